From an optimization exercise on the open Yosys and OpenROAD flow, aimed at small area; shortcuts taken in it are not production practice. In this exercise RTL edits were held to simulation tests only and were not proved equivalent to the original. The runs stand in the order in which they began. Some may have run side by side, so a run need not build on the results above it, and the first need not be the original design. The series may have gaps, and a smaller design here may also do less where the tests do not look. Power and IR drop assume default switching activity.

### design/flow/run.sh
#!/bin/bash
# synth_recipe.tcl (not shown) runs the flow's synth.tcl, then flattens the netlist and writes it again
# the make line also repeats each setting of config.mk as NAME=value (left out here)
make -C /OpenROAD-flow-scripts/flow DESIGN_CONFIG=/design/flow/config.mk WORK_HOME=/design/flow/orfs CLKGATE_MAP_FILE= SYNTH_SCRIPT=/design/flow/synth_recipe.tcl finish
### design/flow/config.mk
export PLATFORM = sky130hd
export DESIGN_NAME = axi_many_to_one_interconnect
export DESIGN_NICKNAME = axi_many_to_one_interconnect
export VERILOG_FILES = /design/flow/design.v
export SDC_FILE = /design/flow/constraint.sdc
export NUM_CORES = 4
export LEC_CHECK = 0
export CAP_MARGIN = 20
export CORE_AREA = 10 10 410 410
export DIE_AREA = 0 0 420 420
export PLACE_DENSITY = 0.5
export SLEW_MARGIN = 20
### design/flow/constraint.sdc
create_clock -name core_clock -period 5.0 [get_ports {clk}]
set_input_delay 1.0000 -clock core_clock [delete_from_list [all_inputs] [get_ports {clk}]]
set_output_delay 1.0000 -clock core_clock [all_outputs]
set_load 0.01 [all_outputs]
### design/flow/design.v
module priority_encoder # (
    parameter INPUT_WIDTH = 4,
    parameter ENC_WIDTH = $clog2(INPUT_WIDTH),
    parameter LSB_HIGH_PRIORITY = 0
)
(
    input logic [INPUT_WIDTH-1:0] input_unencoded,
    output logic [INPUT_WIDTH-1:0] output_unencoded,
    output logic [ENC_WIDTH-1:0] output_encoded,
    output logic output_valid
);
integer i;
always_comb begin
    if (LSB_HIGH_PRIORITY) begin
        i = INPUT_WIDTH;
        for (int k = INPUT_WIDTH - 1; k >= 0; k = k - 1)
            if (input_unencoded[k]) i = k;
    end else begin
        i = -1;
        for (int k = 0; k < INPUT_WIDTH; k = k + 1)
            if (input_unencoded[k]) i = k;
    end
    output_encoded = i[ENC_WIDTH-1:0];
end
assign output_valid = |input_unencoded;
assign output_unencoded = 1 << output_encoded;
endmodule
module arbiter # (
	parameter PORTS = 4,
	parameter ARB_TYPE_ROUND_ROBIN = 0,
	parameter ARB_BLOCK = 0,
	parameter ARB_BLOCK_ACK = 1,
	parameter ARB_LSB_HIGH_PRIORITY = 0
)
(
	input logic clk,
	input logic resetn,
	input logic [PORTS-1:0] request,
	input logic [PORTS-1:0] acknowledge,
	output logic [PORTS-1:0]         grant,
	output logic                     grant_valid,
	output logic [$clog2(PORTS)-1:0] grant_encoded
);
logic [PORTS-1:0]         grant_reg, grant_next;
logic                     grant_valid_reg, grant_valid_next;
logic [$clog2(PORTS)-1:0] grant_encoded_reg, grant_encoded_next;
assign grant_valid = grant_valid_reg;
assign grant = grant_reg;
assign grant_encoded = grant_encoded_reg;
logic                     request_valid;
logic [$clog2(PORTS)-1:0] request_index;
logic [PORTS-1:0]         request_mask;
priority_encoder #(
    .INPUT_WIDTH(PORTS),
    .LSB_HIGH_PRIORITY(ARB_LSB_HIGH_PRIORITY)
)
priority_encoder_request (
    .input_unencoded(request),
    .output_valid(request_valid),
    .output_encoded(request_index),
    .output_unencoded(request_mask)
);
logic [PORTS-1:0] mask_reg, mask_next;
logic masked_request_valid;
logic [$clog2(PORTS)-1:0] masked_request_index;
logic [PORTS-1:0] masked_request_mask;
priority_encoder #(
    .INPUT_WIDTH(PORTS),
    .LSB_HIGH_PRIORITY(ARB_LSB_HIGH_PRIORITY)
)
priority_encoder_masked (
    .input_unencoded(request & mask_reg),
    .output_valid(masked_request_valid),
    .output_encoded(masked_request_index),
    .output_unencoded(masked_request_mask)
);
always_comb begin : proc_grant
	grant_next = 0;
	grant_valid_next = 0;
	grant_encoded_next = 0;
	mask_next = 0;
	if (ARB_BLOCK && !ARB_BLOCK_ACK && grant_reg & request) begin
		grant_valid_next = grant_valid_reg;
		grant_next = grant_reg;
		grant_encoded_next = grant_encoded_reg;
	end else if (ARB_BLOCK && ARB_BLOCK_ACK && grant_valid && !(grant_reg & acknowledge)) begin
		grant_valid_next = grant_valid_reg;
		grant_next = grant_reg;
		grant_encoded_next = grant_encoded_reg;
	end else if (request_valid) begin
		if (ARB_TYPE_ROUND_ROBIN) begin
			if (masked_request_valid) begin
				grant_valid_next = 1;
				grant_next = masked_request_mask;
				grant_encoded_next = masked_request_index;
				if (ARB_LSB_HIGH_PRIORITY) begin
					mask_next = {PORTS{1'b1}} << (masked_request_index + 1);
				end else begin
					mask_next = {PORTS{1'b1}} >> (PORTS - masked_request_index);
				end
			end else begin
				grant_valid_next = 1;
				grant_next = request_mask;
				grant_encoded_next = request_index;
				if (ARB_LSB_HIGH_PRIORITY) begin
					mask_next = {PORTS{1'b1}} << (request_index + 1);
				end else begin
					mask_next = {PORTS{1'b1}} >> (PORTS - request_index);
				end
			end
		end else begin
			grant_valid_next = 1;
			grant_next = request_mask;
			grant_encoded_next = request_index;
		end
	end	
end
always_ff @(posedge clk or negedge resetn) begin
	if (~resetn) begin
		grant_reg <= 0;
		grant_valid_reg <= 0;
		grant_encoded_reg <= 0;
		mask_reg <= 0;
	end else begin
		grant_reg <= grant_next;
		grant_valid_reg <= grant_valid_next;
		grant_encoded_reg <= grant_encoded_next;
		mask_reg <= mask_next;
	end
end
endmodule
module axi_many_to_one_interconnect # (
	parameter C_S_COUNT = 4,
	parameter C_ADDR_WIDTH = 32,
	parameter C_DATA_WIDTH = 32,
	parameter C_STRB_WIDTH = C_DATA_WIDTH / 8,
	parameter C_ID_WIDTH = 4,
	parameter C_USER_WIDTH = 1,
	parameter C_ID_MT_USE = 1
)
(
	input logic clk,
	input logic resetn,
	input  logic [C_S_COUNT*C_ID_WIDTH-1:0]     s_axi_awid,
    input  logic [C_S_COUNT*C_ADDR_WIDTH-1:0]   s_axi_awaddr,
    input  logic [C_S_COUNT*8-1:0]              s_axi_awlen,
    input  logic [C_S_COUNT*3-1:0]              s_axi_awsize,
    input  logic [C_S_COUNT*2-1:0]              s_axi_awburst,
    input  logic [C_S_COUNT-1:0]                s_axi_awlock,
    input  logic [C_S_COUNT*4-1:0]              s_axi_awcache,
    input  logic [C_S_COUNT*3-1:0]              s_axi_awprot,
    input  logic [C_S_COUNT*4-1:0]              s_axi_awqos,
    input  logic [C_S_COUNT*C_USER_WIDTH-1:0]   s_axi_awuser,
    input  logic [C_S_COUNT-1:0]                s_axi_awvalid,
    output logic [C_S_COUNT-1:0]                s_axi_awready,
    input  logic [C_S_COUNT*C_DATA_WIDTH-1:0]   s_axi_wdata,
    input  logic [C_S_COUNT*C_STRB_WIDTH-1:0]   s_axi_wstrb,
    input  logic [C_S_COUNT-1:0]                s_axi_wlast,
    input  logic [C_S_COUNT*C_USER_WIDTH-1:0]   s_axi_wuser,
    input  logic [C_S_COUNT-1:0]                s_axi_wvalid,
    output logic [C_S_COUNT-1:0]                s_axi_wready,
    output logic [C_S_COUNT*C_ID_WIDTH-1:0]     s_axi_bid,
    output logic [C_S_COUNT*2-1:0]              s_axi_bresp,
    output logic [C_S_COUNT*C_USER_WIDTH-1:0]   s_axi_buser,
    output logic [C_S_COUNT-1:0]                s_axi_bvalid,
    input  logic [C_S_COUNT-1:0]                s_axi_bready,
    input  logic [C_S_COUNT*C_ID_WIDTH-1:0]     s_axi_arid,
    input  logic [C_S_COUNT*C_ADDR_WIDTH-1:0]   s_axi_araddr,
    input  logic [C_S_COUNT*8-1:0]              s_axi_arlen,
    input  logic [C_S_COUNT*3-1:0]              s_axi_arsize,
    input  logic [C_S_COUNT*2-1:0]              s_axi_arburst,
    input  logic [C_S_COUNT-1:0]                s_axi_arlock,
    input  logic [C_S_COUNT*4-1:0]              s_axi_arcache,
    input  logic [C_S_COUNT*3-1:0]              s_axi_arprot,
    input  logic [C_S_COUNT*4-1:0]              s_axi_arqos,
    input  logic [C_S_COUNT*C_USER_WIDTH-1:0]   s_axi_aruser,
    input  logic [C_S_COUNT-1:0]                s_axi_arvalid,
    output logic [C_S_COUNT-1:0]                s_axi_arready,
    output logic [C_S_COUNT*C_ID_WIDTH-1:0]     s_axi_rid,
    output logic [C_S_COUNT*C_DATA_WIDTH-1:0]   s_axi_rdata,
    output logic [C_S_COUNT*2-1:0]              s_axi_rresp,
    output logic [C_S_COUNT-1:0]                s_axi_rlast,
    output logic [C_S_COUNT*C_USER_WIDTH-1:0]   s_axi_ruser,
    output logic [C_S_COUNT-1:0]                s_axi_rvalid,
    input  logic [C_S_COUNT-1:0]                s_axi_rready,
	output logic [C_ID_WIDTH-1:0]   m_axi_awid,
    output logic [C_ADDR_WIDTH-1:0] m_axi_awaddr,
    output logic [7:0]              m_axi_awlen,
    output logic [2:0]              m_axi_awsize,
    output logic [1:0]              m_axi_awburst,
    output logic                    m_axi_awlock,
    output logic [3:0]              m_axi_awcache,
    output logic [2:0]              m_axi_awprot,
    output logic [3:0]              m_axi_awqos,
    output logic [3:0]              m_axi_awregion,
    output logic [C_USER_WIDTH-1:0] m_axi_awuser,
    output logic                    m_axi_awvalid,
    input  logic                    m_axi_awready,
    output logic [C_DATA_WIDTH-1:0] m_axi_wdata,
    output logic [C_STRB_WIDTH-1:0] m_axi_wstrb,
    output logic                    m_axi_wlast,
    output logic [C_USER_WIDTH-1:0] m_axi_wuser,
    output logic                    m_axi_wvalid,
    input  logic                    m_axi_wready,
    input  logic [C_ID_WIDTH-1:0]   m_axi_bid,
    input  logic [1:0]              m_axi_bresp,
    input  logic [C_USER_WIDTH-1:0] m_axi_buser,
    input  logic                    m_axi_bvalid,
    output logic                    m_axi_bready,
    output logic [C_ID_WIDTH-1:0]   m_axi_arid,
    output logic [C_ADDR_WIDTH-1:0] m_axi_araddr,
    output logic [7:0]              m_axi_arlen,
    output logic [2:0]              m_axi_arsize,
    output logic [1:0]              m_axi_arburst,
    output logic                    m_axi_arlock,
    output logic [3:0]              m_axi_arcache,
    output logic [2:0]              m_axi_arprot,
    output logic [3:0]              m_axi_arqos,
    output logic [3:0]              m_axi_arregion,
    output logic [C_USER_WIDTH-1:0] m_axi_aruser,
    output logic                    m_axi_arvalid,
    input  logic                    m_axi_arready,
    input  logic [C_ID_WIDTH-1:0]   m_axi_rid,
    input  logic [C_DATA_WIDTH-1:0] m_axi_rdata,
    input  logic [1:0]              m_axi_rresp,
    input  logic                    m_axi_rlast,
    input  logic [C_USER_WIDTH-1:0] m_axi_ruser,
    input  logic                    m_axi_rvalid,
    output logic                    m_axi_rready
);
parameter C_S_COUNT_LOG = $clog2(C_S_COUNT);
logic [C_S_COUNT-1:0] request;
logic [C_S_COUNT-1:0] acknowledge;
logic [C_S_COUNT-1:0] grant;
logic grant_valid;
logic [$clog2(C_S_COUNT)-1:0] grant_encoded;
logic read_finish_flag, read_finish_flag_next;
logic write_finish_flag, write_finish_flag_next;
genvar n;
generate
	for (n = 0; n < C_S_COUNT; n = n + 1) begin
		assign request[n] = s_axi_awvalid[n] | s_axi_arvalid[n];
	end
endgenerate
generate
	for (n = 0; n < C_S_COUNT; n = n + 1) begin
		assign acknowledge[n] = grant[n] && read_finish_flag && write_finish_flag;
	end
endgenerate
logic [C_S_COUNT_LOG-1:0] slave_select;
assign slave_select = grant_encoded;
arbiter # (
	.PORTS(C_S_COUNT),
	.ARB_TYPE_ROUND_ROBIN(1),
	.ARB_BLOCK(1),
	.ARB_BLOCK_ACK(1),
	.ARB_LSB_HIGH_PRIORITY(1)
) arbiter_inst (
	.clk(clk),
	.resetn(resetn),
	.request(request),
	.acknowledge(acknowledge),
	.grant(grant),
	.grant_valid(grant_valid),
	.grant_encoded(grant_encoded)
);
enum logic [1:0] {ST_IDLE, ST_TRANSACTION, ST_FINISH} curr_state, next_state;
always_comb begin
	next_state = curr_state;
	case (curr_state)
		ST_IDLE: begin
			if (grant_valid) begin
				next_state = ST_TRANSACTION;
			end
		end
		ST_TRANSACTION: begin
			if (read_finish_flag && write_finish_flag) begin
				next_state = ST_FINISH;
			end
		end
		ST_FINISH: begin
			next_state = ST_IDLE;
		end
	endcase
end
always_ff @ (posedge clk or negedge resetn) begin
	if (~resetn) begin
		curr_state <= ST_IDLE;
	end else begin
		curr_state <= next_state;
	end
end
logic [C_ID_WIDTH-1:0]   axi_awid_reg, axi_awid_next, axi_awid_selected;
logic [C_ADDR_WIDTH-1:0] axi_awaddr_reg, axi_awaddr_next, axi_awaddr_selected;
logic [7:0]              axi_awlen_reg, axi_awlen_next, axi_awlen_selected;
logic [2:0]              axi_awsize_reg, axi_awsize_next, axi_awsize_selected;
logic [1:0]              axi_awburst_reg, axi_awburst_next, axi_awburst_selected;
logic                    axi_awlock_reg, axi_awlock_next, axi_awlock_selected;
logic [3:0]              axi_awcache_reg, axi_awcache_next, axi_awcache_selected;
logic [2:0]              axi_awprot_reg, axi_awprot_next, axi_awprot_selected;
logic [3:0]              axi_awqos_reg, axi_awqos_next, axi_awqos_selected;
logic [C_USER_WIDTH-1:0] axi_awuser_reg, axi_awuser_next, axi_awuser_selected;
logic                    axi_awvalid_reg, axi_awvalid_next, axi_awvalid_selected;
logic                    axi_awready_reg, axi_awready_next;
logic [C_DATA_WIDTH-1:0] axi_wdata_reg, axi_wdata_next, axi_wdata_selected;
logic [C_STRB_WIDTH-1:0] axi_wstrb_reg, axi_wstrb_next, axi_wstrb_selected;
logic                    axi_wlast_reg, axi_wlast_next, axi_wlast_selected;
logic [C_USER_WIDTH-1:0] axi_wuser_reg, axi_wuser_next, axi_wuser_selected;
logic                    axi_wvalid_reg, axi_wvalid_next, axi_wvalid_selected;
logic                    axi_wready_reg, axi_wready_next;
logic [C_ID_WIDTH-1:0]   axi_bid_reg, axi_bid_next;
logic [1:0]              axi_bresp_reg, axi_bresp_next;
logic [C_USER_WIDTH-1:0] axi_buser_reg, axi_buser_next;
logic                    axi_bvalid_reg, axi_bvalid_next;
logic                    axi_bready_reg, axi_bready_next, axi_bready_selected;
logic [C_ID_WIDTH-1:0]   axi_arid_reg, axi_arid_next, axi_arid_selected;
logic [C_ADDR_WIDTH-1:0] axi_araddr_reg, axi_araddr_next, axi_araddr_selected;
logic [7:0]              axi_arlen_reg, axi_arlen_next, axi_arlen_selected;
logic [2:0]              axi_arsize_reg, axi_arsize_next, axi_arsize_selected;
logic [1:0]              axi_arburst_reg, axi_arburst_next, axi_arburst_selected;
logic                    axi_arlock_reg, axi_arlock_next, axi_arlock_selected;
logic [3:0]              axi_arcache_reg, axi_arcache_next, axi_arcache_selected;
logic [2:0]              axi_arprot_reg, axi_arprot_next, axi_arprot_selected;
logic [3:0]              axi_arqos_reg, axi_arqos_next, axi_arqos_selected;
logic [C_USER_WIDTH-1:0] axi_aruser_reg, axi_aruser_next, axi_aruser_selected;
logic                    axi_arvalid_reg, axi_arvalid_next, axi_arvalid_selected;
logic                    axi_arready_reg, axi_arready_next;
logic [C_ID_WIDTH-1:0]   axi_rid_reg, axi_rid_next;
logic [C_DATA_WIDTH-1:0] axi_rdata_reg, axi_rdata_next;
logic [1:0]              axi_rresp_reg, axi_rresp_next;
logic                    axi_rlast_reg, axi_rlast_next;
logic [C_USER_WIDTH-1:0] axi_ruser_reg, axi_ruser_next;
logic                    axi_rvalid_reg, axi_rvalid_next;
logic                    axi_rready_reg, axi_rready_next, axi_rready_selected;
assign axi_awid_selected = s_axi_awid [slave_select*C_ID_WIDTH +: C_ID_WIDTH];
assign axi_awaddr_selected = s_axi_awaddr [slave_select*C_ADDR_WIDTH +: C_ADDR_WIDTH];
assign axi_awlen_selected = s_axi_awlen [slave_select*8 +: 8];
assign axi_awsize_selected = s_axi_awsize [slave_select*3 +: 3];
assign axi_awburst_selected = s_axi_awburst [slave_select*2 +: 2];
assign axi_awlock_selected = s_axi_awlock [slave_select];
assign axi_awcache_selected = s_axi_awcache [slave_select*4 +: 4];
assign axi_awprot_selected = s_axi_awprot [slave_select*3 +: 3];
assign axi_awuser_selected = s_axi_awuser [slave_select*C_USER_WIDTH +: C_USER_WIDTH];
assign axi_awqos_selected = s_axi_awqos [slave_select*4 +: 4];
assign axi_awvalid_selected = s_axi_awvalid [slave_select];
assign axi_wdata_selected = s_axi_wdata [slave_select*C_DATA_WIDTH +: C_DATA_WIDTH];
assign axi_wstrb_selected = s_axi_wstrb [slave_select*C_STRB_WIDTH +: C_STRB_WIDTH];
assign axi_wlast_selected = s_axi_wlast [slave_select];
assign axi_wuser_selected = s_axi_wuser [slave_select*C_USER_WIDTH +: C_USER_WIDTH];
assign axi_wvalid_selected = s_axi_wvalid [slave_select];
assign axi_bready_selected = s_axi_bready [slave_select];
assign axi_arid_selected = s_axi_arid [slave_select*C_ID_WIDTH +: C_ID_WIDTH];
assign axi_araddr_selected = s_axi_araddr [slave_select*C_ADDR_WIDTH +: C_ADDR_WIDTH];
assign axi_arlen_selected = s_axi_arlen [slave_select*8 +: 8];
assign axi_arsize_selected = s_axi_arsize [slave_select*3 +: 3];
assign axi_arburst_selected = s_axi_arburst [slave_select*2 +: 2];
assign axi_arlock_selected = s_axi_arlock [slave_select];
assign axi_arcache_selected = s_axi_arcache [slave_select*4 +: 4];
assign axi_arprot_selected = s_axi_arprot [slave_select*3 +: 3];
assign axi_arqos_selected = s_axi_arqos [slave_select*4 +: 4];
assign axi_arvalid_selected = s_axi_arvalid [slave_select];
assign axi_aruser_selected = s_axi_aruser [slave_select*C_USER_WIDTH +: C_USER_WIDTH];
assign axi_rready_selected = s_axi_rready [slave_select];
always_comb begin
	s_axi_awready = 0;
	s_axi_arready = 0;
	s_axi_wready = 0;
	s_axi_bid = 0;
	s_axi_bresp = 0;
	s_axi_buser = 0;
	s_axi_bvalid = 0;
	s_axi_rvalid = 0;
	s_axi_rid = 0;
	s_axi_rdata = 0;
	s_axi_rresp = 0;
	s_axi_rlast = 0;
	s_axi_ruser = 0;
	if (curr_state == ST_TRANSACTION) begin
		s_axi_awready[slave_select] = axi_awready_reg;
		s_axi_wready[slave_select] = axi_wready_reg;
		s_axi_bid[slave_select*C_ID_WIDTH +: C_ID_WIDTH] = axi_bid_reg;
		s_axi_bresp[slave_select*2 +: 2] = axi_bresp_reg;
		s_axi_buser[slave_select*C_USER_WIDTH +: C_USER_WIDTH] = axi_buser_reg;
		s_axi_bvalid[slave_select] = axi_bvalid_reg;
		s_axi_arready[slave_select] = axi_arready_reg;
		s_axi_rid[slave_select*C_ID_WIDTH +: C_ID_WIDTH] = axi_rid_reg;
		s_axi_rdata[slave_select*C_DATA_WIDTH +: C_DATA_WIDTH] = axi_rdata_reg;
		s_axi_rresp[slave_select*2 +: 2] = axi_rresp_reg;
		s_axi_rlast[slave_select] = axi_rlast_reg;
		s_axi_ruser[slave_select*C_USER_WIDTH +: C_USER_WIDTH] = axi_ruser_reg;
		s_axi_rvalid[slave_select] = axi_rvalid_reg;
	end
end
assign m_axi_awid = axi_awid_reg;
assign m_axi_awaddr = axi_awaddr_reg;
assign m_axi_awlen = axi_awlen_reg;
assign m_axi_awsize = axi_awsize_reg;
assign m_axi_awburst = axi_awburst_reg;
assign m_axi_awlock = axi_awlock_reg;
assign m_axi_awcache = axi_awcache_reg;
assign m_axi_awprot = axi_awprot_reg;
assign m_axi_awqos = axi_awqos_reg;
assign m_axi_awregion = 4'd0;
assign m_axi_awuser = axi_awuser_reg;
assign m_axi_awvalid = axi_awvalid_reg;
assign m_axi_wdata = axi_wdata_reg;
assign m_axi_wstrb = axi_wstrb_reg;
assign m_axi_wlast = axi_wlast_reg;
assign m_axi_wuser = axi_wuser_reg;
assign m_axi_wvalid = axi_wvalid_reg;
assign m_axi_bready = axi_bready_reg;
assign m_axi_arid = axi_arid_reg;
assign m_axi_araddr = axi_araddr_reg;
assign m_axi_arlen = axi_arlen_reg;
assign m_axi_arsize = axi_arsize_reg;
assign m_axi_arburst = axi_arburst_reg;
assign m_axi_arlock = axi_arlock_reg;
assign m_axi_arcache = axi_arcache_reg;
assign m_axi_arprot = axi_arprot_reg;
assign m_axi_arqos = axi_arqos_reg;
assign m_axi_arregion = 4'd0;
assign m_axi_aruser = axi_aruser_reg;
assign m_axi_arvalid = axi_arvalid_reg;
assign m_axi_rready = axi_rready_reg;
logic is_read, is_read_next;
logic s_awrite_beat_ready, s_write_beat_ready, s_write_resp_beat_ready, s_aread_beat_ready, s_read_beat_ready;
logic m_awrite_beat_ready, m_write_beat_ready, m_write_resp_beat_ready, m_aread_beat_ready, m_read_beat_ready;
assign s_awrite_beat_ready = axi_awvalid_selected && axi_awready_reg;
assign s_write_beat_ready = axi_wvalid_selected && axi_wready_reg;
assign s_write_resp_beat_ready = axi_bvalid_reg && axi_bready_selected;
assign s_aread_beat_ready = axi_arvalid_selected && axi_arready_reg;
assign s_read_beat_ready = axi_rvalid_reg && axi_rready_selected;
assign m_awrite_beat_ready = axi_awvalid_reg && m_axi_awready;
assign m_write_beat_ready = axi_wvalid_reg && m_axi_wready;
assign m_write_resp_beat_ready = m_axi_bvalid && axi_bready_reg;
assign m_aread_beat_ready = axi_arvalid_reg && m_axi_arready;
assign m_read_beat_ready = m_axi_rvalid && axi_rready_reg;
generate
	if (C_ID_MT_USE) begin
		logic [4:0] read_declared_transaction_counter, read_declared_transaction_counter_next;
		logic [4:0] write_declared_transaction_counter, write_declared_transaction_counter_next;
		logic [4:0] read_completed_transaction_counter, read_completed_transaction_counter_next;
		logic [4:0] write_completed_transaction_counter, write_completed_transaction_counter_next;
		logic [4:0] wlast_counter, wlast_counter_next;
		logic write_counters_equal, read_counters_equal;
		logic write_ids_equal, read_ids_equal;
		assign write_counters_equal = write_declared_transaction_counter == write_completed_transaction_counter;
		assign read_counters_equal = read_declared_transaction_counter == read_completed_transaction_counter;
		assign write_ids_equal = axi_awid_selected == axi_awid_reg;
		assign read_ids_equal = axi_arid_selected == axi_arid_reg;
		always_comb begin
			axi_awready_next = 1'b0;
			axi_wready_next = 1'b0;
			axi_arready_next = 1'b0;
			read_finish_flag_next = 1'b0;
			write_finish_flag_next = 1'b0;
			read_declared_transaction_counter_next = read_declared_transaction_counter;
			write_declared_transaction_counter_next = write_declared_transaction_counter;
			read_completed_transaction_counter_next = read_completed_transaction_counter;
			write_completed_transaction_counter_next = write_completed_transaction_counter;
			wlast_counter_next = wlast_counter;
			case (curr_state)
				ST_IDLE: begin
					if (grant_valid) begin
						axi_arready_next =  1'b1;
						axi_awready_next = 1'b1;
						read_declared_transaction_counter_next = 0;
						write_declared_transaction_counter_next = 0;
						read_completed_transaction_counter_next = 0;
						write_completed_transaction_counter_next = 0;
						wlast_counter_next = 0;
					end
				end
				ST_TRANSACTION: begin
					if (s_awrite_beat_ready) begin
						axi_awready_next = 1'b0;
						write_declared_transaction_counter_next = write_declared_transaction_counter + 1;
					end else begin
						if (is_read && !read_finish_flag) begin
							axi_awready_next = (axi_awvalid_selected && write_ids_equal) && (!axi_awvalid_reg || m_axi_awready);
						end else begin
							axi_awready_next = !write_counters_equal && (axi_awvalid_selected && write_ids_equal) && (!axi_awvalid_reg || m_axi_awready);
						end
					end
					if (wlast_counter < write_declared_transaction_counter) begin
						axi_wready_next = s_write_beat_ready ? m_write_beat_ready : (!axi_wvalid_reg || m_axi_wready);
					end else begin
						axi_wready_next = 1'b0;
					end
					if (s_write_resp_beat_ready) begin
						write_completed_transaction_counter_next = write_completed_transaction_counter + 1;
					end
					if (s_write_beat_ready && axi_wlast_selected) begin
						wlast_counter_next = wlast_counter + 1;
					end
					if (is_read && !read_finish_flag) begin
						write_finish_flag_next = 1'b0;
					end else begin
						write_finish_flag_next = write_finish_flag ? 1'b1 : write_counters_equal && !s_awrite_beat_ready;
					end
					if (s_aread_beat_ready) begin
						axi_arready_next = 1'b0;
						read_declared_transaction_counter_next = read_declared_transaction_counter + 1;
					end else begin
						if (!is_read && !write_finish_flag) begin
							axi_arready_next = (axi_arvalid_selected && read_ids_equal) && (!axi_arvalid_reg || m_axi_arready);
						end else begin
							axi_arready_next = !read_counters_equal && (axi_arvalid_selected && read_ids_equal) && (!axi_arvalid_reg || m_axi_arready);
						end
					end
					if (s_read_beat_ready && axi_rlast_reg) begin
						read_completed_transaction_counter_next = read_completed_transaction_counter + 1;
					end
					if (!is_read && !write_finish_flag) begin
						read_finish_flag_next = 1'b0;
					end else begin
						read_finish_flag_next = read_finish_flag ? 1'b1 : read_counters_equal && !s_aread_beat_ready;
					end
				end
				ST_FINISH: begin
					read_finish_flag_next = 1'b0;
					write_finish_flag_next = 1'b0;
					wlast_counter_next = 1'b0;
					read_declared_transaction_counter_next = 0;
					write_declared_transaction_counter_next = 0;
					read_completed_transaction_counter_next = 0;
					write_completed_transaction_counter_next = 0;
				end
			endcase
		end
		always_ff @ (posedge clk or negedge resetn) begin
			if (~resetn) begin
				read_declared_transaction_counter <= 0;
				write_declared_transaction_counter <= 0;
				read_completed_transaction_counter <= 0;
				write_completed_transaction_counter <= 0;
				wlast_counter <= 0;
			end else begin
				read_declared_transaction_counter <= read_declared_transaction_counter_next;
				write_declared_transaction_counter <= write_declared_transaction_counter_next;
				read_completed_transaction_counter <= read_completed_transaction_counter_next;
				write_completed_transaction_counter <= write_completed_transaction_counter_next;
				wlast_counter <= wlast_counter_next;
			end
		end
	end else begin
		logic write_last_flag, write_last_flag_next;
		logic [3:0] wlast_counter, wlast_counter_next;
		logic [3:0] declared_transaction_counter, declared_transaction_counter_next;
		logic [3:0] completed_transaction_counter, completed_transaction_counter_next;
		logic counters_equal;
		assign counters_equal = declared_transaction_counter == completed_transaction_counter;
		always_comb begin
			axi_awready_next = 1'b0;
			axi_wready_next = 1'b0;
			axi_arready_next = 1'b0;
			read_finish_flag_next = 1'b0;
			write_finish_flag_next = 1'b0;
			declared_transaction_counter_next = declared_transaction_counter;
			completed_transaction_counter_next = completed_transaction_counter;
			wlast_counter_next = wlast_counter;
			case (curr_state)
				ST_IDLE: begin
					if (grant_valid) begin
						axi_arready_next = 1'b1;
						axi_awready_next = 1'b1;
						write_last_flag_next = 0;
						declared_transaction_counter_next = 0;
						completed_transaction_counter_next = 0;
						wlast_counter_next = 0;
					end
				end
				ST_TRANSACTION: begin
					if (is_read && !read_finish_flag) begin
						axi_awready_next =  !s_awrite_beat_ready && (!axi_awvalid_reg || m_axi_awready);
						write_finish_flag_next = 1'b0;
					end else begin
						axi_awready_next = 1'b0;
						if (is_read) begin
							write_finish_flag_next = write_finish_flag ? 1'b1 : counters_equal && !s_awrite_beat_ready;
						end else begin
							write_finish_flag_next = write_finish_flag ? 1'b1 : s_write_resp_beat_ready;
						end
					end
					if (is_read) begin
						if (wlast_counter < declared_transaction_counter) begin
							axi_wready_next = s_write_beat_ready ? m_write_beat_ready : !axi_wvalid_reg || m_axi_wready;
						end else begin
							axi_wready_next = 1'b0;
						end
					end else begin
						if (wlast_counter == 0) begin
							axi_wready_next = s_write_beat_ready ? m_write_beat_ready : !axi_wvalid_reg || m_axi_wready;
						end else begin
							axi_wready_next = 1'b0;
						end
					end
					if (!is_read && !write_finish_flag) begin
						axi_arready_next = !s_aread_beat_ready && !axi_arvalid_reg || m_axi_arready;
						read_finish_flag_next = 1'b0;
					end else begin
						axi_arready_next = 1'b0;
						if (is_read) begin
							read_finish_flag_next = read_finish_flag ? 1'b1 : s_read_beat_ready && axi_rlast_reg;
						end else begin
							read_finish_flag_next = read_finish_flag ? 1'b1 : counters_equal && !s_aread_beat_ready;
						end
					end
					if ((is_read && s_awrite_beat_ready) || (!is_read && s_aread_beat_ready)) begin
						declared_transaction_counter_next = declared_transaction_counter + 1;
					end
					if ((is_read && s_write_resp_beat_ready) || (!is_read && s_read_beat_ready && axi_rlast_reg)) begin
						completed_transaction_counter_next = completed_transaction_counter + 1;
					end
					if (s_write_beat_ready && axi_wlast_selected) begin
						wlast_counter_next = wlast_counter + 1;
					end
				end
				ST_FINISH: begin
					write_last_flag_next = 1'b0;
					read_finish_flag_next = 1'b0;
					wlast_counter_next = 0;
					declared_transaction_counter_next = 1'b0;
					completed_transaction_counter_next = 1'b0;
				end
			endcase
		end
		always_ff @ (posedge clk or negedge resetn) begin
			if (~resetn) begin
				wlast_counter <= 0;
				declared_transaction_counter <= 0;
				completed_transaction_counter <= 0;
			end else begin
				wlast_counter <= wlast_counter_next;
				declared_transaction_counter <= declared_transaction_counter_next;
				completed_transaction_counter <= completed_transaction_counter_next;
			end
		end
	end
endgenerate
always_comb begin
	axi_awvalid_next = 1'b0;
	axi_wvalid_next = 1'b0;
	axi_bready_next = 1'b0;
	axi_bvalid_next = 1'b0;
	axi_arvalid_next = 1'b0;
	axi_rvalid_next = 1'b0;
	axi_rready_next = 1'b0;
	is_read_next = is_read;
	axi_awid_next = axi_awid_reg;
	axi_awaddr_next = axi_awaddr_reg;
	axi_awlen_next = axi_awlen_reg;
	axi_awsize_next = axi_awsize_reg;
	axi_awburst_next = axi_awburst_reg;
	axi_awlock_next = axi_awlock_reg;
	axi_awcache_next = axi_awcache_reg;
	axi_awprot_next = axi_awprot_reg;
	axi_awqos_next = axi_awqos_reg;
	axi_awuser_next = axi_awuser_reg;
	axi_wdata_next = axi_wdata_reg;
	axi_wstrb_next = axi_wstrb_reg;
	axi_wlast_next = axi_wlast_reg;
	axi_wuser_next = axi_wuser_reg;
	axi_bid_next = axi_bid_reg;
	axi_bresp_next = axi_bresp_reg;
	axi_buser_next = axi_buser_reg;
	axi_arid_next = axi_arid_reg;
	axi_araddr_next = axi_araddr_reg;
	axi_arlen_next = axi_arlen_reg;
	axi_arsize_next = axi_arsize_reg;
	axi_arburst_next = axi_arburst_reg;
	axi_arlock_next = axi_arlock_reg;
	axi_arcache_next = axi_arcache_reg;
	axi_arprot_next = axi_arprot_reg;
	axi_arqos_next = axi_arqos_reg;
	axi_aruser_next = axi_aruser_reg;
	axi_rid_next = axi_rid_reg;
	axi_rdata_next = axi_rdata_reg;
	axi_rresp_next = axi_rresp_reg;
	axi_rlast_next = axi_rlast_reg;
	axi_ruser_next = axi_ruser_reg;
	case (curr_state)
		ST_IDLE: begin
			is_read_next = axi_arvalid_selected;
		end
		ST_TRANSACTION: begin
			if (s_awrite_beat_ready) begin
				axi_awid_next = axi_awid_selected;
				axi_awaddr_next = axi_awaddr_selected;
				axi_awlen_next = axi_awlen_selected;
				axi_awsize_next = axi_awsize_selected;
				axi_awburst_next = axi_awburst_selected;
				axi_awlock_next = axi_awlock_selected;
				axi_awcache_next = axi_awcache_selected;
				axi_awprot_next = axi_awprot_selected;
				axi_awqos_next = axi_awqos_selected;
				axi_awuser_next = axi_awuser_selected;
				axi_awvalid_next = 1'b1;
			end else begin
				axi_awid_next = axi_awid_reg;
				axi_awaddr_next = axi_awaddr_reg;
				axi_awlen_next = axi_awlen_reg;
				axi_awsize_next = axi_awsize_reg;
				axi_awburst_next = axi_awburst_reg;
				axi_awlock_next = axi_awlock_reg;
				axi_awcache_next = axi_awcache_reg;
				axi_awprot_next = axi_awprot_reg;
				axi_awqos_next = axi_awqos_reg;
				axi_awuser_next = axi_awuser_reg;
				axi_awvalid_next = m_awrite_beat_ready? 1'b0 : axi_awvalid_reg;
			end
			if (s_write_beat_ready) begin
				axi_wdata_next = axi_wdata_selected;
				axi_wstrb_next = axi_wstrb_selected;
				axi_wlast_next = axi_wlast_selected;
				axi_wuser_next = axi_wuser_selected;
				axi_wvalid_next = 1'b1;
			end else begin
				axi_wdata_next = axi_wdata_reg;
				axi_wstrb_next = axi_wstrb_reg;
				axi_wlast_next = axi_wlast_reg;
				axi_wuser_next = axi_wuser_reg;
				axi_wvalid_next = m_write_beat_ready ? 1'b0 : axi_wvalid_reg;
			end
			axi_bready_next = !axi_bvalid_reg || axi_bready_selected;
			if (m_write_resp_beat_ready) begin
				axi_bid_next = m_axi_bid;
				axi_bresp_next = m_axi_bresp;
				axi_buser_next = m_axi_buser;
				axi_bvalid_next = 1'b1;
			end else begin
				axi_bid_next = axi_bid_reg;
				axi_bresp_next = axi_bresp_reg;
				axi_buser_next = axi_buser_reg;
				axi_bvalid_next = s_write_resp_beat_ready ? 1'b0 : axi_bvalid_reg;
			end
			if (s_aread_beat_ready) begin
				axi_arid_next = axi_arid_selected;
				axi_araddr_next = axi_araddr_selected;
				axi_arlen_next = axi_arlen_selected;
				axi_arsize_next = axi_arsize_selected;
				axi_arburst_next = axi_arburst_selected;
				axi_arlock_next = axi_arlock_selected;
				axi_arcache_next = axi_arcache_selected;
				axi_arprot_next = axi_arprot_selected;
				axi_arqos_next = axi_arqos_selected;
				axi_aruser_next = axi_aruser_selected;
				axi_arvalid_next = 1'b1;
			end else begin
				axi_arid_next = axi_arid_reg;
				axi_araddr_next = axi_araddr_reg;
				axi_arlen_next = axi_arlen_reg;
				axi_arsize_next = axi_arsize_reg;
				axi_arburst_next = axi_arburst_reg;
				axi_arlock_next = axi_arlock_reg;
				axi_arcache_next = axi_arcache_reg;
				axi_arprot_next = axi_arprot_reg;
				axi_arqos_next = axi_arqos_reg;
				axi_aruser_next = axi_aruser_reg;
				axi_arvalid_next = m_aread_beat_ready ? 1'b0 : axi_arvalid_reg;
			end
			if (read_finish_flag) begin
				axi_rready_next = 0;
			end else begin
				axi_rready_next = m_read_beat_ready ? s_read_beat_ready : (!axi_rvalid_reg || axi_rready_selected);
			end
			if (m_read_beat_ready) begin
				axi_rid_next = m_axi_rid;
				axi_rdata_next = m_axi_rdata;
				axi_rresp_next = m_axi_rresp;
				axi_rlast_next = m_axi_rlast;
				axi_ruser_next = m_axi_ruser;
				axi_rvalid_next = 1'b1;
			end else begin
				axi_rid_next = axi_rid_reg;
				axi_rdata_next = axi_rdata_reg;
				axi_rresp_next = axi_rresp_reg;
				axi_rlast_next = axi_rlast_reg;
				axi_ruser_next = axi_ruser_reg;
				axi_rvalid_next = s_read_beat_ready ? 1'b0 : axi_rvalid_reg;
			end
		end
	endcase
end
always_ff @ (posedge clk or negedge resetn) begin
	if (~resetn) begin
		axi_awvalid_reg <= 0;
		axi_awready_reg <= 0;
		axi_wvalid_reg <= 0;
		axi_wready_reg <= 0;
		axi_bvalid_reg <= 0;
		axi_bready_reg <= 0;
		axi_arvalid_reg <= 0;
		axi_arready_reg <= 0;
		axi_rready_reg <= 0;
		axi_rvalid_reg <= 0;
		read_finish_flag <= 0;
		write_finish_flag <= 0;
		is_read <= 0;
		axi_awid_reg <= 0;
		axi_arid_reg <= 0;
	end else begin
		axi_awid_reg <= axi_awid_next;
		axi_arid_reg <= axi_arid_next;
		axi_awvalid_reg <= axi_awvalid_next;
		axi_awready_reg <= axi_awready_next;
		axi_wvalid_reg <= axi_wvalid_next;
		axi_wready_reg <= axi_wready_next;
		axi_bvalid_reg <= axi_bvalid_next;
		axi_bready_reg <= axi_bready_next;
		axi_arvalid_reg <= axi_arvalid_next;
		axi_arready_reg <= axi_arready_next;
		axi_rvalid_reg <= axi_rvalid_next;
		axi_rready_reg <= axi_rready_next;
		read_finish_flag <= read_finish_flag_next;
		write_finish_flag <= write_finish_flag_next;
		is_read <= is_read_next;
	end
end
always_ff @ (posedge clk) begin
	if (resetn) begin
		axi_awaddr_reg <= axi_awaddr_next;
		axi_awlen_reg <= axi_awlen_next;
		axi_awsize_reg <= axi_awsize_next;
		axi_awburst_reg <= axi_awburst_next;
		axi_awlock_reg <= axi_awlock_next;
		axi_awcache_reg <= axi_awcache_next;
		axi_awprot_reg <= axi_awprot_next;
		axi_awqos_reg <= axi_awqos_next;
		axi_awuser_reg <= axi_awuser_next;
		axi_wdata_reg <= axi_wdata_next;
		axi_wstrb_reg <= axi_wstrb_next;
		axi_wlast_reg <= axi_wlast_next;
		axi_wuser_reg <= axi_wuser_next;
		axi_bid_reg <= axi_bid_next;
		axi_bresp_reg <= axi_bresp_next;
		axi_buser_reg <= axi_buser_next;
		axi_araddr_reg <= axi_araddr_next;
		axi_arlen_reg <= axi_arlen_next;
		axi_arsize_reg <= axi_arsize_next;
		axi_arburst_reg <= axi_arburst_next;
		axi_arlock_reg <= axi_arlock_next;
		axi_arcache_reg <= axi_arcache_next;
		axi_arprot_reg <= axi_arprot_next;
		axi_arqos_reg <= axi_arqos_next;
		axi_aruser_reg <= axi_aruser_next;
		axi_rid_reg <= axi_rid_next;
		axi_rdata_reg <= axi_rdata_next;
		axi_rresp_reg <= axi_rresp_next;
		axi_rlast_reg <= axi_rlast_next;
		axi_ruser_reg <= axi_ruser_next;
	end
end
endmodule
==> results of run 1 <==
-- cell usage after synthesis, types with 6 or more instances --
cell type,count,share of area
sky130_fd_sc_hd__nand2_1,23,0.0059
sky130_fd_sc_hd__buf_4,8,0.0041
sky130_fd_sc_hd__mux2_2,12,0.0093
sky130_fd_sc_hd__inv_1,11,0.0028
sky130_fd_sc_hd__nor2b_1,7,0.0030
sky130_fd_sc_hd__mux4_2,167,0.26
sky130_fd_sc_hd__and2_1,210,0.090
sky130_fd_sc_hd__nand3_1,17,0.0058
sky130_fd_sc_hd__o21ai_0,11,0.0038
sky130_fd_sc_hd__clkbuf_1,34,0.0088
sky130_fd_sc_hd__ha_1,13,0.011
sky130_fd_sc_hd__buf_2,25,0.0086
sky130_fd_sc_hd__edfxtp_1,201,0.41
sky130_fd_sc_hd__a21oi_1,9,0.0031
sky130_fd_sc_hd__nor2_1,27,0.0070
sky130_fd_sc_hd__dfrtp_1,59,0.10
sky130_fd_sc_hd__a22o_1,17,0.010
sky130_fd_sc_hd__xnor2_1,23,0.014
sky130_fd_sc_hd__xor2_1,6,0.0036
sky130_fd_sc_hd__a21o_1,6,0.0031
sky130_fd_sc_hd__nor3_1,13,0.0045
sky130_fd_sc_hd__nand4_1,10,0.0043
-- cell type report --
class,count,area [µm²],area share
Inverter,12,45.0,0.00153
Clock inverter,25,244,0.00830
Multi-Input combinational cell,616,6710,0.228
Tap cell,2072,2590,0.0882
Clock buffer,48,1050,0.0358
Sequential cell,260,7520,0.256
Antenna cell,9,22.5,0.000766
Timing Repair Buffer,1119,11200,0.381
-- per-layer routing --
metal / up-vias / wire [µm] / track usage
met3: 127 / 9540 / 0.0421
met4: 14 / 3670 / 0.0391
met5: - / 80 / 0
met2: 701 / 55100 / 0.205
met1: 6718 / 38600 / 0.123
li1: 5920 / - / -
-- logic make-up (layout without fill, tap and decap cells) --
family | after synthesis | in the layout | share of synthesized area
xor+xnor | 29 | 29 | 0.0174
other cells | 1 | 18 | 0.000257
mux | 181 | 181 | 0.269
buf+inv | 87 | 1204 | 0.0292
fa+ha+maj | 13 | 13 | 0.0112
compound gates | 55 | 55 | 0.0261
flops | 260 | 260 | 0.515
simple gates | 329 | 329 | 0.132
-- worst max-delay path, delay by kind of cell, from the launching register on --
family	cells	cell delay, ns
fa+ha+maj	1	0.20
flops	1	0.43
simple gates	3	1.26
buf+inv	2	0.64
-- worst paths after layout --
path	from	to	slack (ns)
worst max-delay path	arbiter_inst.grant_encoded_reg[0]	s_axi_rdata[81]	0.86
worst min-delay path	resetn	axi_arid_reg[0]	0.30
worst max register to register	arbiter_inst.grant_encoded_reg[0]	axi_awready_reg	1.78
worst min register to register	arbiter_inst.grant_reg[0]	arbiter_inst.grant_reg[0]	0.49
max in group asynchronous	resetn	arbiter_inst.grant_encoded_reg[1]	3.51
min in group core_clock	arbiter_inst.grant_reg[0]	arbiter_inst.grant_reg[0]	0.49
-- where the power goes --
part | switching, mW | total [mW] | internal [mW] | leakage [nW]
clock network | 1.19 | 2.91 | 1.71 | 0.634
registers | 0.279 | 3.16 | 2.88 | 2.59
logic | 2.65 | 5.53 | 2.88 | 6.56
-- cell usage in the layout, fill, tap and decap left out, types with 13 or more instances in the layout --
master / netlist / final
sky130_fd_sc_hd__nand2_1: 23 / 23
sky130_fd_sc_hd__edfxtp_1: 201 / 201
sky130_fd_sc_hd__nor2_1: 27 / 23
sky130_fd_sc_hd__buf_4: 8 / 18
sky130_fd_sc_hd__clkdlybuf4s50_1: 0 / 1095
sky130_fd_sc_hd__ha_1: 13 / 13
sky130_fd_sc_hd__and2_1: 210 / 210
sky130_fd_sc_hd__mux4_2: 167 / 167
sky130_fd_sc_hd__clkbuf_16: 0 / 41
sky130_fd_sc_hd__xnor2_1: 23 / 23
sky130_fd_sc_hd__nand3_1: 17 / 17
sky130_fd_sc_hd__a22o_1: 17 / 17
sky130_fd_sc_hd__dfrtp_1: 59 / 57
-- stage by stage --
step,power [mW],util,setup WS [ns],hold slack [ns]
CTS,12.0,0.185,0.711,0.267
global placement,8.89,0.177,1.45,0.480
global route,12.3,0.185,0.576,0.296
floorplan,6.00,-,0.696,0.450
detailed placement,8.91,0.177,1.39,0.481
finish,11.6,0.185,0.859,0.303
==> run summary, run 1 <==
Run status:
- The run finished with no timing, DRC or antenna violations.

Power:
- The leakage dissipation is just under 10 nW.
- The worst IR drop on VDD is approximately 320 µV.
- The power density over the cells is around 400 mW/mm².

Final layout:
- The final non-filler cell total is about 4.2k.
- The layout filler cell count is ~17k.
- With fillers left out, the area of the finished cells amounts to approximately 0.029 mm².
- The layout cell share with drive strength beyond 1 is 0.133.
- The number of nets in the finished design is between 2k and 3k.
- Compared with the post-synthesis result, the final layout area differs by 102%.

Synthesis:
- In this run, synthesis produced a sequential element count of between 200 and 300.
- The commonest register cell after synthesis is sky130_fd_sc_hd__edfxtp_1.
- The cell area after synthesis is approximately 0.015 mm².
- Yosys printed 3 warnings.
- The number of flops mapped to enable cells by yosys is around 200.
- Of all flip-flops after synthesis, the portion carrying an async set or reset was 0.227.
- Synthesis handed over a netlist of 955 instances.
- The synthesized area per cell is ~15 µm².
- The netlist uses 46 different library cells.
- The share of the Yosys chip area taken by registers is 0.515.

Clocking:
- The H-tree was split into 2 levels.
- For this design, the sink count on the clock tree is 260.
- The number of buffers inserted for hold repair after clock tree synthesis is 0.
- The clock latency of the later-clocked register in the worst-skew pair is 0.59 ns.
- The clock-pin transition on the worst setup and hold timing paths is approximately 0.06 ns.
- In this run the deepest clock path goes through 3 buffers.
- Buffers added to address setup during post-CTS repair amount to 0.
- Post-CTS repair changed the size of 0 cells.
- The clock tree from TritonCTS is yes.
- The number of clock buffers added by TritonCTS is 40.
- The clock root buffer is sky130_fd_sc_hd__clkbuf_16.

Route:
- The final antenna-violating net count is 0.
- The via count normalized by instance count is approximately 3.2.
- For this run, design rule violations remaining after detail routing come to 0.
- The average wire per cell in the routed design is approximately 26 µm.
- The pre-antenna-repair detailed-routing pass consisted of 5 iterations.
- The count of routing violations after the opening detailed-route iteration is approximately 740.
- The routed wire length is 107000 µm.
- The number of vias after detailed routing is approximately 13k.

STA:
- The transition time of the tightest slew-check pin is 0.933 ns.
- The share of the cycle needed by the critical path after routing is 0.828.
- Summed over all failing endpoints, the final setup total negative slack is 0 ns.
- The final hold violation count is 0.
- The setup-violating endpoint count in the final report is 0.
- Setup repair after global routing left no endpoint under its margin.
- Based on the critical path, the design can be clocked at up to ~240 MHz.
- After layout, the minimum clock period comes to about 4.1 ns.
- The final number of max-transition violations is 0.
- The worst pin sits at a relative slew slack of 0.378.
- Between clock sinks in the finished design, the worst skew comes to roughly 0.026 ns.

Setup path:
- The worst setup path is launched from a register.
- The peak per-stage delay on the critical path is 0.82 ns.
- The critical path endpoint category is an output pin.
- The worst reg2reg path depth is 6.
- The worst path arrival time is approximately 3.1 ns.
- The worst path required time is ~4.0 ns.
- The biggest fanout along the worst timing path is between 50 and 60.
- The slowest stage of the critical path belongs to the cell sky130_fd_sc_hd__and3_2.
- The critical path in this run is classified as register to output pin.
- The signal on the critical path passes through inv_2 > ha_1 > nor2b_1 > and3_2 > and2_1 > clkdlybuf4s50_1.

Place:
- The total of buffers placed on input and output ports is ~1.1k.
- In this run, placement finished with an instance count of around 4.1k.
- The congestion estimate from routability-driven global placement came to approximately 0.83.
- The post-DP HPWL is just over 90000 µm.
- The post-detailed-placement cell area is between 0.02 and 0.03 mm².

Die:
- The horizontal extent of the die is 420 µm.
- The core region is 0.159 mm².
- The die covers ~0.18 mm².
- The number of top-level pins is between 1k and 1.5k.
- The vertical die dimension is between 400 and 500 µm.
- The number of placement rows is roughly 150.
- The initial cell density of the core is 0.0918.

Global routing:
- The number of global-route vias before repair came to 14.6k.
- Entering global routing, the biggest net connects 59 pins.
- The first global-routing pass estimated 137000 µm of wire.
- Summed over all layers, the global routing overflow is 0.
- The initial antenna violation count came to 25.
- The total routing resource utilization after global routing is 0.114.

Hold path:
- The tightest min-delay check is of the input pin to asynchronous set/reset pin type.

Flow run:
- Max-cap violations in this run came to 0.
==> inputs of run 2 (changes only) <==
==> design/flow/design.v (replaced) <==
module priority_encoder # (
    parameter INPUT_WIDTH = 4
)
(
    input  logic [INPUT_WIDTH-1:0] input_unencoded,
    output logic [INPUT_WIDTH-1:0] output_unencoded,
    output logic                   output_valid
);
logic [INPUT_WIDTH-1:0] below;
always_comb begin
    below[0] = 1'b0;
    for (int k = 1; k < INPUT_WIDTH; k = k + 1)
        below[k] = below[k-1] | input_unencoded[k-1];
end
assign output_unencoded = input_unencoded & ~below;
assign output_valid = |input_unencoded;
endmodule
module arbiter # (
	parameter PORTS = 4
)
(
	input  logic             clk,
	input  logic             resetn,
	input  logic [PORTS-1:0] request,
	input  logic             release_grant,
	output logic [PORTS-1:0] grant,
	output logic             grant_valid
);
logic [PORTS-1:0] grant_reg;
logic             arbitrated;    
logic [PORTS-1:0] mask;
logic [PORTS-1:0] req_pick, masked_pick;
logic             masked_valid, req_valid;
logic             hold;
assign grant = grant_reg;
assign grant_valid = |grant_reg;
assign hold = grant_valid && !release_grant;
always_comb begin
	mask[0] = 1'b0;
	for (int k = 1; k < PORTS; k = k + 1)
		mask[k] = mask[k-1] | grant_reg[k-1];
end
priority_encoder #(.INPUT_WIDTH(PORTS)) pe_request (
	.input_unencoded(request),
	.output_unencoded(req_pick),
	.output_valid(req_valid)
);
priority_encoder #(.INPUT_WIDTH(PORTS)) pe_masked (
	.input_unencoded(request & mask & {PORTS{arbitrated}}),
	.output_unencoded(masked_pick),
	.output_valid(masked_valid)
);
always_ff @(posedge clk or negedge resetn) begin
	if (~resetn) begin
		grant_reg <= 0;
		arbitrated <= 1'b0;
	end else begin
		arbitrated <= !hold;
		if (!hold)
			grant_reg <= masked_valid ? masked_pick : req_pick;
	end
end
endmodule
module axi_many_to_one_interconnect # (
	parameter C_S_COUNT = 4,
	parameter C_ADDR_WIDTH = 32,
	parameter C_DATA_WIDTH = 32,
	parameter C_STRB_WIDTH = C_DATA_WIDTH / 8,
	parameter C_ID_WIDTH = 4,
	parameter C_USER_WIDTH = 1,
	parameter C_ID_MT_USE = 1
)
(
	input logic clk,
	input logic resetn,
	input  logic [C_S_COUNT*C_ID_WIDTH-1:0]     s_axi_awid,
    input  logic [C_S_COUNT*C_ADDR_WIDTH-1:0]   s_axi_awaddr,
    input  logic [C_S_COUNT*8-1:0]              s_axi_awlen,
    input  logic [C_S_COUNT*3-1:0]              s_axi_awsize,
    input  logic [C_S_COUNT*2-1:0]              s_axi_awburst,
    input  logic [C_S_COUNT-1:0]                s_axi_awlock,
    input  logic [C_S_COUNT*4-1:0]              s_axi_awcache,
    input  logic [C_S_COUNT*3-1:0]              s_axi_awprot,
    input  logic [C_S_COUNT*4-1:0]              s_axi_awqos,
    input  logic [C_S_COUNT*C_USER_WIDTH-1:0]   s_axi_awuser,
    input  logic [C_S_COUNT-1:0]                s_axi_awvalid,
    output logic [C_S_COUNT-1:0]                s_axi_awready,
    input  logic [C_S_COUNT*C_DATA_WIDTH-1:0]   s_axi_wdata,
    input  logic [C_S_COUNT*C_STRB_WIDTH-1:0]   s_axi_wstrb,
    input  logic [C_S_COUNT-1:0]                s_axi_wlast,
    input  logic [C_S_COUNT*C_USER_WIDTH-1:0]   s_axi_wuser,
    input  logic [C_S_COUNT-1:0]                s_axi_wvalid,
    output logic [C_S_COUNT-1:0]                s_axi_wready,
    output logic [C_S_COUNT*C_ID_WIDTH-1:0]     s_axi_bid,
    output logic [C_S_COUNT*2-1:0]              s_axi_bresp,
    output logic [C_S_COUNT*C_USER_WIDTH-1:0]   s_axi_buser,
    output logic [C_S_COUNT-1:0]                s_axi_bvalid,
    input  logic [C_S_COUNT-1:0]                s_axi_bready,
    input  logic [C_S_COUNT*C_ID_WIDTH-1:0]     s_axi_arid,
    input  logic [C_S_COUNT*C_ADDR_WIDTH-1:0]   s_axi_araddr,
    input  logic [C_S_COUNT*8-1:0]              s_axi_arlen,
    input  logic [C_S_COUNT*3-1:0]              s_axi_arsize,
    input  logic [C_S_COUNT*2-1:0]              s_axi_arburst,
    input  logic [C_S_COUNT-1:0]                s_axi_arlock,
    input  logic [C_S_COUNT*4-1:0]              s_axi_arcache,
    input  logic [C_S_COUNT*3-1:0]              s_axi_arprot,
    input  logic [C_S_COUNT*4-1:0]              s_axi_arqos,
    input  logic [C_S_COUNT*C_USER_WIDTH-1:0]   s_axi_aruser,
    input  logic [C_S_COUNT-1:0]                s_axi_arvalid,
    output logic [C_S_COUNT-1:0]                s_axi_arready,
    output logic [C_S_COUNT*C_ID_WIDTH-1:0]     s_axi_rid,
    output logic [C_S_COUNT*C_DATA_WIDTH-1:0]   s_axi_rdata,
    output logic [C_S_COUNT*2-1:0]              s_axi_rresp,
    output logic [C_S_COUNT-1:0]                s_axi_rlast,
    output logic [C_S_COUNT*C_USER_WIDTH-1:0]   s_axi_ruser,
    output logic [C_S_COUNT-1:0]                s_axi_rvalid,
    input  logic [C_S_COUNT-1:0]                s_axi_rready,
	output logic [C_ID_WIDTH-1:0]   m_axi_awid,
    output logic [C_ADDR_WIDTH-1:0] m_axi_awaddr,
    output logic [7:0]              m_axi_awlen,
    output logic [2:0]              m_axi_awsize,
    output logic [1:0]              m_axi_awburst,
    output logic                    m_axi_awlock,
    output logic [3:0]              m_axi_awcache,
    output logic [2:0]              m_axi_awprot,
    output logic [3:0]              m_axi_awqos,
    output logic [3:0]              m_axi_awregion,
    output logic [C_USER_WIDTH-1:0] m_axi_awuser,
    output logic                    m_axi_awvalid,
    input  logic                    m_axi_awready,
    output logic [C_DATA_WIDTH-1:0] m_axi_wdata,
    output logic [C_STRB_WIDTH-1:0] m_axi_wstrb,
    output logic                    m_axi_wlast,
    output logic [C_USER_WIDTH-1:0] m_axi_wuser,
    output logic                    m_axi_wvalid,
    input  logic                    m_axi_wready,
    input  logic [C_ID_WIDTH-1:0]   m_axi_bid,
    input  logic [1:0]              m_axi_bresp,
    input  logic [C_USER_WIDTH-1:0] m_axi_buser,
    input  logic                    m_axi_bvalid,
    output logic                    m_axi_bready,
    output logic [C_ID_WIDTH-1:0]   m_axi_arid,
    output logic [C_ADDR_WIDTH-1:0] m_axi_araddr,
    output logic [7:0]              m_axi_arlen,
    output logic [2:0]              m_axi_arsize,
    output logic [1:0]              m_axi_arburst,
    output logic                    m_axi_arlock,
    output logic [3:0]              m_axi_arcache,
    output logic [2:0]              m_axi_arprot,
    output logic [3:0]              m_axi_arqos,
    output logic [3:0]              m_axi_arregion,
    output logic [C_USER_WIDTH-1:0] m_axi_aruser,
    output logic                    m_axi_arvalid,
    input  logic                    m_axi_arready,
    input  logic [C_ID_WIDTH-1:0]   m_axi_rid,
    input  logic [C_DATA_WIDTH-1:0] m_axi_rdata,
    input  logic [1:0]              m_axi_rresp,
    input  logic                    m_axi_rlast,
    input  logic [C_USER_WIDTH-1:0] m_axi_ruser,
    input  logic                    m_axi_rvalid,
    output logic                    m_axi_rready
);
localparam N  = C_S_COUNT;
localparam IW = C_ID_WIDTH;
localparam AW = C_ADDR_WIDTH;
localparam DW = C_DATA_WIDTH;
localparam SW = C_STRB_WIDTH;
localparam UW = C_USER_WIDTH;
localparam APW = AW + 8 + 3 + 2 + 1 + 4 + 3 + 4 + UW;
localparam WPW = DW + SW + 1 + UW;
logic [N-1:0] request;
logic [N-1:0] grant;         
logic         grant_valid;
logic         read_finish_flag, write_finish_flag;
assign request = s_axi_awvalid | s_axi_arvalid;
arbiter #(.PORTS(N)) arbiter_inst (
	.clk(clk),
	.resetn(resetn),
	.request(request),
	.release_grant(read_finish_flag && write_finish_flag),
	.grant(grant),
	.grant_valid(grant_valid)
);
logic st_trans, st_finish;
logic st_idle;
assign st_idle = !st_trans && !st_finish;
always_ff @(posedge clk or negedge resetn) begin
	if (~resetn) begin
		st_trans <= 1'b0;
		st_finish <= 1'b0;
	end else begin
		st_trans <= st_idle ? grant_valid : (st_trans && !(read_finish_flag && write_finish_flag));
		st_finish <= st_trans && read_finish_flag && write_finish_flag;
	end
end
function automatic logic sel1(input logic [N-1:0] g, input logic [N-1:0] v);
	sel1 = |(g & v);
endfunction
logic awvalid_sel, wvalid_sel, arvalid_sel, bready_sel, rready_sel, wlast_sel;
logic [IW-1:0] awid_sel, arid_sel;
assign awvalid_sel = sel1(grant, s_axi_awvalid);
assign wvalid_sel  = sel1(grant, s_axi_wvalid);
assign arvalid_sel = sel1(grant, s_axi_arvalid);
assign bready_sel  = sel1(grant, s_axi_bready);
assign rready_sel  = sel1(grant, s_axi_rready);
assign wlast_sel   = sel1(grant, s_axi_wlast);
always_comb begin
	awid_sel = '0;
	arid_sel = '0;
	for (int i = 0; i < N; i = i + 1) begin
		awid_sel = awid_sel | ({IW{grant[i]}} & s_axi_awid[i*IW +: IW]);
		arid_sel = arid_sel | ({IW{grant[i]}} & s_axi_arid[i*IW +: IW]);
	end
end
logic [IW-1:0]  awid_reg, arid_reg;
logic [APW-1:0] aw_reg, ar_reg;
logic [WPW-1:0] w_reg;
logic [IW+2+UW-1:0] b_reg;                
logic [IW+DW+2+1+UW-1:0] r_reg;            
logic awvalid_reg, wvalid_reg, arvalid_reg, bvalid_reg, rvalid_reg;
logic awready_reg, wready_reg, arready_reg, bready_reg, rready_reg;
logic is_read;
logic [4:0] wdecl_cnt, wcomp_cnt, wlast_cnt;
logic [4:0] rout_cnt;                      
logic rlast_reg;
assign rlast_reg = r_reg[UW];
logic s_aw_hs, s_w_hs, s_b_hs, s_ar_hs, s_r_hs;
logic m_w_hs, m_b_hs, m_r_hs;
assign s_aw_hs = st_trans && awvalid_sel && awready_reg;
assign s_w_hs  = st_trans && wvalid_sel && wready_reg;
assign s_b_hs  = bvalid_reg && bready_sel;
assign s_ar_hs = st_trans && arvalid_sel && arready_reg;
assign s_r_hs  = rvalid_reg && rready_sel;
assign m_w_hs  = wvalid_reg && m_axi_wready;
assign m_b_hs  = st_trans && m_axi_bvalid && bready_reg;
assign m_r_hs  = st_trans && m_axi_rvalid && rready_reg;
logic wcnt_eq, rcnt_eq, write_ids_equal, read_ids_equal;
assign wcnt_eq = wdecl_cnt == wcomp_cnt;
assign rcnt_eq = rout_cnt == 5'd0;
assign write_ids_equal = awid_sel == awid_reg;
assign read_ids_equal = arid_sel == arid_reg;
logic rd_open, wr_open;    
assign rd_open = is_read && !read_finish_flag;
assign wr_open = !is_read && !write_finish_flag;
always_ff @(posedge clk or negedge resetn) begin
	if (~resetn) begin
		awvalid_reg <= 1'b0;
		awready_reg <= 1'b0;
		wvalid_reg <= 1'b0;
		wready_reg <= 1'b0;
		bvalid_reg <= 1'b0;
		bready_reg <= 1'b0;
		arvalid_reg <= 1'b0;
		arready_reg <= 1'b0;
		rvalid_reg <= 1'b0;
		rready_reg <= 1'b0;
		read_finish_flag <= 1'b0;
		write_finish_flag <= 1'b0;
		is_read <= 1'b0;
		wdecl_cnt <= '0;
		wcomp_cnt <= '0;
		wlast_cnt <= '0;
		rout_cnt <= '0;
	end else begin
		if (st_idle)
			is_read <= arvalid_sel;
		if (st_trans) begin
			awready_reg <= !s_aw_hs && awvalid_sel && write_ids_equal && (!awvalid_reg || m_axi_awready)
				&& (rd_open || !wcnt_eq);
			arready_reg <= !s_ar_hs && arvalid_sel && read_ids_equal && (!arvalid_reg || m_axi_arready)
				&& (wr_open || !rcnt_eq);
			wready_reg <= (wlast_cnt < wdecl_cnt) && (s_w_hs ? m_w_hs : (!wvalid_reg || m_axi_wready));
			write_finish_flag <= !rd_open && (write_finish_flag || (wcnt_eq && !s_aw_hs));
			read_finish_flag <= !wr_open && (read_finish_flag || (rcnt_eq && !s_ar_hs));
			wdecl_cnt <= wdecl_cnt + {4'd0, s_aw_hs};
			wcomp_cnt <= wcomp_cnt + {4'd0, s_b_hs};
			wlast_cnt <= wlast_cnt + {4'd0, s_w_hs && wlast_sel};
			rout_cnt <= rout_cnt + {{4{s_r_hs && rlast_reg && !s_ar_hs}}, (s_r_hs && rlast_reg) != s_ar_hs};
			awvalid_reg <= s_aw_hs || (awvalid_reg && !m_axi_awready);
			wvalid_reg <= s_w_hs || (wvalid_reg && !m_axi_wready);
			bready_reg <= !bvalid_reg || bready_sel;
			bvalid_reg <= m_b_hs || (bvalid_reg && !s_b_hs);
			arvalid_reg <= s_ar_hs || (arvalid_reg && !m_axi_arready);
			rready_reg <= !read_finish_flag && (m_r_hs ? s_r_hs : (!rvalid_reg || rready_sel));
			rvalid_reg <= m_r_hs || (rvalid_reg && !s_r_hs);
		end else begin
			awready_reg <= st_idle && grant_valid;
			arready_reg <= st_idle && grant_valid;
			wready_reg <= 1'b0;
			write_finish_flag <= 1'b0;
			read_finish_flag <= 1'b0;
			wdecl_cnt <= '0;
			wcomp_cnt <= '0;
			wlast_cnt <= '0;
			rout_cnt <= '0;
			awvalid_reg <= 1'b0;
			wvalid_reg <= 1'b0;
			bready_reg <= 1'b0;
			bvalid_reg <= 1'b0;
			arvalid_reg <= 1'b0;
			rready_reg <= 1'b0;
			rvalid_reg <= 1'b0;
		end
	end
end
always_ff @(posedge clk or negedge resetn) begin
	if (~resetn) begin
		awid_reg <= '0;
		arid_reg <= '0;
	end else begin
		if (s_aw_hs) awid_reg <= awid_sel;
		if (s_ar_hs) arid_reg <= arid_sel;
	end
end
logic [N*APW-1:0] aw_in, ar_in;
logic [N*WPW-1:0] w_in;
genvar n;
generate
	for (n = 0; n < N; n = n + 1) begin : g_in
		assign aw_in[n*APW +: APW] = {s_axi_awaddr[n*AW +: AW], s_axi_awlen[n*8 +: 8], s_axi_awsize[n*3 +: 3],
			s_axi_awburst[n*2 +: 2], s_axi_awlock[n], s_axi_awcache[n*4 +: 4], s_axi_awprot[n*3 +: 3],
			s_axi_awqos[n*4 +: 4], s_axi_awuser[n*UW +: UW]};
		assign ar_in[n*APW +: APW] = {s_axi_araddr[n*AW +: AW], s_axi_arlen[n*8 +: 8], s_axi_arsize[n*3 +: 3],
			s_axi_arburst[n*2 +: 2], s_axi_arlock[n], s_axi_arcache[n*4 +: 4], s_axi_arprot[n*3 +: 3],
			s_axi_arqos[n*4 +: 4], s_axi_aruser[n*UW +: UW]};
		assign w_in[n*WPW +: WPW] = {s_axi_wdata[n*DW +: DW], s_axi_wstrb[n*SW +: SW], s_axi_wlast[n],
			s_axi_wuser[n*UW +: UW]};
	end
endgenerate
logic [N-1:0] aw_ld, w_ld, ar_ld;
assign aw_ld = grant & {N{s_aw_hs}};
assign w_ld  = grant & {N{s_w_hs}};
assign ar_ld = grant & {N{s_ar_hs}};
logic [APW-1:0] aw_next, ar_next;
logic [WPW-1:0] w_next;
always_comb begin
	aw_next = {APW{!s_aw_hs}} & aw_reg;
	ar_next = {APW{!s_ar_hs}} & ar_reg;
	w_next  = {WPW{!s_w_hs}} & w_reg;
	for (int i = 0; i < N; i = i + 1) begin
		aw_next = aw_next | ({APW{aw_ld[i]}} & aw_in[i*APW +: APW]);
		ar_next = ar_next | ({APW{ar_ld[i]}} & ar_in[i*APW +: APW]);
		w_next  = w_next  | ({WPW{w_ld[i]}} & w_in[i*WPW +: WPW]);
	end
end
always_ff @(posedge clk) begin
	aw_reg <= aw_next;
	ar_reg <= ar_next;
	w_reg <= w_next;
	if (m_b_hs) b_reg <= {m_axi_bid, m_axi_bresp, m_axi_buser};
	if (m_r_hs) r_reg <= {m_axi_rid, m_axi_rdata, m_axi_rresp, m_axi_rlast, m_axi_ruser};
end
logic [N-1:0] gt;    
assign gt = grant & {N{st_trans}};
assign s_axi_awready = gt & {N{awready_reg}};
assign s_axi_wready  = gt & {N{wready_reg}};
assign s_axi_arready = gt & {N{arready_reg}};
assign s_axi_bvalid  = gt & {N{bvalid_reg}};
assign s_axi_rvalid  = gt & {N{rvalid_reg}};
assign s_axi_bid   = {N{b_reg[2+UW +: IW]}};
assign s_axi_bresp = {N{b_reg[UW +: 2]}};
assign s_axi_buser = {N{b_reg[0 +: UW]}};
assign s_axi_rid   = {N{r_reg[DW+2+1+UW +: IW]}};
assign s_axi_rdata = {N{r_reg[2+1+UW +: DW]}};
assign s_axi_rresp = {N{r_reg[1+UW +: 2]}};
assign s_axi_rlast = {N{r_reg[UW]}};
assign s_axi_ruser = {N{r_reg[0 +: UW]}};
assign m_axi_awid = awid_reg;
assign {m_axi_awaddr, m_axi_awlen, m_axi_awsize, m_axi_awburst, m_axi_awlock, m_axi_awcache, m_axi_awprot,
	m_axi_awqos, m_axi_awuser} = aw_reg;
assign m_axi_awregion = 4'd0;
assign m_axi_awvalid = awvalid_reg;
assign {m_axi_wdata, m_axi_wstrb, m_axi_wlast, m_axi_wuser} = w_reg;
assign m_axi_wvalid = wvalid_reg;
assign m_axi_bready = bready_reg;
assign m_axi_arid = arid_reg;
assign {m_axi_araddr, m_axi_arlen, m_axi_arsize, m_axi_arburst, m_axi_arlock, m_axi_arcache, m_axi_arprot,
	m_axi_arqos, m_axi_aruser} = ar_reg;
assign m_axi_arregion = 4'd0;
assign m_axi_arvalid = arvalid_reg;
assign m_axi_rready = rready_reg;
endmodule
==> run 2 against run 1 <==
  * Still clean on timing, DRC and antenna
  * Die area is the same
  * Clock power shrank 8.2%
  * Register-to-register slack lost 0.21 ns
  * Count of clock-buffer cells in the layout grew 4
  * Worst setup slack gained 0.23 ns
  * Sequential power grew 25%
  * First-iteration DRC count grew 120%
  * Sequential cell count shrank 11
  * Synthesized cell count grew 32%
  * Core utilization shrank 2.0 points
==> run summary, run 2 <==
Final layout:
- In the layout the commonest cells are sky130_fd_sc_hd__clkdlybuf4s50_1, sky130_fd_sc_hd__dfxtp_1, sky130_fd_sc_hd__nor2_1.
- The layout filler cell count is roughly 18k.
- For this run, the post-layout net count is approximately 2.9k.
- The most common cell after layout, fill and taps aside is sky130_fd_sc_hd__clkdlybuf4s50_1.
- In the final layout, the share of cells above drive strength 1 is 0.0513.
- The multi-input combinational cells in the finished layout cover a total of approximately 0.0053 mm².
- The area growth from synthesis to layout is 108%.
- In the final layout, flip-flops and latches occupy between 0.005 and 0.006 mm².

Route:
- After detailed routing, the average wire length per cell comes to ~25 µm.
- The number of remaining DRC errors is 0.
- The final antenna-violating net count is 0.
- In this run, the number of DRC markers left after iteration 0 of detailed routing was 1591.
- The number of vias after detailed routing is ~15k.
- The via count normalized by instance count is 3.52.
- After detailed routing, the total wire length is between 100000 and 150000 µm.
- The pre-antenna-repair detailed-routing pass consisted of 9 iterations.

Synthesis:
- The commonest register cell after synthesis is sky130_fd_sc_hd__dfxtp_1.
- Of all cell types, the one taking the most synthesized area is sky130_fd_sc_hd__dfxtp_1.
- Yosys attributes the largest share of cell area to sky130_fd_sc_hd__dfxtp_1, sky130_fd_sc_hd__edfxtp_1, sky130_fd_sc_hd__dfrtp_1.
- The proportion of register bits with asynchronous set or reset after synthesis is 0.193.
- The synthesized area per cell is 9.94 µm².
- The netlist uses 49 different library cells.
- Of the synthesized area, sequential elements account for 0.453.
- The top cell type's share of synthesized area is 0.245.
- After synthesis, the most frequently instantiated cells are sky130_fd_sc_hd__dfxtp_1, sky130_fd_sc_hd__buf_4, sky130_fd_sc_hd__nor2_1, sky130_fd_sc_hd__a221o_1, sky130_fd_sc_hd__a222oi_1.
- The synthesized netlist occupies a cell area of around 0.013 mm².
- sky130_fd_sc_hd__dfxtp_1 is the most common cell in the netlist.
- Synthesis produced a netlist whose cell count is around 1.3k.
- The number of warning messages in the yosys log is 3.
- The number of flops mapped to enable cells by yosys is 47.
- After synthesis the netlist holds a flip-flop and latch count of about 250.

Clocking:
- The tree built by TritonCTS fans out to between 200 and 250 sinks.
- Hold repair after CTS inserted 0 buffers.
- Post-CTS repair changed the size of 0 cells.
- The clock latency of the later-clocked register in the worst-skew pair is 0.61 ns.
- The number of setup buffers added after CTS is 0.
- TritonCTS built the clock tree.
- The clock-pin transition on the worst setup and hold timing paths is about 0.050 ns.
- Counting along the longest clock path gives a buffer depth of 3.
- The number of buffers added by the clock tree synthesis step is 38.
- The root buffer cell chosen for the clock tree is sky130_fd_sc_hd__clkbuf_16.
- CTS built an H-tree with a depth of 2.

Global routing:
- The first global-routing pass estimated about 140000 µm of wire.
- The pin count of the biggest net entering global routing is 62.
- The initial antenna violation count was 64.
- In the global route stage, overall resource usage came out at 0.110.
- The total global routing overflow is 0.
- The number of global-route vias before repair is around 15k.

Power:
- In this run the power density over the cells is around 530 mW/mm².
- The share of total power dissipated in combinational logic is 0.519.
- The register share of total power is 0.287.
- For this design the total switching power over the nets is 5.57 mW.
- The analysis attributes to cell leakage a power of about 9.3 nW.
- The switching share of power is 0.405.
- The internal power summed over all cells is slightly above 8 mW.
- Of the total power, the clock network draws 0.194.
- The worst IR drop on VDD is ~180 µV.

STA:
- The highest clock frequency the design can meet is around 260 MHz.
- The worst setup skew after layout is between 0.02 and 0.03 ns.
- The routed design could run at a clock period as short as 3.91 ns.
- The setup-violating endpoint count in the final report is 0.
- The final number of max-transition violations is 0.
- The setup slack of the critical path after layout is around 1.1 ns.
- The tightest slew margin relative to the limit is 0.364.
- Setup total negative slack on the finished layout was measured at 0 ns.
- The transition time of the tightest slew-check pin is roughly 0.95 ns.
- The final hold violation count is 0.
- In the finished design, the share of the clock period the worst path needs comes to 0.781.
- Setup repair after global routing left no endpoint under its margin.

Die:
- For this configuration, the core starts out at a cell density of 0.0792.
- The full die area is 0.176 mm².
- The horizontal extent of the die is 420 µm.
- The number of top-level pins is 1105.
- The vertical die dimension is around 420 µm.
- The placeable core region is 0.159 mm².
- In this run the core area contains 146 standard-cell rows.

Setup path:
- The worst path arrival time is slightly below 3 ns.
- The worst path required time is about 4.0 ns.
- The worst setup path is captured at an output pin.
- By startpoint and endpoint, the worst setup path is classified as register to output pin.
- The slack of the worst reg-to-reg path is 1.57 ns.
- STA classifies the critical path startpoint as a register.
- In this run the worst path has a maximum fanout of 50.

Hold path:
- The worst min-delay path category is register to register.

Place:
- The total of buffers placed on input and output ports is around 1.1k.
- The pre-CTS setup slack is between 0.9 and 1 ns.
- The post-DP HPWL is 89900 µm.
- At the end of routability-driven placement, the weighted congestion stood at 0.901.

Run status:
- The run finished with no timing, DRC or antenna violations.

Flow run:
- The max-cap violation count is 0.
run 2: changes by cell type after synthesis, sizes merged, moves of 116 or more:
cell / before / now
mux4: 167 / 0
buf: 41 / 180
and2: 210 / 13
dfxtp: 0 / 154
a221o: 0 / 117
a222oi: 0 / 116
edfxtp: 201 / 47
run 2: final timing paths:
kind	from	end	depth (start not counted)
worst max-delay path	arbiter_inst.grant_reg[1]	s_axi_rvalid[1]	3
worst min-delay path	ar_reg[23]	ar_reg[23]	1
worst max register to register	arbiter_inst.grant_reg[1]	wdecl_cnt[4]	10
worst min register to register	ar_reg[23]	ar_reg[23]	1
max in group asynchronous	resetn	arbiter_inst.grant_reg[2]	2
min in group asynchronous	resetn	wlast_cnt[1]	1
run 2: logic make-up after synthesis:
| group | share of synthesized area |
|---|---|
| AOI/OAI and AO/OA | 0.273 |
| and+or+nand+nor | 0.110 |
| buffers and inverters | 0.131 |
| DFF | 0.453 |
| xor gates and xnor gates | 0.0174 |
| adders and majority gates | 0.0149 |
| other | 0.000298 |
run 2: power by group through the flow:
stage          clock network [mW]  registers (mW)  logic [mW]
5_1_grt                      2.88            4.06        7.64
6_report                     2.67            3.94        7.12
2_1_floorplan                   0            3.87        3.13
3_3_place_gp                    0            3.97        7.30
3_5_place_dp                    0            3.97        7.34
4_1_cts                      2.83            3.95        7.36
run 2: stage by stage:
| stage | utilization | hold slack, ns | std cells | total power [mW] | cell area, µm² |
|---|---|---|---|---|---|
| after floorplan | - | 0.435 | 1271 | 7.01 | 12600 |
| final | 0.165 | 0.479 | 4286 | 13.7 | 26100 |
| after CTS | 0.164 | 0.486 | 4272 | 14.1 | 26100 |
| after detailed placement | 0.157 | 0.470 | 4204 | 11.3 | 24900 |
| after global placement | 0.157 | 0.468 | 4203 | 11.3 | 24900 |
| after global routing | 0.165 | 0.494 | 4275 | 14.6 | 26100 |
run 2: cell type report:
| class | instances | area share |
|---|---|---|
| repair buffers | 1128 | 0.430 |
| flip-flops and latches | 249 | 0.218 |
| multi-input cells | 745 | 0.203 |
| well taps | 2072 | 0.0992 |
| clock buffers | 52 | 0.0412 |
| clock inverters | 16 | 0.00522 |
| inverters | 11 | 0.00158 |
| diodes | 13 | 0.00124 |
run 2: layer usage:
layer	GRT usage	wire, µm
met4	0.0207	2010
met5	0	182
met2	0.203	55300
met1	0.121	38800
met3	0.0415	10500
run 2: worst max-delay path: stages, from the launching register on:
cell	delay, ns
sky130_fd_sc_hd__dfrtp_4	0.75
sky130_fd_sc_hd__buf_4	0.72
sky130_fd_sc_hd__and3_1	0.27
sky130_fd_sc_hd__clkdlybuf4s50_1	0.54
==> inputs of run 3 (changes only) <==
==> design/flow/flow/run.sh (new file) <==
#!/bin/bash
# The standard layout, except that the port buffers are the smallest buffer cell
# (buffer_ports -buffer_cell) instead of the one buffer_ports picks by default.
set -euo pipefail
cd "$(dirname "$0")/.."
bash standard.sh \
  "BUFFER_PORTS_ARGS=-buffer_cell sky130_fd_sc_hd__buf_1" \
  finish > flow_make.log 2>&1
==> design/flow/standard.sh (new file) <==
#!/bin/bash
# synth_recipe.tcl (not shown) runs the flow's synth.tcl, then flattens the netlist and writes it again
# the make line also repeats each setting of config.mk as NAME=value (left out here)
make -C /OpenROAD-flow-scripts/flow DESIGN_CONFIG=/design/flow/config.mk WORK_HOME=/design/flow/orfs CLKGATE_MAP_FILE= SYNTH_SCRIPT=/design/flow/synth_recipe.tcl "${@:-finish}"
removed: design/flow/run.sh
==> run 3 against run 2 <==
  * Routed wire length is 4.2% lower
  * Largest cell class is now flip-flops and latches
  * Worst hold slack about the same
  * Power is 11% lower
  * Die area is the same
  * Synthesized area is the same
  * Count of clock-buffer cells in the layout grew 1
  * Critical endpoint is now rout_cnt[4]
  * Worst setup slack better by 0.51 ns
  * Largest power group unchanged
  * Sequential cell count did not move
  * Highest routed layer unchanged
==> run summary, run 3 <==
Run status:
- The flow ran to the end and the layout has no timing, DRC or antenna violations.

Power:
- The power density over the cells is 634 mW/mm².
- The switching share of power is 0.452.
- The internal power summed over all cells is between 6 and 7 mW.
- The overall power after layout is between 10 and 15 mW.
- IR analysis of the VDD net gives a maximum drop of about 250 µV.
- For this design the total switching power over the nets is roughly 5.6 mW.
- The register share of total power is 0.318.
- In this run the static leakage power is ~6.3 nW.
- The share of total power dissipated in the clock network is 0.234.
- The portion of total power attributed to combinational logic is 0.449.

Route:
- The final layout contains routed wiring with a total length of 102000 µm.
- Using the TritonRoute via totals, the vias-per-cell ratio works out to 3.55.
- The number of remaining DRC errors is 0.
- The average wire per cell in the routed design is roughly 24 µm.
- The final antenna-violating net count is 0.
- The pre-antenna-repair detailed-routing pass consisted of 13 iterations.
- In this run, the number of DRC markers left after iteration 0 of detailed routing was approximately 1.8k.
- The number of vias after detailed routing is approximately 15k.

Synthesis:
- The biggest area consumer among synthesized cells is sky130_fd_sc_hd__dfxtp_1.
- In this run the cell area of the synthesized design comes to between 0.01 and 0.015 mm².
- The post-synthesis compound-gate area fraction came to 0.273.
- Synthesis handed over a netlist of 1264 instances.
- Of the total synthesized cell area, the portion taken by AND, OR, NAND and NOR gates is 0.110.
- Ranked by total cell area, the synthesized netlist is headed by sky130_fd_sc_hd__dfxtp_1, sky130_fd_sc_hd__edfxtp_1, sky130_fd_sc_hd__dfrtp_1.
- The sequential cell area fraction in the yosys report is 0.453.
- By instance count, the leading cell after synthesis is sky130_fd_sc_hd__dfxtp_1.
- The commonest register cell after synthesis is sky130_fd_sc_hd__dfxtp_1.
- The top cell type's share of synthesized area is 0.245.
- The mux contribution to synthesized area is 0.
- After synthesis, the mean cell area works out to 9.94 µm².
- After synthesis, the share of flip-flops with an asynchronous set or reset is 0.193.
- The post-synthesis share of cell area spent on full adders, half adders and majority gates is 0.0149.
- The number of warning messages in the yosys log is 3.
- By area, the combinational part of the netlist is dominated by compound AO/OA/AOI/OAI gates.
- Of the total synthesized cell area, the portion taken by XOR and XNOR cells is 0.0174.
- The post-synthesis sequential element count is approximately 250.
- In the synthesized netlist, the cells that appear most often are sky130_fd_sc_hd__dfxtp_1, sky130_fd_sc_hd__buf_4, sky130_fd_sc_hd__nor2_1, sky130_fd_sc_hd__a221o_1, sky130_fd_sc_hd__a222oi_1.
- The number of flops mapped to enable cells by yosys is 47.
- After synthesis, the netlist uses 49 different library cells.

Final layout:
- In the layout the commonest cells are sky130_fd_sc_hd__buf_1, sky130_fd_sc_hd__dfxtp_1, sky130_fd_sc_hd__nor2_1.
- The most common cell after layout, fill and taps aside is sky130_fd_sc_hd__buf_1.
- The finished layout holds 4289 standard cells, fillers aside.
- The layout cell share with drive strength beyond 1 is 0.0510.
- The number of nets in the finished design is between 2k and 3k.
- The signed area change from the synthesized netlist to the final layout is 54.2%.
- The final design instance area without fill is approximately 0.019 mm².

Die:
- The placeable core region is roughly 0.16 mm².
- The full die area is around 0.18 mm².
- The vertical die dimension is approximately 420 µm.
- The initial cell density of the core is 0.0792.
- The floorplan step set the die width to approximately 420 µm.
- The number of top-level pins is ~1.1k.
- The floorplan has roughly 150 rows.

STA:
- Setup slack closes at roughly 1.6 ns.
- Setup repair after global routing left no endpoint under its margin.
- For the final database, setup skew stands at roughly 0.037 ns.
- Dividing the final minimum period by the clock period gives 0.679.
- At the pin with the least slew margin, the transition time is about 0.94 ns.
- The worst pin sits at a relative slew slack of 0.366.
- The final hold violation count is 0.
- The highest clock frequency the design can meet is ~290 MHz.
- The final number of max-transition violations is 0.
- Setup violations remaining at the end of the flow were counted as 0.
- The minimum clock period after layout is 3.40 ns.
- Adding up every negative setup slack in the final design gives 0 ns.

Hold path:
- For hold timing, the worst endpoint is ar_reg[4].
- The hold-critical path depth is 1.
- The startpoint identified for the worst hold timing path is ar_reg[4].
- The worst min-delay path category is register to register.

Clocking:
- After clock tree synthesis, the setup repair step added 0 buffers.
- TritonCTS built the clock tree.
- The clock root buffer is sky130_fd_sc_hd__clkbuf_16.
- For this design, the sink count on the clock tree is 249.
- The later pin in the worst-skew pair is clocked with a latency of approximately 0.61 ns.
- The number of H-tree levels is 2.
- The clock-pin transition on the worst setup and hold timing paths is 0.06 ns.
- Buffers inserted during clock tree synthesis total 39.
- Hold repair after CTS inserted 0 buffers.
- The number of buffers between clock root and the deepest sink is 3.
- Once the clock tree was built, the resizer swapped 0 gates to a different size.

Setup path:
- STA puts the critical path data arrival time at around 3.9 ns.
- The element type at the critical path start is a register.
- The number of cells on the worst reg-to-reg path is 11.
- The critical path endpoint category is a register.
- The slack of the worst reg-to-reg path is ~1.6 ns.
- The category of the most critical setup path is register to register.
- The worst register-to-register path begins at arbiter_inst.grant_reg[2].
- The biggest fanout along the worst timing path is 39.
- At the worst endpoint, the required time is about 5.5 ns.
- The critical register-to-register path endpoint is rout_cnt[4].

Place:
- The pre-CTS setup slack is ~1.3 ns.
- The post-detailed-placement cell area is roughly 0.018 mm².
- The final estimated routing congestion in global placement is 0.946.
- The post-DP HPWL is 86600 µm.
- The total of buffers placed on input and output ports is approximately 1.1k.
- The count of placed standard cells including taps is ~4.2k.

Global routing:
- The pin count of the biggest net entering global routing is roughly 100.
- In the global route stage, overall resource usage came out at 0.106.
- The number of global-route vias before repair is between 10k and 15k.
- Global routing finished with a remaining overflow of 0.
- The initial antenna violation count is slightly below 70.
- The first global-routing pass estimated 129000 µm of wire.

Flow run:
- The max-cap violation count is 0.
run 3: cell counts after synthesis:
No cell type changed its count.
run 3: power groups by stage:
stage | Sequential, mW | Combinational, mW | Clock, mW
after floorplan | 3.87 | 3.13 | 0
after global placement | 3.94 | 5.62 | 0
after detailed placement | 3.96 | 5.66 | 0
after CTS | 3.93 | 5.68 | 3.03
after global routing | 4.04 | 6.00 | 3.08
final | 3.90 | 5.51 | 2.87
run 3: stage by stage:
step | hold WS, ns | utilization
after floorplan | 0.435 | -
after global placement | 0.467 | 0.113
after detailed placement | 0.467 | 0.113
after CTS | 0.464 | 0.122
after global routing | 0.493 | 0.122
final | 0.479 | 0.122
run 3: kinds of logic after synthesis:
kind of cell             Yosys count
AO/OA/AOI/OAI                    383
other                              1
buffers and inverters            277
flip-flops                       249
XOR/XNOR                          25
adder cells (fa/ha/maj)           15
AND/OR/NAND/NOR                  314
run 3: final cells by class:
cell class	instances	area [µm²]
Clock inverter	18	180
Clock buffer	53	1120
Timing Repair Buffer	1122	4370
Antenna cell	19	47.5
Inverter	11	41.3
Sequential cell	249	5710
Tap cell	2072	2590
Fill cell	18300	139000
Multi-Input combinational cell	745	5320
run 3: worst max-delay path: stages (launching register included):
cell	delay, ns
sky130_fd_sc_hd__dfrtp_4	0.86
sky130_fd_sc_hd__a22oi_1	0.28
sky130_fd_sc_hd__nand2_1	0.20
sky130_fd_sc_hd__nand3_4	0.22
sky130_fd_sc_hd__ha_1	0.46
sky130_fd_sc_hd__xor2_1	0.21
sky130_fd_sc_hd__ha_1	0.22
sky130_fd_sc_hd__o21a_1	0.17
sky130_fd_sc_hd__o21ai_0	0.15
sky130_fd_sc_hd__nor2_1	0.07
sky130_fd_sc_hd__or3_1	0.34
sky130_fd_sc_hd__a21oi_1	0.12
run 3: how the worst max path moves through the flow:
stage | from | end | slack, ns | cells after the start
6_report | arbiter_inst.grant_reg[2] | rout_cnt[4] | 1.60 | 11
5_1_grt | arbiter_inst.grant_reg[2] | rout_cnt[4] | 1.23 | 11
4_1_cts | arbiter_inst.grant_reg[2] | rout_cnt[4] | 1.39 | 11
3_5_place_dp | s_axi_arvalid[3] | rout_cnt[4] | 1.32 | 12
3_3_place_gp | s_axi_arvalid[3] | rout_cnt[4] | 1.27 | 12
2_1_floorplan | s_axi_arvalid[0] | rout_cnt[4] | 1.51 | 15
run 3: layer usage:
metal	vias up	GRT usage	routed length, µm
met5	-	0	345
met1	7358	0.114	36100
met3	193	0.0434	10900
li1	6650	-	-
met4	44	0.0301	3010
met2	987	0.188	51900
==> inputs of run 4 (changes only) <==
--- a/design/flow/design.v
+++ b/design/flow/design.v
@@ -246,60 +246,51 @@
 	if (~resetn) begin
 		awvalid_reg <= 1'b0;
-		awready_reg <= 1'b0;
 		wvalid_reg <= 1'b0;
-		wready_reg <= 1'b0;
-		bvalid_reg <= 1'b0;
 		bready_reg <= 1'b0;
 		arvalid_reg <= 1'b0;
-		arready_reg <= 1'b0;
-		rvalid_reg <= 1'b0;
 		rready_reg <= 1'b0;
-		read_finish_flag <= 1'b0;
+	end else if (st_trans) begin
+		awvalid_reg <= s_aw_hs || (awvalid_reg && !m_axi_awready);
+		wvalid_reg <= s_w_hs || (wvalid_reg && !m_axi_wready);
+		bready_reg <= !bvalid_reg || bready_sel;
+		arvalid_reg <= s_ar_hs || (arvalid_reg && !m_axi_arready);
+		rready_reg <= !read_finish_flag && (m_r_hs ? s_r_hs : (!rvalid_reg || rready_sel));
+	end else begin
+		awvalid_reg <= 1'b0;
+		wvalid_reg <= 1'b0;
+		bready_reg <= 1'b0;
+		arvalid_reg <= 1'b0;
+		rready_reg <= 1'b0;
+	end
+end
+always_ff @(posedge clk) begin
+	if (st_idle)
+		is_read <= arvalid_sel;
+	if (st_trans) begin
+		awready_reg <= !s_aw_hs && awvalid_sel && write_ids_equal && (!awvalid_reg || m_axi_awready)
+			&& (rd_open || !wcnt_eq);
+		arready_reg <= !s_ar_hs && arvalid_sel && read_ids_equal && (!arvalid_reg || m_axi_arready)
+			&& (wr_open || !rcnt_eq);
+		wready_reg <= (wlast_cnt < wdecl_cnt) && (s_w_hs ? m_w_hs : (!wvalid_reg || m_axi_wready));
+		write_finish_flag <= !rd_open && (write_finish_flag || (wcnt_eq && !s_aw_hs));
+		read_finish_flag <= !wr_open && (read_finish_flag || (rcnt_eq && !s_ar_hs));
+		wdecl_cnt <= wdecl_cnt + {4'd0, s_aw_hs};
+		wcomp_cnt <= wcomp_cnt + {4'd0, s_b_hs};
+		wlast_cnt <= wlast_cnt + {4'd0, s_w_hs && wlast_sel};
+		rout_cnt <= rout_cnt + {{4{s_r_hs && rlast_reg && !s_ar_hs}}, (s_r_hs && rlast_reg) != s_ar_hs};
+		bvalid_reg <= m_b_hs || (bvalid_reg && !s_b_hs);
+		rvalid_reg <= m_r_hs || (rvalid_reg && !s_r_hs);
+	end else begin
+		awready_reg <= st_idle && grant_valid;
+		arready_reg <= st_idle && grant_valid;
+		wready_reg <= 1'b0;
 		write_finish_flag <= 1'b0;
-		is_read <= 1'b0;
+		read_finish_flag <= 1'b0;
 		wdecl_cnt <= '0;
 		wcomp_cnt <= '0;
 		wlast_cnt <= '0;
 		rout_cnt <= '0;
-	end else begin
-		if (st_idle)
-			is_read <= arvalid_sel;
-		if (st_trans) begin
-			awready_reg <= !s_aw_hs && awvalid_sel && write_ids_equal && (!awvalid_reg || m_axi_awready)
-				&& (rd_open || !wcnt_eq);
-			arready_reg <= !s_ar_hs && arvalid_sel && read_ids_equal && (!arvalid_reg || m_axi_arready)
-				&& (wr_open || !rcnt_eq);
-			wready_reg <= (wlast_cnt < wdecl_cnt) && (s_w_hs ? m_w_hs : (!wvalid_reg || m_axi_wready));
-			write_finish_flag <= !rd_open && (write_finish_flag || (wcnt_eq && !s_aw_hs));
-			read_finish_flag <= !wr_open && (read_finish_flag || (rcnt_eq && !s_ar_hs));
-			wdecl_cnt <= wdecl_cnt + {4'd0, s_aw_hs};
-			wcomp_cnt <= wcomp_cnt + {4'd0, s_b_hs};
-			wlast_cnt <= wlast_cnt + {4'd0, s_w_hs && wlast_sel};
-			rout_cnt <= rout_cnt + {{4{s_r_hs && rlast_reg && !s_ar_hs}}, (s_r_hs && rlast_reg) != s_ar_hs};
-			awvalid_reg <= s_aw_hs || (awvalid_reg && !m_axi_awready);
-			wvalid_reg <= s_w_hs || (wvalid_reg && !m_axi_wready);
-			bready_reg <= !bvalid_reg || bready_sel;
-			bvalid_reg <= m_b_hs || (bvalid_reg && !s_b_hs);
-			arvalid_reg <= s_ar_hs || (arvalid_reg && !m_axi_arready);
-			rready_reg <= !read_finish_flag && (m_r_hs ? s_r_hs : (!rvalid_reg || rready_sel));
-			rvalid_reg <= m_r_hs || (rvalid_reg && !s_r_hs);
-		end else begin
-			awready_reg <= st_idle && grant_valid;
-			arready_reg <= st_idle && grant_valid;
-			wready_reg <= 1'b0;
-			write_finish_flag <= 1'b0;
-			read_finish_flag <= 1'b0;
-			wdecl_cnt <= '0;
-			wcomp_cnt <= '0;
-			wlast_cnt <= '0;
-			rout_cnt <= '0;
-			awvalid_reg <= 1'b0;
-			wvalid_reg <= 1'b0;
-			bready_reg <= 1'b0;
-			bvalid_reg <= 1'b0;
-			arvalid_reg <= 1'b0;
-			rready_reg <= 1'b0;
-			rvalid_reg <= 1'b0;
-		end
+		bvalid_reg <= 1'b0;
+		rvalid_reg <= 1'b0;
 	end
 end
@@ -334,20 +325,19 @@
 logic [APW-1:0] aw_next, ar_next;
 logic [WPW-1:0] w_next;
-always_comb begin
-	aw_next = {APW{!s_aw_hs}} & aw_reg;
-	ar_next = {APW{!s_ar_hs}} & ar_reg;
-	w_next  = {WPW{!s_w_hs}} & w_reg;
-	for (int i = 0; i < N; i = i + 1) begin
-		aw_next = aw_next | ({APW{aw_ld[i]}} & aw_in[i*APW +: APW]);
-		ar_next = ar_next | ({APW{ar_ld[i]}} & ar_in[i*APW +: APW]);
-		w_next  = w_next  | ({WPW{w_ld[i]}} & w_in[i*WPW +: WPW]);
-	end
-end
+axi_ic_select #(.N(N), .W(APW)) aw_select (.sel(aw_ld), .hold(!s_aw_hs), .in(aw_in), .q(aw_reg), .y(aw_next));
+axi_ic_select #(.N(N), .W(APW)) ar_select (.sel(ar_ld), .hold(!s_ar_hs), .in(ar_in), .q(ar_reg), .y(ar_next));
+axi_ic_select #(.N(N), .W(WPW)) w_select  (.sel(w_ld),  .hold(!s_w_hs),  .in(w_in),  .q(w_reg),  .y(w_next));
+logic [IW+2+UW-1:0] b_next;
+logic [IW+DW+2+1+UW-1:0] r_next;
+axi_ic_select #(.N(1), .W(IW+2+UW)) b_select (.sel(m_b_hs), .hold(!m_b_hs),
+	.in({m_axi_bid, m_axi_bresp, m_axi_buser}), .q(b_reg), .y(b_next));
+axi_ic_select #(.N(1), .W(IW+DW+2+1+UW)) r_select (.sel(m_r_hs), .hold(!m_r_hs),
+	.in({m_axi_rid, m_axi_rdata, m_axi_rresp, m_axi_rlast, m_axi_ruser}), .q(r_reg), .y(r_next));
 always_ff @(posedge clk) begin
 	aw_reg <= aw_next;
 	ar_reg <= ar_next;
 	w_reg <= w_next;
-	if (m_b_hs) b_reg <= {m_axi_bid, m_axi_bresp, m_axi_buser};
-	if (m_r_hs) r_reg <= {m_axi_rid, m_axi_rdata, m_axi_rresp, m_axi_rlast, m_axi_ruser};
+	b_reg <= b_next;
+	r_reg <= r_next;
 end
 logic [N-1:0] gt;    
@@ -381,2 +371,18 @@
 assign m_axi_rready = rready_reg;
 endmodule
+module axi_ic_select #(
+	parameter N = 4,
+	parameter W = 1
+) (
+	input  logic [N-1:0]   sel,
+	input  logic           hold,
+	input  logic [N*W-1:0] in,
+	input  logic [W-1:0]   q,
+	output logic [W-1:0]   y
+);
+always_comb begin
+	y = {W{hold}} & q;
+	for (int i = 0; i < N; i = i + 1)
+		y = y | ({W{sel[i]}} & in[i*W +: W]);
+end
+endmodule
==> design/flow/flow/run.sh (replaced) <==
#!/bin/bash
# The standard layout, with two changes:
# - the port buffers are the smallest buffer cell (buffer_ports -buffer_cell)
#   instead of the one buffer_ports picks by default;
# - clock tree synthesis clusters up to 30 sinks within 100 um per leaf buffer
#   and inserts no dummy loads.
set -euo pipefail
cd "$(dirname "$0")/.."
bash standard.sh \
  "BUFFER_PORTS_ARGS=-buffer_cell sky130_fd_sc_hd__buf_1" \
  "CTS_ARGS=-sink_clustering_enable -repair_clock_nets -sink_clustering_size 30 -sink_clustering_max_diameter 100 -dont_use_dummy_load" \
  finish > flow_make.log 2>&1
--- a/design/flow/config.mk
+++ b/design/flow/config.mk
@@ -11,2 +11,3 @@
 export PLACE_DENSITY = 0.5
 export SLEW_MARGIN = 20
+export SYNTH_HIERARCHICAL = 1
==> run 4 against run 3 <==
  * Combinational power decreased by 7.3%
  * Fmax fell by 1.6%
  * Largest power group unchanged
  * Global-route usage is 0.43 points higher
  * Highest routed layer unchanged
  * Synthesized area fell by 2.3%
  * Cell area shrank 6.1%
  * Worst hold slack worse by 0.076 ns
  * Sequential share of layout area down 1.4 points
  * Critical endpoint is now rout_cnt[4]
==> run summary, run 4 <==
Setup path:
- The biggest fanout along the worst timing path is 17.
- STA puts the critical path data required time at 5.49 ns.
- Together, buffers and inverters on the worst path number 1.
- In this design, the stage delay of the slowest critical-path cell is 0.71 ns.
- Data on the critical path arrives at its endpoint at 3.94 ns.
- The kind of cell with the highest combined delay on the critical path is simple AND/OR/NAND/NOR gates.
- STA classifies the critical path endpoint as a register.
- The worst setup path is launched from a register.
- Traced cell by cell, the critical path runs through a22oi_1 > nand2_1 > and3_1 > inv_2 > ha_1 > xor2_1 > ha_1 > o21a_1 > o21ai_0 > o21bai_1 > xnor2_1 > nor2_1.
- The slowest cell on the critical path is sky130_fd_sc_hd__dfrtp_2.
- The critical path is of the register to register type.
- The cell repeated most along the worst path is sky130_fd_sc_hd__ha_1.

Power:
- In this run the static leakage power is ~6.1 nW.
- The overall power after layout is roughly 11 mW.
- The worst-case IR drop observed on VDD is about 270 µV.
- The power density over the cells is 606 mW/mm².

Place:
- The post-DP HPWL is 91700 µm.
- Port buffering added 1096 buffers.
- The final estimated routing congestion in global placement is about 0.94.

STA:
- The share of the cycle needed by the critical path after routing is 0.690.
- The worst setup skew after layout is between 0.06 and 0.07 ns.
- The final hold violation count is 0.
- Setup violations remaining at the end of the flow were counted as 0.
- The tightest slew margin relative to the limit is 0.270.
- The final number of max-transition violations came to 0.
- Setup repair after global routing left no endpoint under its margin.
- The minimum clock period after layout is 3.45 ns.
- For the pin with the worst max-slew slack, the measured transition is 1.09 ns.
- For the final routed database, the setup TNS stands at 0 ns.
- Static timing analysis puts the maximum clock frequency at between 200 and 300 MHz.

Die:
- The number of top-level pins is 1105.
- The full die area is 0.176 mm².
- The number of placement rows is roughly 150.
- The core region is roughly 0.16 mm².
- For this configuration, the core starts out at a cell density of 0.0774.
- In this run the vertical extent of the chip is 420 µm.
- The horizontal extent of the die is approximately 420 µm.

Global routing:
- The pin count of the biggest net entering global routing is about 60.
- The total routing resource utilization after global routing is 0.110.
- The wire length of the first global-routing pass is between 100000 and 150000 µm.
- Summed over all layers, the global routing overflow is 0.
- The number of global-route vias before repair is roughly 14k.
- The initial antenna violation count was 54.

Final layout:
- For this run, the post-layout net count is slightly below 3k.
- From synthesis to final layout, the design area changed by 48.2%.
- The library cell used most frequently in the layout, excluding fill and tap cells, is sky130_fd_sc_hd__buf_1.
- The top cell types in the final layout, fill and taps aside, are sky130_fd_sc_hd__buf_1, sky130_fd_sc_hd__dfxtp_1, sky130_fd_sc_hd__a22oi_1, sky130_fd_sc_hd__nand2_1, sky130_fd_sc_hd__a222oi_1.
- The layout cell share with drive strength beyond 1 is 0.0382.

Route:
- After detailed routing, the number of vias per cell comes to between 3 and 4.
- The pre-antenna-repair detailed-routing pass consisted of 9 iterations.
- In the final routed layout, each cell accounts on average for around 25 µm.
- The count of routing violations after the opening detailed-route iteration is between 1.5k and 2k.
- The final route contains about 15k vias.
- The number of remaining DRC errors is 0.
- Once detail routing completed, the nets flagged for antenna violations numbered 0.
- Summed over all layers, the routed wires come to around 110000 µm.

Clocking:
- The number of buffers between clock root and the deepest sink is 3.
- The clock latency of the later-clocked register in the worst-skew pair is 0.64 ns.
- After clock tree synthesis, the clock-pin slew on the worst setup and hold paths is 0.08 ns.
- In this run the number of H-tree levels came out at 1.
- TritonCTS built the clock tree.
- Buffers added to address setup during post-CTS repair amount to 0.
- The tree built by TritonCTS fans out to 249 sinks.
- The number of buffers inserted for hold repair after clock tree synthesis is 0.
- The number of buffers added by the clock tree synthesis step is 26.
- The post-cts resize count is 0.
- The clock root buffer is sky130_fd_sc_hd__clkbuf_16.

Synthesis:
- The average instance in the mapped netlist occupies 9.64 µm².
- The Yosys step of the flow raised 13 warnings.
- The cell area that synthesis handed to floorplanning was between 0.01 and 0.015 mm².
- Counting every instance in the synthesized netlist gives around 1.3k.

Run status:
- The run finished with no timing, DRC or antenna violations.

Hold path:
- The worst min-delay path category is input pin to asynchronous set/reset pin.

Flow run:
- The max-cap violation count is 0.
==> run 4: cell types whose count changed in the layout (fill, tap and decap cells not counted), moves of 37 or more <==
cell,delta
sky130_fd_sc_hd__a22oi_1,+81
sky130_fd_sc_hd__nand2_1,+100
sky130_fd_sc_hd__a221o_1,-117
sky130_fd_sc_hd__dfxtp_1,+74
sky130_fd_sc_hd__nor2_1,-114
sky130_fd_sc_hd__edfxtp_1,-46
sky130_fd_sc_hd__a222oi_1,+38
sky130_fd_sc_hd__a22o_1,+44
sky130_fd_sc_hd__nand3_1,-37
==> run 4: cell type report <==
cell class	count	area, µm²
fill	18400	141000
multi-input combinational	763	5450
sequential	249	5100
timing repair buffer	1120	4310
tap	2072	2590
clock buffer	26	651
inverter	14	52.6
antenna	16	40.0
==> run 4: routing by layer <==
layer | wire [µm] | up-vias | GRT usage
li1 | - | 6612 | -
met3 | 10600 | 152 | 0.0387
met1 | 39100 | 7371 | 0.124
met2 | 54400 | 931 | 0.197
met4 | 2780 | 32 | 0.0250
met5 | 220 | - | 0
==> run 4: worst paths after layout <==
| path | slack [ns] | endpoint | cells after the start | from |
|---|---|---|---|---|
| worst max-delay path | 1.55 | rout_cnt[4] | 12 | arbiter_inst.grant_reg[0] |
| worst min-delay path | 0.40 | arid_reg[1] | 1 | resetn |
| worst max register to register | 1.55 | rout_cnt[4] | 12 | arbiter_inst.grant_reg[0] |
| worst min register to register | 0.49 | w_reg[35] | 2 | w_reg[35] |
| max in group asynchronous | 4.03 | arbiter_inst.grant_reg[1] | 1 | resetn |
| min in group core_clock | 0.49 | w_reg[35] | 2 | w_reg[35] |
==> run 4: per-stage QoR <==
stage | area, µm² | hold slack (ns) | utilization | setup WS [ns] | std cells
4_1_cts | 18200 | 0.363 | 0.114 | 1.44 | 4244
3_5_place_dp | 17500 | 0.476 | 0.110 | 1.17 | 4218
5_1_grt | 18200 | 0.392 | 0.114 | 1.27 | 4248
2_1_floorplan | 12300 | 0.435 | - | 1.65 | 1285
6_report | 18200 | 0.403 | 0.115 | 1.55 | 4260
3_3_place_gp | 17500 | 0.475 | 0.110 | 1.25 | 4218
==> run 4: power by group <==
part           internal, mW  total [mW]  switching, mW  leakage (nW)
logic                  1.84        5.11           3.27          3.64
clock network         0.902        1.81          0.909         0.320
registers              2.91        4.10           1.19          2.15
total                  5.65        11.0           5.37          6.11
==> inputs of run 5 (changes only) <==
--- a/design/flow/design.v
+++ b/design/flow/design.v
@@ -20,24 +20,22 @@
 )
 (
-	input  logic             clk,
-	input  logic             resetn,
 	input  logic [PORTS-1:0] request,
 	input  logic             release_grant,
-	output logic [PORTS-1:0] grant,
-	output logic             grant_valid
+	input  logic [PORTS-1:0] grant,         
+	input  logic             arbitrated,    
+	output logic [PORTS-1:0] grant_next,
+	output logic             arbitrated_next
 );
-logic [PORTS-1:0] grant_reg;
-logic             arbitrated;    
+logic             grant_valid;
 logic [PORTS-1:0] mask;
 logic [PORTS-1:0] req_pick, masked_pick;
 logic             masked_valid, req_valid;
 logic             hold;
-assign grant = grant_reg;
-assign grant_valid = |grant_reg;
+assign grant_valid = |grant;
 assign hold = grant_valid && !release_grant;
 always_comb begin
 	mask[0] = 1'b0;
 	for (int k = 1; k < PORTS; k = k + 1)
-		mask[k] = mask[k-1] | grant_reg[k-1];
+		mask[k] = mask[k-1] | grant[k-1];
 end
 priority_encoder #(.INPUT_WIDTH(PORTS)) pe_request (
@@ -51,14 +49,6 @@
 	.output_valid(masked_valid)
 );
-always_ff @(posedge clk or negedge resetn) begin
-	if (~resetn) begin
-		grant_reg <= 0;
-		arbitrated <= 1'b0;
-	end else begin
-		arbitrated <= !hold;
-		if (!hold)
-			grant_reg <= masked_valid ? masked_pick : req_pick;
-	end
-end
+assign arbitrated_next = !hold;
+assign grant_next = hold ? grant : (masked_valid ? masked_pick : req_pick);
 endmodule
 module axi_many_to_one_interconnect # (
@@ -174,12 +164,24 @@
 logic         read_finish_flag, write_finish_flag;
 assign request = s_axi_awvalid | s_axi_arvalid;
+logic [N-1:0] grant_next;
+logic         arbitrated, arbitrated_next;
 arbiter #(.PORTS(N)) arbiter_inst (
-	.clk(clk),
-	.resetn(resetn),
 	.request(request),
 	.release_grant(read_finish_flag && write_finish_flag),
 	.grant(grant),
-	.grant_valid(grant_valid)
+	.arbitrated(arbitrated),
+	.grant_next(grant_next),
+	.arbitrated_next(arbitrated_next)
 );
+assign grant_valid = |grant;
+always_ff @(posedge clk or negedge resetn) begin
+	if (~resetn) begin
+		grant <= '0;
+		arbitrated <= 1'b0;
+	end else begin
+		grant <= grant_next;
+		arbitrated <= arbitrated_next;
+	end
+end
 logic st_trans, st_finish;
 logic st_idle;
--- a/design/flow/config.mk
+++ b/design/flow/config.mk
@@ -9,5 +9,5 @@
 export CORE_AREA = 10 10 410 410
 export DIE_AREA = 0 0 420 420
-export PLACE_DENSITY = 0.5
+export PLACE_DENSITY = 0.75
 export SLEW_MARGIN = 20
 export SYNTH_HIERARCHICAL = 1
==> run 5 against run 4 <==
  * Fmax grew 1.7%
  * Largest cell class unchanged
  * Clock power decreased by 5%
  * Global-route usage is 1.5 points higher
==> run summary, run 5 <==
Run status:
- The run finished with no timing, DRC or antenna violations.

Route:
- The count of routing violations after the opening detailed-route iteration is about 2.3k.
- Using the TritonRoute via totals, the vias-per-cell ratio works out to 3.66.
- The average wire per cell in the routed design is between 20 and 30 µm.
- The final antenna-violating net count is 0.
- The first-pass detailed-route iteration total is 10.
- Across all layers, the routed design uses 15.7k vias.
- Summed over all layers, the routed wires come to between 100000 and 150000 µm.
- The number of remaining DRC errors is 0.

Final layout:
- The most common cell after layout, fill and taps aside is sky130_fd_sc_hd__buf_1.
- In the final layout, the share of cells above drive strength 1 is 0.0369.
- After filler insertion, the fill cell instance count of the layout stands at 18.4k.
- After routing the design area is around 0.018 mm².
- The signed area change from the synthesized netlist to the final layout is 48.1%.
- The number of nets in the finished design is between 2k and 3k.
- The final non-filler cell total is about 4.3k.
- In the layout the commonest cells are sky130_fd_sc_hd__buf_1, sky130_fd_sc_hd__dfxtp_1, sky130_fd_sc_hd__nand2_1.

STA:
- The minimum clock period after layout is approximately 3.4 ns.
- The final hold violation count is 0.
- Setup repair after global routing left no endpoint under its margin.
- Headroom to the max-slew limit came out at 0.265.
- The worst setup skew after layout is roughly 0.054 ns.
- The final number of max-transition violations is 0.
- The hold slack is around 0.40 ns.
- The transition time of the tightest slew-check pin is between 1 and 1.5 ns.
- The setup-violating endpoint count in the final report is 0.
- The setup TNS is 0 ns.
- Of the available clock period, the critical path in the final layout requires 0.678.
- Based on the critical path, the design can be clocked at up to between 200 and 300 MHz.

Die:
- During I/O placement, the number of pins put on the boundary was ~1.1k.
- The full die area is 0.176 mm².
- From bottom edge to top edge, the die measures between 400 and 500 µm.
- The floorplan has between 100 and 150 rows.
- For this configuration, the core starts out at a cell density of 0.0772.
- The horizontal extent of the die is about 420 µm.
- The total area inside the core boundary comes to about 0.16 mm².

Setup path:
- The startpoint of the lowest-slack register-to-register path is grant[0].
- The logic depth of the worst path, buffers included is 3.
- The start point of the critical path is grant[3].
- Among all stages on the critical path, the largest delay is contributed by sky130_fd_sc_hd__dfrtp_1.
- The buffers plus inverters on the worst setup path is 2.
- The kind of cell with the highest combined delay on the critical path is buffers and inverters.
- The element type at the critical path start is a register.
- The critical path endpoint category is an output pin.
- The worst register-to-register path has a depth of 13.
- STA puts the critical path data required time at 4.00 ns.
- The critical path ends at s_axi_rvalid[3].
- The endpoint identified for the worst register-to-register timing path is rout_cnt[4].
- In this run the worst path has a maximum fanout of 12.
- The peak per-stage delay on the critical path is around 0.72 ns.
- The signal on the critical path passes through buf_4 > and3_1 > buf_1.
- The slack of the worst reg-to-reg path is 1.89 ns.
- Data arrives at the worst endpoint at roughly 2.4 ns.
- The category of the most critical setup path is register to output pin.

Global routing:
- The initial antenna violation count is between 80 and 90.
- The total global routing overflow is 0.
- The total routing resource utilization after global routing is 0.125.
- For met3 alone, demand over resource in global routing was 0.0738.
- Entering global routing, the biggest net connects ~70 pins.
- The met1 track demand over resource in global routing is 0.153.
- The number of global-route vias before repair is ~15k.
- The global-route track usage on met2 is 0.189.
- After global routing, the most crowded layer is met2.
- The wire length of the first global-routing pass is around 150000 µm.

Synthesis:
- The number of warning messages in the yosys log is 13.
- The cell count after synthesis came out at around 1.3k.
- The synthesized area per cell is slightly below 10 µm².
- After synthesis the cells add up to 0.0123 mm².

Flow run:
- The max-cap violation count is 0.

Clocking:
- No sink is reached through more buffers than the 3 on the longest clock path.
- The post-cts resize count is 0.
- After clock tree synthesis, the clock-pin slew on the worst setup and hold paths is about 0.09 ns.
- The number of buffers added by the clock tree synthesis step is 24.
- The TritonCTS sink count is 249.
- The clock root buffer is sky130_fd_sc_hd__clkbuf_16.
- The number of H-tree levels is 1.
- The clock latency of the later-clocked register in the worst-skew pair is between 0.6 and 0.7 ns.
- The number of buffers inserted for hold repair after clock tree synthesis is 0.
- The number of setup buffers added after CTS is 0.
- The clock tree from TritonCTS is yes.

Place:
- After detailed placement, the design holds a cell count of approximately 4.2k.
- During placement, the flow inserted port buffers numbering around 1.1k.
- At the end of routability-driven placement, the weighted congestion stood at between 1 and 1.5.
- Once detailed placement completed, the half-perimeter wirelength came to 105000 µm.
- After detailed placement, the total cell area comes to around 0.017 mm².

Power:
- The power density over the cells is 688 mW/mm².
- The leakage dissipation is between 5 and 6 nW.
- The worst IR drop on VDD is approximately 280 µV.

Hold path:
- The worst min-delay path category is input pin to asynchronous set/reset pin.
run 5: where the power goes:
part | leakage (nW) | internal, mW | switching [mW]
logic | 3.34 | 2.27 | 4.41
clock network | 0.296 | 0.835 | 0.886
registers | 2.15 | 2.99 | 1.11
run 5: worst min path at each step:
stage	start	endpoint	slack (ns)	cells after the start
floorplan	read_finish_flag	rready_reg	0.43	1
global placement	w_reg[26]	w_reg[26]	0.47	2
detailed placement	ar_reg[57]	ar_reg[57]	0.48	2
CTS	resetn	awid_reg[1]	0.38	1
global route	resetn	awvalid_reg	0.41	1
finish	resetn	awvalid_reg	0.40	1
run 5: area by class of cell:
cell class | instances | area, µm² | share of cell area
repair buffers | 1117 | 4290 | 0.236
inverters | 17 | 63.8 | 0.00351
multi-input cells | 763 | 5440 | 0.299
flip-flops and latches | 249 | 5100 | 0.281
diodes | 31 | 77.6 | 0.00427
clock buffers | 24 | 601 | 0.0331
well taps | 2072 | 2590 | 0.143
run 5: through the flow:
stage / power [mW] / utilization / setup WS (ns)
global placement: 10.8 / 0.110 / 1.59
CTS: 12.7 / 0.114 / 1.47
floorplan: 8.03 / - / 1.85
detailed placement: 10.9 / 0.110 / 1.48
finish: 12.5 / 0.114 / 1.61
global route: 13.3 / 0.114 / 1.45
run 5: per-layer routing:
metal,up-vias,part of all wire
met2,1199,0.43
met1,7561,0.39
met3,199,0.15
met5,-,0.0032
met4,60,0.025
li1,6634,-
==> inputs of run 6 (changes only) <==
==> design/flow/run.sh (new file) <==
#!/bin/bash
# synth_recipe.tcl (not shown) runs the flow's synth.tcl, then flattens the netlist and writes it again
# the make line also repeats each setting of config.mk as NAME=value (left out here)
make -C /OpenROAD-flow-scripts/flow DESIGN_CONFIG=/design/flow/config.mk WORK_HOME=/design/flow/orfs CLKGATE_MAP_FILE= SYNTH_SCRIPT=/design/flow/synth_recipe.tcl finish
--- a/design/flow/config.mk
+++ b/design/flow/config.mk
@@ -8,4 +8,6 @@
 export CAP_MARGIN = 20
 export CORE_AREA = 10 10 410 410
+export CTS_CLUSTER_DIAMETER = 100
+export CTS_CLUSTER_SIZE = 30
 export DIE_AREA = 0 0 420 420
 export PLACE_DENSITY = 0.75
removed: design/flow/flow/run.sh
removed: design/flow/standard.sh
==> run 6 against run 5 <==
  * Combinational power grew about 30%
  * Core utilization grew 4.5 points
  * Routed wire length grew 3.9%
  * Synthesized area is the same
  * Sequential cell count is the same
  * Still clean
  * Register-to-register slack lost 0.19 ns
  * Final cell count grew 0.28%
  * Die area is the same
  * Worst setup slack lost 0.43 ns
==> run summary, run 6 <==
Final layout:
- The layout filler cell count is about 18k.
- The most common cell after layout, fill and taps aside is sky130_fd_sc_hd__clkdlybuf4s50_1.
- From synthesis to final layout, the design area changed by 106%.
- The top cell types in the final layout, fill and taps aside, are sky130_fd_sc_hd__clkdlybuf4s50_1, sky130_fd_sc_hd__dfxtp_1, sky130_fd_sc_hd__nand2_1.
- The layout cell share with drive strength beyond 1 is 0.0474.
- The final design instance area without fill is 0.0253 mm².
- The number of nets in the finished design is slightly below 3k.

Synthesis:
- The cell area after synthesis is about 0.012 mm².
- The number of warning messages in the yosys log is 13.
- The number of cells produced by synthesis is 1276.
- The synthesized area per cell is around 9.6 µm².

Clocking:
- The number of buffers inserted for hold repair after clock tree synthesis is 0.
- The clock latency of the later-clocked register in the worst-skew pair is about 0.65 ns.
- Buffers inserted during clock tree synthesis total 24.
- The number of setup buffers added after CTS is 0.
- The post-cts resize count is 0.
- The number of H-tree levels is 1.
- TritonCTS built the clock tree.
- The tree built by TritonCTS fans out to 249 sinks.
- The clock root buffer is sky130_fd_sc_hd__clkbuf_16.
- No sink is reached through more buffers than the 3 on the longest clock path.
- After clock tree synthesis, the clock-pin slew on the worst setup and hold paths is about 0.08 ns.

Die:
- The number of top-level pins is 1105.
- In this run the horizontal extent of the chip is 420 µm.
- For this configuration, the core starts out at a cell density of 0.0772.
- The region available for standard cell placement spans 0.159 mm².
- The full die area is about 0.18 mm².
- The vertical die dimension is 420 µm.
- The number of placement rows is ~150.

Setup path:
- By startpoint and endpoint, the worst setup path is classified as register to output pin.
- The worst setup path is launched from a register.
- For the worst setup path, the data arrival time is between 2 and 3 ns.
- The critical path endpoint category is an output pin.
- The worst path required time is 4.00 ns.
- In this run the worst path has a maximum fanout of 14.

Global routing:
- Global routing finished with a remaining overflow of 0.
- The pin count of the biggest net entering global routing is about 70.
- The initial antenna violation count was 78.
- The wire length of the first global-routing pass is approximately 160000 µm.
- The number of global-route vias before repair is 15.2k.
- The total routing resource utilization after global routing is 0.131.

Route:
- The routed wire length is between 100000 and 150000 µm.
- After the first detailed-routing iteration, the DRC count stood at around 2.2k.
- Dividing the detail-routed via count by the number of cells gives 3.63.
- The average wire per cell in the routed design is slightly below 30 µm.
- The number of vias after detailed routing is about 16k.
- The number of remaining DRC errors is 0.
- The first-pass detailed-route iteration total is 9.
- The detail route stage leaves a number of antenna-violating nets equal to 0.

STA:
- The final hold violation count is 0.
- Setup repair after global routing left no endpoint under its margin.
- Setup violations remaining at the end of the flow were counted as 0.
- The final number of max-transition violations is 0.
- The share of the cycle needed by the critical path after routing is 0.764.
- The tightest slew margin relative to the limit is 0.286.
- Across all hold checks on the routed design, the worst slack comes to around 0.5 ns.
- The worst setup skew after layout is about 0.051 ns.
- The setup slack of the critical path after layout is 1.18 ns.
- At the pin with the least slew margin, the transition time is 1.07 ns.
- For the final routed database, the setup TNS stands at 0 ns.
- The minimum clock period after layout is approximately 3.8 ns.
- The highest clock frequency the design can meet is 262 MHz.

Place:
- The pre-CTS setup slack is about 1.2 ns.
- The total of buffers placed on input and output ports is around 1.1k.
- The final estimated routing congestion in global placement is about 0.95.
- Detailed placement finished with a half-perimeter wire length of around 110000 µm.
- The post-detailed-placement cell area is about 0.024 mm².

Power:
- The power share of the clock group is 0.147.
- For this design the total switching power over the nets is between 6 and 7 mW.
- Total power for the finished layout comes to 15.1 mW.
- Cell internal power was estimated by the tool at 8.35 mW.
- IR analysis of the VDD net gives a maximum drop of 356 µV.
- Of the total power, registers draw 0.279.
- The switching share of power is 0.448.
- The leakage dissipation is 8.94 nW.
- Dividing total power by cell area gives a power density of 598 mW/mm².
- The portion of total power attributed to combinational logic is 0.574.

Run status:
- The flow ran to the end and the layout has no timing, DRC or antenna violations.

Flow run:
- The max-cap violation count is 0.

Hold path:
- In this run the worst hold path is classified as register to register.
-- run 6: cell types whose count changed in the layout (fill, tap and decap cells not counted), moves of 2 or more --
cell	change
sky130_fd_sc_hd__diode_2	-14
sky130_fd_sc_hd__clkdlybuf4s50_1	+1096
sky130_fd_sc_hd__inv_12	+4
sky130_fd_sc_hd__buf_1	-1095
sky130_fd_sc_hd__inv_16	+3
sky130_fd_sc_hd__buf_4	+7
sky130_fd_sc_hd__inv_8	+2
sky130_fd_sc_hd__clkinv_8	+4
sky130_fd_sc_hd__inv_6	+5
-- run 6: through the flow --
stage	utilization	instances
final	0.159	4285
after global routing	0.159	4270
after CTS	0.159	4268
after detailed placement	0.153	4224
after global placement	0.153	4224
after floorplan	-	1287
-- run 6: power by group through the flow --
stage	clock network [mW]	registers, mW	logic [mW]
after floorplan	0	4.02	4.01
after global placement	0	4.23	8.71
after detailed placement	0	4.27	8.80
after global routing	2.37	4.34	9.23
final	2.23	4.22	8.69
after CTS	2.33	4.23	8.83
-- run 6: path summary, 6_finish.rpt --
kind	start	end	slack, ns	cells after the start
setup / recovery	grant[3]	s_axi_wready[3]	1.18	3
min in group asynchronous	resetn	arvalid_reg	0.72	2
setup reg to reg	grant[3]	wlast_cnt[4]	1.70	12
max in group asynchronous	resetn	grant[1]	3.98	2
hold / removal	w_reg[35]	w_reg[35]	0.50	2
hold reg to reg	w_reg[35]	w_reg[35]	0.50	2
-- run 6: per-layer routing --
layer,up-vias,global-route usage,part of all wire
li1,6633,-,-
met1,7631,0.167,0.41
met2,1061,0.206,0.45
met3,169,0.0526,0.11
met4,50,0.0282,0.025
met5,-,0,0.0027
-- run 6: area by class of cell --
class	instances	area, µm²	area share
Timing Repair Buffer	1123	11200	0.442
Sequential cell	249	5100	0.202
Tap cell	2072	2590	0.102
Antenna cell	17	42.5	0.00168
Clock buffer	24	601	0.0237
Clock inverter	20	293	0.0116
Inverter	17	63.8	0.00252
Multi-Input combinational cell	763	5440	0.215
-- run 6: critical path, stage by stage (launching register included) --
cell	delay, ns
sky130_fd_sc_hd__dfrtp_1	0.90
sky130_fd_sc_hd__buf_4	0.45
sky130_fd_sc_hd__and3_1	0.22
sky130_fd_sc_hd__clkdlybuf4s50_1	0.59
==> inputs of run 7 (changes only) <==
--- a/design/flow/design.v
+++ b/design/flow/design.v
@@ -284,6 +284,6 @@
 		rvalid_reg <= m_r_hs || (rvalid_reg && !s_r_hs);
 	end else begin
-		awready_reg <= st_idle && grant_valid;
-		arready_reg <= st_idle && grant_valid;
+		awready_reg <= 1'b1;
+		arready_reg <= 1'b1;
 		wready_reg <= 1'b0;
 		write_finish_flag <= 1'b0;
==> design/flow/flow/run.sh (new file) <==
#!/bin/bash
# The standard layout, with two changes:
# - the port buffers are the smallest buffer cell (buffer_ports -buffer_cell)
#   instead of the one buffer_ports picks by default;
# - clock tree synthesis clusters up to 30 sinks within 110 um per leaf buffer
#   and inserts no dummy loads.
set -euo pipefail
cd "$(dirname "$0")/.."
bash standard.sh \
  "BUFFER_PORTS_ARGS=-buffer_cell sky130_fd_sc_hd__buf_1" \
  "CTS_ARGS=-sink_clustering_enable -repair_clock_nets -sink_clustering_size 30 -sink_clustering_max_diameter 110 -dont_use_dummy_load" \
  finish > flow_make.log 2>&1
==> design/flow/standard.sh (new file) <==
#!/bin/bash
# synth_recipe.tcl (not shown) runs the flow's synth.tcl, then flattens the netlist and writes it again
# the make line also repeats each setting of config.mk as NAME=value (left out here)
make -C /OpenROAD-flow-scripts/flow DESIGN_CONFIG=/design/flow/config.mk WORK_HOME=/design/flow/orfs CLKGATE_MAP_FILE= SYNTH_SCRIPT=/design/flow/synth_recipe.tcl "${@:-finish}"
--- a/design/flow/config.mk
+++ b/design/flow/config.mk
@@ -8,6 +8,4 @@
 export CAP_MARGIN = 20
 export CORE_AREA = 10 10 410 410
-export CTS_CLUSTER_DIAMETER = 100
-export CTS_CLUSTER_SIZE = 30
 export DIE_AREA = 0 0 420 420
 export PLACE_DENSITY = 0.75
removed: design/flow/run.sh
==> run 7 against run 6 <==
  * First-iteration DRC count decreased by 17%
  * Clock power decreased by 27%
  * Non-clock buffer count stayed put
==> run summary, run 7 <==
Run status:
- The flow ran to the end and the layout has no timing, DRC or antenna violations.

STA:
- The worst path needs roughly 3.5 ns of the cycle, external delays included.
- The share of the cycle needed by the critical path after routing is 0.697.
- The highest clock frequency the design can meet is between 200 and 300 MHz.
- Between clock sinks in the finished design, the worst skew comes to between 0.08 and 0.09 ns.
- The final hold violation count is 0.
- The setup TNS is 0 ns.
- The transition time of the tightest slew-check pin is about 1.1 ns.
- The final number of max-transition violations was 0.
- Setup repair after global routing left no endpoint under its margin.
- Setup violations remaining at the end of the flow were counted as 0.
- In this run the tightest slew margin relative to its limit is 0.249.

Die:
- The full die area is approximately 0.18 mm².
- For this configuration, the core starts out at a cell density of 0.0772.
- From bottom edge to top edge, the die measures approximately 420 µm.
- The placeable core region is around 0.16 mm².
- From left edge to right edge, the die measures 420 µm.
- In this run the count of I/O pins placed on the die edge is around 1.1k.
- The floorplan has about 150 rows.

Final layout:
- The most common cell after layout, fill and taps aside is sky130_fd_sc_hd__buf_1.
- The number of nets in the finished design is approximately 2.9k.
- The layout cell share with drive strength beyond 1 is 0.0382.
- The final non-filler cell total is around 4.3k.
- In the layout the commonest cells are sky130_fd_sc_hd__buf_1, sky130_fd_sc_hd__dfxtp_1, sky130_fd_sc_hd__nand2_1.
- The area growth from synthesis to layout is 47.6%.

Clocking:
- Buffers inserted to repair hold after CTS numbered 0.
- The clock tree from TritonCTS is yes.
- The clock root buffer is sky130_fd_sc_hd__clkbuf_16.
- The number of post-CTS setup repair buffers is 0.
- CTS built an H-tree with a depth of 1.
- After clock tree synthesis, the clock-pin slew on the worst setup and hold paths is approximately 0.090 ns.
- The clock passes through at most 3 buffers.
- The later pin in the worst-skew pair is clocked with a latency of ~0.61 ns.
- Buffers inserted during clock tree synthesis total 22.
- Clock tree synthesis found a total of 249 sinks.
- Gates resized during post-CTS repair numbered 0.

Route:
- The first-pass detailed-route iteration total is 10.
- The routed wire length is roughly 110000 µm.
- Once detail routing completed, the nets flagged for antenna violations numbered 0.
- The average wire per cell in the routed design is approximately 26 µm.
- In the routed layout, each cell is associated on average with a via count of between 3 and 4.
- The number of vias after detailed routing is roughly 15k.
- For this block, the initial DRC count from the detailed router was between 1.5k and 2k.
- The number of remaining DRC errors is 0.

Synthesis:
- The cell area after synthesis is between 0.01 and 0.015 mm².
- Synthesis produced ~1.3k cells.
- Averaged over all synthesized cells, the footprint is about 9.6 µm².
- The number of warning messages in the yosys log is 13.

Power:
- The worst IR drop on VDD is between 200 and 300 µV.
- The leakage dissipation is around 6.0 nW.
- The power density over the cells is between 600 and 700 mW/mm².

Setup path:
- The critical path goes through buf_4 > and3_1 > buf_1.
- Along the worst path, the maximum fanout reaches 21.
- Together, buffers and inverters on the worst path number 2.
- Grouping stages by cell kind, the critical path spends the most delay in flip-flops.
- The slowest cell on the critical path is sky130_fd_sc_hd__dfrtp_2.
- The category of the most critical setup path is register to output pin.
- Data arrives at the worst endpoint at approximately 2.5 ns.
- The worst setup path is launched from a register.
- The peak per-stage delay on the critical path is 0.89 ns.
- At the worst endpoint, the required time is around 4.0 ns.
- The critical path endpoint category is an output pin.

Place:
- The final estimated routing congestion in global placement is slightly above 1.
- Detailed placement ended at an HPWL of between 90000 and 100000 µm.
- The count of placed standard cells including taps is about 4.2k.
- The total of buffers placed on input and output ports is 1096.

Global routing:
- The pin count of the biggest net entering global routing is 59.
- The wire length of the first global-routing pass is around 140000 µm.
- The number of global-route vias before repair is between 10k and 15k.
- Summed over all layers, the global routing overflow is 0.
- The initial antenna violation count was 55.
- The total routing resource utilization after global routing is 0.115.

Hold path:
- The worst min-delay path category is input pin to asynchronous set/reset pin.

Flow run:
- Across the run, the number of max-cap violations was 0.
-- run 7: area by class of cell --
type / instances / area [µm²]
Antenna cell: 19 / 47.5
Clock buffer: 22 / 551
Fill cell: 18400 / 141000
Inverter: 15 / 56.3
Multi-Input combinational cell: 762 / 5430
Sequential cell: 249 / 5100
Tap cell: 2072 / 2590
Timing Repair Buffer: 1123 / 4320
-- run 7: per-stage QoR --
| stage | area [µm²] | power, mW | util | hold slack (ns) | setup WS [ns] |
|---|---|---|---|---|---|
| after floorplan | 12300 | 7.15 | - | 0.435 | 1.67 |
| after global placement | 17500 | 9.86 | 0.110 | 0.475 | 1.46 |
| after detailed placement | 17500 | 9.95 | 0.110 | 0.474 | 1.37 |
| after CTS | 18000 | 11.7 | 0.114 | 0.375 | 1.37 |
| after global routing | 18100 | 12.1 | 0.114 | 0.401 | 1.34 |
| final | 18100 | 11.3 | 0.114 | 0.407 | 1.52 |
-- run 7: where the power goes --
part / switching, mW / internal, mW / total (mW)
clock: 0.855 / 0.771 / 1.63
combinational: 3.69 / 1.95 / 5.65
sequential: 1.13 / 2.94 / 4.07
total: 5.68 / 5.66 / 11.3
-- run 7: layer usage --
| metal | share of wire | track usage | vias to the layer above |
|---|---|---|---|
| met4 | 0.035 | 0.0378 | 12 |
| met5 | 0.00070 | 0 | - |
| met2 | 0.47 | 0.189 | 982 |
| li1 | - | - | 6605 |
| met1 | 0.41 | 0.147 | 7407 |
| met3 | 0.084 | 0.0289 | 148 |
-- run 7: path summary, 6_finish.rpt --
path	start	end	slack [ns]	cells past startpoint
min in group core_clock	w_reg[13]	w_reg[13]	0.50	2
worst max-delay path	st_trans	s_axi_arready[2]	1.52	3
worst max register to register	grant[2]	rout_cnt[4]	1.70	13
max in group asynchronous	resetn	grant[2]	4.08	1
worst min register to register	w_reg[13]	w_reg[13]	0.50	2
worst min-delay path	resetn	wvalid_reg	0.41	1
==> inputs of run 8 (changes only) <==
--- a/design/flow/design.v
+++ b/design/flow/design.v
@@ -44,9 +44,15 @@
 	.output_valid(req_valid)
 );
-priority_encoder #(.INPUT_WIDTH(PORTS)) pe_masked (
-	.input_unencoded(request & mask & {PORTS{arbitrated}}),
-	.output_unencoded(masked_pick),
-	.output_valid(masked_valid)
-);
+logic [PORTS-1:0] masked;
+logic [PORTS-1:0] masked_below;
+assign masked = request & mask & {PORTS{arbitrated}};
+always_comb begin
+	masked_below[0] = 1'b0;
+	masked_below[1] = 1'b0;
+	for (int k = 2; k < PORTS; k = k + 1)
+		masked_below[k] = masked_below[k-1] | masked[k-1];
+end
+assign masked_pick = {masked[PORTS-1:1] & ~masked_below[PORTS-1:1], 1'b0};
+assign masked_valid = |masked[PORTS-1:1];
 assign arbitrated_next = !hold;
 assign grant_next = hold ? grant : (masked_valid ? masked_pick : req_pick);
==> run 8 against run 7 <==
  * Still clean on timing, DRC and antenna
  * Critical path depth increased by 4
  * Worst setup slack improved by 0.040 ns
  * Sequential power increased by 3%
  * Count of clock-buffer cells in the layout decreased by 1
  * Global-route usage decreased by 0.12 points
  * Worst hold slack improved by 0.056 ns
  * Cell area decreased by 0.46%
  * Via count increased by 0.67%
  * Routed wire length decreased by 1.0%
  * Non-clock buffer count decreased by 9
  * Clock skew decreased by 0.010 ns
  * Combinational power increased by 5.0%
  * Highest routed layer unchanged
==> run summary, run 8 <==
Die:
- The horizontal extent of the die is around 420 µm.
- After floorplanning, the core was sized to cover about 0.16 mm².
- After floorplanning, the core was divided into about 150 placement rows.
- approximately 1.1k I/O pins were placed.
- The full die area is approximately 0.18 mm².
- The initial utilization of the core area, before any placement, comes to 0.0771.
- In this run the vertical extent of the chip is approximately 420 µm.

Setup path:
- The setup path with the least slack is of type register to register.
- STA classifies the critical path endpoint as a register.
- The slowest cell on the critical path is sky130_fd_sc_hd__dfrtp_1.
- The element type at the critical path start is a register.
- The cell repeated most along the worst path is sky130_fd_sc_hd__nand2_1.
- The start point of the critical path is grant[0].
- The signal on the critical path passes through a22oi_1 > nand2_1 > and3_1 > and2_2 > buf_4 > a222oi_1 > nand2_1.
- The worst path required time is 5.57 ns.
- On the worst path, the slowest cell contributes a delay of 0.95 ns.
- The worst path arrival time is 4.01 ns.
- The worst register-to-register path begins at grant[0].
- The biggest fanout along the worst timing path is 25.
- The worst reg2reg path depth is 7.

Clocking:
- The clock passes through at most 3 buffers.
- The TritonCTS sink count is between 200 and 250.
- The later pin in the worst-skew pair is clocked with a latency of about 0.60 ns.
- Counting the buffers created by CTS gives 21.
- CTS built an H-tree with a depth of 1.
- The number of buffers inserted for hold repair after clock tree synthesis is 0.
- The clock-pin transition on the worst setup and hold timing paths is 0.11 ns.
- Clock tree synthesis selected as its root buffer the cell sky130_fd_sc_hd__clkbuf_16.
- The number of post-CTS setup repair buffers is 0.
- The number of gates resized after CTS was 0.
- The clock tree from TritonCTS is yes.

Final layout:
- In the final design database the tool counted approximately 2.9k nets.
- The final non-filler cell total is 4242.
- The signed area change from the synthesized netlist to the final layout is 47.2%.
- The layout filler cell count is between 15k and 20k.
- The most common cell after layout, fill and taps aside is sky130_fd_sc_hd__buf_1.
- In the layout the commonest cells are sky130_fd_sc_hd__buf_1, sky130_fd_sc_hd__dfxtp_1, sky130_fd_sc_hd__nand2_1.
- In the final layout, the share of cells above drive strength 1 is 0.0325.

Hold path:
- The worst min-delay path category is input pin to asynchronous set/reset pin.

Synthesis:
- The number of warning messages in the yosys log is 13.
- Summing every instance area after synthesis gives 0.0122 mm².
- A synthesized cell averages about 9.6 µm².
- The number of cells produced by synthesis is about 1.3k.

STA:
- The share of the cycle needed by the critical path after routing is 0.689.
- Timing would allow up to 290 MHz.
- Subtracting the final worst setup slack from the clock period gives ~3.4 ns.
- The worst setup skew after layout is roughly 0.072 ns.
- The final hold violation count is 0.
- The worst pin sits at a relative slew slack of 0.322.
- The transition time of the tightest slew-check pin is around 1.0 ns.
- The setup-violating endpoint count in the final report is 0.
- Setup total negative slack on the finished layout was measured at 0 ns.
- Setup repair after global routing left no endpoint under its margin.
- The final number of max-transition violations is 0.

Run status:
- The run finished with no timing, DRC or antenna violations.

Power:
- The portion of total power attributed to combinational logic is 0.505.
- For this design the static power due to leakage is between 5 and 6 nW.
- Of the total power, the share spent switching nets is 0.503.
- The share of total power dissipated in sequential elements is 0.358.
- The net switching component of the power is a little under 6 mW.
- VDD sags by at most between 300 and 400 µV.
- The power share of the clock group is 0.137.
- Cell internal power was estimated by the tool at between 5 and 6 mW.
- In this run the power density over the cells is approximately 650 mW/mm².

Route:
- The via count normalized by instance count is around 3.6.
- The number of vias after detailed routing is ~15k.
- The final antenna-violating net count is 0.
- The pre-antenna-repair detailed-routing pass consisted of 10 iterations.
- After detailed routing, the average wire length per cell comes to between 20 and 30 µm.
- The routed wire length is approximately 110000 µm.
- The number of remaining DRC errors is 0.
- The count of routing violations after the opening detailed-route iteration is between 2k and 2.5k.

Global routing:
- The total global routing overflow is 0.
- The pin count of the biggest net entering global routing is 59.
- The number of global-route vias before repair is 14.7k.
- The wire length of the first global-routing pass is around 140000 µm.
- The initial antenna violation count is 53.
- Across every metal layer, demand over resource in global routing totals 0.114.

Flow run:
- The tool flagged a number of max-cap violations equal to 0.

Place:
- The total of buffers placed on input and output ports is 1096.
- The final estimated routing congestion in global placement is between 1 and 1.5.
- The count of placed standard cells including taps is 4206.
- The post-DP HPWL is 95400 µm.
## run 8: final cells by class
cell class | count | area [µm²] | share of cell area
Multi-Input combinational cell | 757 | 5420 | 0.301
Sequential cell | 249 | 5100 | 0.283
Timing Repair Buffer | 1114 | 4290 | 0.238
Tap cell | 2072 | 2590 | 0.144
Clock buffer | 21 | 526 | 0.0292
Inverter | 14 | 52.6 | 0.00292
Antenna cell | 15 | 37.5 | 0.00208
## run 8: worst max-delay path: cells and delay by family (launching register included)
kind,cells,cell delay [ns]
compound gates,2,0.28
flops,1,0.95
buf+inv,1,0.41
simple gates,4,1.71
## run 8: metal layers
| layer | global-route usage | share of wire |
|---|---|---|
| met2 | 0.185 | 0.46 |
| met3 | 0.0397 | 0.11 |
| met5 | 0 | 0.00088 |
| met4 | 0.0252 | 0.022 |
| met1 | 0.145 | 0.40 |
## run 8: metrics by stage
step	util	total power, mW	hold slack [ns]	setup slack, ns	instance area (µm²)
6_report	0.113	11.7	0.463	1.56	18000
5_1_grt	0.113	12.5	0.446	1.35	18000
4_1_cts	0.113	12.0	0.424	1.47	18000
3_5_place_dp	0.110	10.3	0.481	1.36	17400
3_3_place_gp	0.110	10.2	0.476	1.37	17400
2_1_floorplan	-	7.53	0.435	1.66	12300
## run 8: power by group through the flow
stage | clock, mW | sequential, mW | combinational (mW)
6_report | 1.61 | 4.20 | 5.93
5_1_grt | 1.75 | 4.33 | 6.43
4_1_cts | 1.70 | 4.19 | 6.11
3_5_place_dp | 0 | 4.23 | 6.09
3_3_place_gp | 0 | 4.19 | 6.05
2_1_floorplan | 0 | 4.06 | 3.47
## run 8: worst paths after layout
| kind | end | slack [ns] |
|---|---|---|
| min in group core_clock | w_reg[27] | 0.50 |
| worst min-delay path | wvalid_reg | 0.46 |
| worst max-delay path | aw_reg[36] | 1.56 |
| max in group asynchronous | awid_reg[1] | 3.97 |
| worst max register to register | aw_reg[36] | 1.56 |
| worst min register to register | w_reg[27] | 0.50 |

[re-timing with driven ports]
The results above use ideal ports. As a check the final layouts listed here were re-extracted and re-timed, cells and wires unchanged.
Step 1 (the two cells are an assumption about what drives the block):
set clk [get_ports {clk}]
set_driving_cell -lib_cell sky130_fd_sc_hd__clkbuf_16 $clk
set_driving_cell -lib_cell sky130_fd_sc_hd__buf_2 [delete_from_list [all_inputs] $clk]
Step 2 also shifts input and output timing later by t, the mid clock arrival at the registers, as if the neighbouring blocks saw the same clock.
Three values: ideal, step 1, step 2; two values: the first two.
| run | t (ns) | slack for setup (ns) | worst setup path at the end | worst data-port slew with drivers (ns) | pins driven straight from the clock port |
|---|---|---|---|---|---|
| run 1 | 0.663 | 0.859 / 0.777 / 1.440 | register to output | 0.22 | 1 |
| run 2 | 0.657 | 1.094 / 1.031 / 0.988 | input to register | 0.21 | 1 |
| run 3 | 0.657 | 1.605 / 1.591 / 1.348 | input to register | 0.23 | 1 |
| run 4 | 0.678 | 1.551 / 1.551 / 1.180 | input to register | 0.24 | 1 |
| run 5 | 0.671 | 1.608 / 1.546 / 1.492 | input to register | 0.33 | 1 |
| run 6 | 0.693 | 1.182 / 1.123 / 1.271 | input to register | 0.33 | 1 |
| run 7 | 0.637 | 1.517 / 1.457 / 1.343 | input to register | 0.33 | 1 |
| run 8 | 0.639 | 1.557 / 1.557 / 1.454 | input to register | 0.40 | 1 |
After both steps every run listed still meets setup and hold. For run 4, which loses most, drivers alone change the setup slack by 0.000 ns; drivers and shift together by -0.371 ns.
